This design comes from an exercise in tuning for small area on the open sky130 flow, not from production work. Only simulation tests tie the RTL to the original design; equivalence was not proved. The runs stand in the order in which they began. Some may have run side by side, so a run need not build on the results above it, and the first need not be the original design. Some runs may be left out. An edit can pass the tests and still lose a function that they never use. Power figures rest on the tool's default switching activity, not on a simulated workload.

<file path="flow/run.sh">
#!/bin/bash
# synth_recipe.tcl (not shown) runs the flow's synth.tcl, then flattens the netlist and writes it again
# the make line also repeats each setting of config.mk as NAME=value (left out here)
make -C /OpenROAD-flow-scripts/flow DESIGN_CONFIG=/design/flow/config.mk WORK_HOME=/design/flow/orfs CLKGATE_MAP_FILE= SYNTH_SCRIPT=/design/flow/synth_recipe.tcl finish
</file>
<file path="flow/config.mk">
export PLATFORM = sky130hd
export DESIGN_NAME = arith_lite
export DESIGN_NICKNAME = arith_lite
export VERILOG_FILES = /design/flow/design.v
export SDC_FILE = /design/flow/constraint.sdc
export NUM_CORES = 4
export LEC_CHECK = 0
export CAP_MARGIN = 20
export CORE_MARGIN = 2
export CORE_UTILIZATION = 40
export SLEW_MARGIN = 20
</file>
<file path="flow/constraint.sdc">
create_clock -name core_clock -period 7.5 [get_ports {clk_i}]
set_input_delay 1.5000 -clock core_clock [delete_from_list [all_inputs] [get_ports {clk_i}]]
set_output_delay 1.5000 -clock core_clock [all_outputs]
set_load 0.01 [all_outputs]
</file>
<file path="flow/design.v">
module arith_lite(
   input logic clk_i,
   input logic rst_ni,
   input logic [31:0] inp_a,
   input logic [31:0] inp_b,
   input logic [1:0] op,
   output logic [31:0] sum_o,
   output logic [31:0] mult_o,
   output logic eq_o
);
   logic [1:0]  op_q;
   logic [2:0]  op_onehot;
   always_comb begin
      op_onehot = '0;
      for(int i=0; i<3; i++) begin
         if(op_q==i) begin
            op_onehot[i] = 1'b1;
         end
      end
   end
   logic [31:0] a_q, b_q;
   logic [31:0] sum_res, sum_q;
   logic [31:0] mul_res, mul_q;
   logic        eq_res, eq_q;
   assign sum_res = op_onehot[0] ? (a_q + b_q) : '0;
   assign mul_res = op_onehot[1] ? (a_q * b_q) : '0;
   assign eq_res  = op_onehot[2] ? (a_q == b_q) : 1'b0;   
   assign sum_o = sum_q;
   assign mult_o = mul_q;
   assign eq_o = eq_q;
   always_ff @(posedge clk_i, negedge rst_ni) begin
      if(~rst_ni) begin
         sum_q <= '0;
         mul_q <= '0;
         eq_q  <= '0;
         a_q   <= '0;
         b_q   <= '0;
         op_q  <= '0;
      end else begin
         sum_q <= sum_res;
         mul_q <= mul_res;
         eq_q  <= eq_res;
         op_q  <= op;
         a_q   <= inp_a;
         b_q   <= inp_b;
      end  
   end  
endmodule  
</file>
==> metrics.cfg, run 1 <==
[outcome]
outcome = finished clean

[worst_hold_path]
whs_endpoint = sum_q[31]$_DFF_PN0_
whs_path_depth = 3
hold_start = a_q[31]$_DFF_PN0_
hold_class = reg2reg

[clock_network]
ctsResizeCount = 0
cts_root_buf = clkbuf_16
ctsHtreeMaxLevel = 4
clk_pin_slew_ps = 80
post_cts_buffers = 0
hold_buffers = 0
clock_sinks = 131
cts_tree = yes
insertion_delay_ps = 500
clockBufferDepth = 2
numCtsBuffers = 17

[yosys]
synth-seq-cells = 131
synth-edff-count = 0
async_reset_ff_share_pct = 100.0
yosysSeqAreaShare_pct = 15.73
synth.distinct_cells = 60
synthCells = 2140
synth_top_flop_cell = dfrtp_1
syn_avg_cell_area_sq_um = 9.740
syn_area_sq_mm = 0.02084
synth-warning-count = 1

[worst_setup_path]
arrival_ps = 7640
slowest_delay_ps = 800
crit_slowest_cell = dfrtp_1
crit_chain = and2_1 > fa_1 > fa_1 > fa_1 > inv_1 > fa_1 > inv_1 > fa_1 > fa_1 > fa_1 > fa_1 > ha_1 > a21o_1 > a21o_1 > a21o_1 > a2111oi_0 > o211ai_1 > a31oi_1 > xor2_1 > nor2_1
crit-reg2reg-launch = b_q[7]$_DFF_PN0_
critPathLaunch = b_q[7]$_DFF_PN0_
end_kind = flop
worstPathRequired_ps = 7860
criticalPathCategory = reg2reg
path_max_fanout = 22
r2r_end = mul_q[28]$_DFF_PN0_
r2r_cells = 20
startpoint_type = flop
cpMostUsedCell = fa_1
regToRegSetupSlack_ps = 220

[final_layout]
layout.area.seq_sq_mm = 0.003281
multi_input_area_sq_mm = 0.01578
nFillCells = 4864
diodes = 0
final_cell_count_no_fill = 2961
nets = 2899
drive_gt1_share_pct = 5.085
area_growth_pct = 14.39

[detailed_routing]
drt-met1-wl_mm = 26.94
drt_pre_antenna_iters = 5
routed_wl_mm = 60.14
wl_met3_mm = 3.209
ant_nets = 0
wire_per_inst_microns = 20.31
viasPerCell = 5.074
drt-initial-drc-count = 922
drc = 0
route.vias.total = 15030
route.met2.wl_mm = 28.15
top_layer_used = met4

[floorplan]
io_pins = 133
placementRows = 83
start_util_pct = 40.55
core_sq_mm = 0.05141
die_h_microns = 232.3
die_width_microns = 232.3
die_area_sq_mm = 0.05395

[grt]
grt_max_degree = 76
grt_pass1_vias = 16700
overflow = 0
grt_usage_pct = 23.67
antenna_found_initial = 0
grt_pass1_wl_mm = 95.63

[sta]
timing.final.max_slew_violations = 0
finalSetupTns_ps = 0
fmax_mhz = 137.4
finalHoldViolations = 0
grt_setup_unrepaired = no
slew_headroom_pct = 34.75
finalSetupViolCount = 0
finClkSkew_ps = 21.17
period_share_pct = 97.04
whs_ps = 638.8
period_minus_slack_ps = 7278
worstMarginPinSlew_ps = 978.8

[placement]
placed_cells = 2929
dp_hpwl_mm = 48.81
io_buffers = 132
gp_congestion = 0.9267

[flow_run]
drv_cap = 0

synth_stat cells, types with 7 or more instances:
library cell  instances  area, sq um
xor2_1               31        271.5
xnor2_1              61        534.3
nor2b_1               7        43.79
a21oi_1              43        215.2
a211oi_1              8        60.06
clkbuf_1             86        322.8
nor3_1               30        150.1
o21a_1               14        105.1
fa_1                409         8188
and3_1                8        50.05
inv_1               386         1449
a21o_1               32        240.2
nand3_1               7        35.03
o21ai_1               7        35.03
dfrtp_1             131         3278
ha_1                154         1927
o21ai_0              26        130.1
and2_1              311         1946
nor2_1               55        206.5
nor4_1                9        56.30
nand2_1             238        893.4
per-stage QoR:
step | util [%] | area (sq um) | worst slack (ps)
floorplan | - | 20840 | 761.4
global placement | 45.16 | 23220 | 262.9
detailed placement | 45.16 | 23220 | 130.8
CTS | 46.37 | 23840 | 143.7
global route | 46.38 | 23840 | 17.37
finish | 46.38 | 23840 | 221.9
placed cells by master (no fill, tap or decap), types with 43 or more instances in the layout:
cell	n
fa_1	409
xnor2_1	61
buf_4	64
ha_1	154
inv_1	386
a21oi_1	43
nand2_1	238
and2_1	311
clkdlybuf4s50_1	131
dfrtp_1	129
nor2_1	55
critical path: cells and delay by family (launching register included):
kind / cells / cell delay, ps
adder cells (fa/ha/maj): 9 / 4220
AO/OA/AOI/OAI: 6 / 1540
flip-flops: 1 / 800
AND/OR/NAND/NOR: 2 / 300
XOR/XNOR: 1 / 160
buffers and inverters: 2 / 110
flip-flops by register name (all words and copies together) (netlist names):
signal and flops:
a_q 32, op_q 2, mul_q 32, b_q 32, sum_q 32, eq_q 1
routing by layer:
metal	global-route usage [%]	vias up
li1	-	6744
met1	31.88	7741
met2	38.39	454
met3	4.285	86
met4	8.133	0
met5	0	-
area by class of cell:
cell class	count	share of cell area, %
Sequential cell	131	13.76
Timing Repair Buffer	199	7.813
Inverter	386	6.077
Multi-Input combinational cell	1533	66.18
Clock buffer	17	1.784
Clock inverter	15	0.8186
Tap cell	680	3.568
worst max path at each step:
| stage | to |
|---|---|
| 3_5_place_dp | mul_q[28]$_DFF_PN0_ |
| 6_report | mul_q[28]$_DFF_PN0_ |
| 4_1_cts | mul_q[28]$_DFF_PN0_ |
| 3_3_place_gp | mul_q[31]$_DFF_PN0_ |
| 5_1_grt | mul_q[30]$_DFF_PN0_ |
| 2_1_floorplan | mul_q[28]$_DFF_PN0_ |
kinds of logic after synthesis:
kind of cell | share of synthesized area [%]
xor+xnor | 3.974
fa+ha+maj | 48.53
simple gates | 17.37
flops | 15.73
buf+inv | 8.590
mux | 0.09605
compound gates | 5.721
Power of run 1 is not shown: default switching activity piles up to over one toggle a cycle in this logic, so the estimate is an artifact.
==> run 2: too many edits to list; what changed since run 1 <==
flow/design.v: 48 -> 953 lines; modules unchanged: 0
  arith_lite: edited, 48 -> 938 lines, shown in part
  al_fa: new, 4 lines
  al_han: new, 4 lines
  al_sel3: new, 4 lines
  al_sel2: new, 3 lines
==> module arith_lite, changes in run 2, first 54 of 980 lines <==
@@ -1,48 +1,938 @@
 module arith_lite(
-   input logic clk_i,
-   input logic rst_ni,
-   input logic [31:0] inp_a,
-   input logic [31:0] inp_b,
-   input logic [1:0] op,
+   input  logic        clk_i,
+   input  logic        rst_ni,
+   input  logic [31:0] inp_a,
+   input  logic [31:0] inp_b,
+   input  logic [1:0]  op,
    output logic [31:0] sum_o,
    output logic [31:0] mult_o,
-   output logic eq_o
+   output logic        eq_o
 );
-   logic [1:0]  op_q;
-   logic [2:0]  op_onehot;
-   always_comb begin
-      op_onehot = '0;
-      for(int i=0; i<3; i++) begin
-         if(op_q==i) begin
-            op_onehot[i] = 1'b1;
-         end
-      end
+   wire [1:0] tag_d = {op[0] ^ op[1], ~op[0]};
+   wire       mul1  = op == 2'd1;
+   wire [31:0] m1 = mul1 ? {inp_a[30:0], 1'b0} : inp_b;
+   logic [31:0] ta_p, ta_g, ta_c, ta_s;
+   assign ta_p[0] = inp_a[0] ^ m1[0];
+   assign ta_g[0] = inp_a[0] & m1[0];
+   assign ta_p[1] = inp_a[1] ^ m1[1];
+   assign ta_g[1] = inp_a[1] & m1[1];
+   assign ta_p[2] = inp_a[2] ^ m1[2];
+   assign ta_g[2] = inp_a[2] & m1[2];
+   assign ta_p[3] = inp_a[3] ^ m1[3];
+   assign ta_g[3] = inp_a[3] & m1[3];
+   assign ta_p[4] = inp_a[4] ^ m1[4];
+   assign ta_g[4] = inp_a[4] & m1[4];
+   assign ta_p[5] = inp_a[5] ^ m1[5];
+   assign ta_g[5] = inp_a[5] & m1[5];
+   assign ta_p[6] = inp_a[6] ^ m1[6];
+   assign ta_g[6] = inp_a[6] & m1[6];
+   assign ta_p[7] = inp_a[7] ^ m1[7];
+   assign ta_g[7] = inp_a[7] & m1[7];
+   assign ta_p[8] = inp_a[8] ^ m1[8];
+   assign ta_g[8] = inp_a[8] & m1[8];
+   assign ta_p[9] = inp_a[9] ^ m1[9];
+   assign ta_g[9] = inp_a[9] & m1[9];
+   assign ta_p[10] = inp_a[10] ^ m1[10];
+   assign ta_g[10] = inp_a[10] & m1[10];
+   assign ta_p[11] = inp_a[11] ^ m1[11];
+   assign ta_g[11] = inp_a[11] & m1[11];
==> module al_fa as of run 2 <==
module al_fa(input logic a, input logic b, input logic c, output logic s, output logic co);
   assign s  = a ^ b ^ c;
   assign co = (a & b) | (a & c) | (b & c);
endmodule
==> module al_han as of run 2 <==
module al_han(input logic a, input logic b, output logic s, output logic co);
   assign s  = ~(a ^ b);
   assign co = a | b;
endmodule
==> module al_sel3 as of run 2 <==
module al_sel3(input logic s1, input logic a, input logic s2, input logic b,
               input logic s3, input logic t, output logic y);
   assign y = ~((s1 & a) | (s2 & b) | (s3 & t));
endmodule
==> module al_sel2 as of run 2 <==
module al_sel2(input logic s1, input logic a, input logic s3, input logic t, output logic y);
   assign y = ~((s1 & a) | (s3 & t));
endmodule
removed: flow/run.sh
==> flow/flow/run.sh (new file) <==
#!/bin/bash
set -euo pipefail
bash standard.sh 'BUFFER_PORTS_ARGS=-buffer_cell sky130_fd_sc_hd__buf_1' finish > flow_make.log 2>&1
==> flow/standard.sh (new file) <==
#!/bin/bash
# synth_recipe.tcl (not shown) runs the flow's synth.tcl, then flattens the netlist and writes it again
# the make line also repeats each setting of config.mk as NAME=value (left out here)
make -C /OpenROAD-flow-scripts/flow DESIGN_CONFIG=/design/flow/config.mk WORK_HOME=/design/flow/orfs CLKGATE_MAP_FILE= SYNTH_SCRIPT=/design/flow/synth_recipe.tcl "${@:-finish}"
--- a/flow/config.mk
+++ b/flow/config.mk
@@ -6,6 +6,11 @@
 export NUM_CORES = 4
 export LEC_CHECK = 0
+export ABC_AREA = 0
+export ABC_CLOCK_PERIOD_IN_PS = 100000
 export CAP_MARGIN = 20
 export CORE_MARGIN = 2
 export CORE_UTILIZATION = 40
+export PLACE_DENSITY = 0.5
 export SLEW_MARGIN = 20
+export SYNTH_HIERARCHICAL = 1
+export SYNTH_MINIMUM_KEEP_SIZE = 0
==> run 2 against run 1 <==
Clock-buffer cell count rose by 3. Register-to-register slack improved by 30 ps. First-iteration DRC count rose to 3.6 times the previous value. Routed wire length fell by 12%. Fmax rose by 0.41%.
==> metrics.cfg, run 2 <==
[clock_network]
ctsHtreeMaxLevel = 4  ; unchanged
post_cts_buffers = 0  ; unchanged
insertion_delay_ps = 460  ; -40 ps
ctsResizeCount = 0  ; unchanged
cts_root_buf = clkbuf_16
hold_buffers = 0  ; unchanged
numCtsBuffers = 17  ; unchanged
clock_sinks = 134  ; +2.3%
clockBufferDepth = 2  ; unchanged
clk_pin_slew_ps = 80  ; about the same
cts_tree = yes

[yosys]
synthCells = 1123  ; -48%
synth-seq-cells = 134  ; +2.3%
synthTopCellsByArea = fa_1 (33%), dfxtp_1 (20%), a222oi_1 (20%)
yosysTopAreaCellShare_pct = 32.65  ; -6.6 points
synth-warning-count = 7  ; +6
synth.distinct_cells = 45  ; -25%
synth-edff-count = 0  ; unchanged
synth_common_cells = a222oi_1 (256), fa_1 (213), dfxtp_1 (130)
yosysMostFrequentCell = a222oi_1
synth_top_flop_cell = dfxtp_1
syn_avg_cell_area_sq_um = 11.63  ; +19%
yosysSeqAreaShare_pct = 20.69  ; +5.0 points
async_reset_ff_share_pct = 2.985  ; -97 points
yosys.area.top_type = fa_1
syn_area_sq_mm = 0.01306  ; -37%

[grt]
antenna_found_initial = 0  ; unchanged
overflow = 0  ; unchanged
grt_usage_pct = 31.42  ; +7.8 points
grt_pass1_wl_mm = 77.65  ; -19%
grt_pass1_vias = 12010  ; -28%
grt_max_degree = 33  ; -57%

[floorplan]
start_util_pct = 40.35  ; -0.20 points
io_pins = 133  ; unchanged
core_sq_mm = 0.03237  ; -37%
placementRows = 66  ; -20%
die_area_sq_mm = 0.03411  ; -37%
die_width_microns = 184.7  ; -20%
die_h_microns = 184.7  ; -20%

[detailed_routing]
drt_pre_antenna_iters = 15  ; +10
ant_nets = 0  ; unchanged
drt-initial-drc-count = 3290  ; +260%
drc = 0  ; unchanged
routed_wl_mm = 52.94  ; -12%
wire_per_inst_microns = 29.20  ; +44%
viasPerCell = 6.779  ; +34%
route.vias.total = 12290  ; -18%

[worst_setup_path]
cp_top_family = adder cells
slowest_delay_ps = 630  ; -170 ps
regToRegSetupSlack_ps = 250  ; +30 ps
startpoint_type = flop
end_kind = flop
crit-reg2reg-launch = tag1_q[0]$_DFF_PN0_
critPathLaunch = tag1_q[0]$_DFF_PN0_
arrival_ps = 7590  ; -50 ps
crit_slowest_cell = a222oi_1
criticalPathCategory = reg2reg
worstPathRequired_ps = 7840  ; -20 ps
cpMostUsedCell = fa_1
path_max_fanout = 16  ; -27%
critPathBufInv = 3  ; +1

[sta]
whs_ps = 328.6  ; -310.2 ps
fmax_mhz = 138.0  ; +0.41%
period_minus_slack_ps = 7249  ; -29.37 ps
worstMarginPinSlew_ps = 1123  ; +144.0 ps
finalSetupViolCount = 0  ; unchanged
timing.final.max_slew_violations = 0  ; unchanged
finClkSkew_ps = 19.42  ; -1.746 ps
finalSetupTns_ps = 0  ; unchanged
setup_slack_ps = 251.2  ; +29.37 ps
period_share_pct = 96.65  ; -0.39 points
finalHoldViolations = 0  ; unchanged
slew_headroom_pct = 25.05  ; -9.7 points
grt_setup_unrepaired = no

[power_and_ir_drop]
max-vdd-ir-drop_mv = 0.2272
powerDensity_mw_per_mm2 = 323.3
p_leak_nw = 5.356

[worst_hold_path]
hold_start = e1_q$_DFF_P_
hold_class = reg2reg

[flow_run]
drv_cap = 0  ; unchanged

[final_layout]
drive_gt1_share_pct = 13.94  ; +8.9 points
final_util_pct = 47.84  ; +1.5 points
area_growth_pct = 18.57
nets = 1699  ; -41%
final_cell_mix = a222oi_1 (256), fa_1 (213), buf_1 (132)
final_common_cell = a222oi_1

[placement]
gp_congestion = 0.9626  ; +3.9%
place_ws_ps = 351.7  ; +220.9 ps
dp_hpwl_mm = 38.65  ; -21%
io_buffers = 132  ; unchanged

[outcome]
outcome = finished clean

[run 2: changes by cell type in the layout (fill, tap and decap cells not counted), sizes merged, moves of 30 or more]
cell,before,now
clkdlybuf4s50,131,0
mux2,0,30
nor2,55,90
buf,68,230
ha,154,60
nand2,238,25
dfxtp,0,130
and2,311,1
fa,409,213
a21oi,43,8
a222oi,0,256
dfrtp,131,4
inv,392,104
[run 2: where the power goes]
part | switching (W) | internal (W) | leakage, nW
sequential | 0.000255 | 0.000915 | 1.14
clock | 0.000388 | 0.000429 | 0.255
combinational | 0.00161 | 0.00141 | 3.96
total | 0.00225 | 0.00276 | 5.36
[run 2: cell type report]
| type | instances | area (sq um) |
|---|---|---|
| fillers | 3065 | 16880 |
| multi-input cells | 876 | 10010 |
| flip-flops and latches | 134 | 2703 |
| repair buffers | 230 | 1319 |
| well taps | 442 | 553.0 |
| clock buffers | 20 | 436.7 |
| inverters | 99 | 371.6 |
| clock inverters | 11 | 95.09 |
| diodes | 1 | 2.502 |
[run 2: per-layer routing]
metal	global-route usage (%)	share of wire, %	up-vias
li1	-	-	5048
met5	0	0	-
met1	42.15	39	5961
met4	15.37	5.3	0
met3	8.556	12	192
met2	46.86	43	1090
[run 2: per-module statistics from Yosys (local to each module, per instance)]
module / flops+latches / cells / area [sq um]
arith_lite: 134 / 655 / 6375
al_fa: 0 / 1 / 20.02
al_sel2: 0 / 1 / 12.51
al_sel3: 0 / 1 / 10.01
[run 2: metrics by stage]
stage          power [W]  instances  area (sq um)
2_1_floorplan   0.003277       1123         13090
3_3_place_gp    0.004199       1781         14950
3_5_place_dp    0.004200       1781         14950
4_1_cts         0.005039       1812         15480
5_1_grt         0.005525       1812         15480
6_report        0.005007       1813         15490
[run 2: worst paths after layout]
path                                             to  cells after the start
worst min register to register         e2_q$_DFF_P_                      0
worst max register to register     rn_q[31]$_DFF_P_                     25
max in group asynchronous       tag1_q[0]$_DFF_PN0_                      1
min in group asynchronous       tag2_q[0]$_DFF_PN0_                      1
worst min-delay path                   e2_q$_DFF_P_                      0
worst max-delay path               rn_q[31]$_DFF_P_                     25
[run 2: cells by family (layout without fill, tap and decap cells)]
| logic type | Yosys count | after routing | share of synthesized area [%] |
|---|---|---|---|
| AOI/OAI and AO/OA | 324 | 324 | 24.03 |
| DFF | 134 | 134 | 20.69 |
| buffers and inverters | 113 | 360 | 3.247 |
| muxes | 31 | 31 | 2.663 |
| adders and majority gates | 273 | 273 | 38.39 |
| xor gates and xnor gates | 59 | 59 | 3.956 |
| and+or+nand+nor | 189 | 189 | 7.012 |
| other | 0 | 1 | 0 |
==> inputs of run 3 (changes only) <==
--- a/flow/design.v
+++ b/flow/design.v
@@ -192,46 +192,45 @@
    assign ta_c[30] = ta_G29_0;
    assign ta_c[31] = ta_G30_0;
-   assign ta_s[0] = ta_p[0] ^ ta_c[0];
-   assign ta_s[1] = ta_p[1] ^ ta_c[1];
-   assign ta_s[2] = ta_p[2] ^ ta_c[2];
-   assign ta_s[3] = ta_p[3] ^ ta_c[3];
-   assign ta_s[4] = ta_p[4] ^ ta_c[4];
-   assign ta_s[5] = ta_p[5] ^ ta_c[5];
-   assign ta_s[6] = ta_p[6] ^ ta_c[6];
-   assign ta_s[7] = ta_p[7] ^ ta_c[7];
-   assign ta_s[8] = ta_p[8] ^ ta_c[8];
-   assign ta_s[9] = ta_p[9] ^ ta_c[9];
-   assign ta_s[10] = ta_p[10] ^ ta_c[10];
-   assign ta_s[11] = ta_p[11] ^ ta_c[11];
-   assign ta_s[12] = ta_p[12] ^ ta_c[12];
-   assign ta_s[13] = ta_p[13] ^ ta_c[13];
-   assign ta_s[14] = ta_p[14] ^ ta_c[14];
-   assign ta_s[15] = ta_p[15] ^ ta_c[15];
-   assign ta_s[16] = ta_p[16] ^ ta_c[16];
-   assign ta_s[17] = ta_p[17] ^ ta_c[17];
-   assign ta_s[18] = ta_p[18] ^ ta_c[18];
-   assign ta_s[19] = ta_p[19] ^ ta_c[19];
-   assign ta_s[20] = ta_p[20] ^ ta_c[20];
-   assign ta_s[21] = ta_p[21] ^ ta_c[21];
-   assign ta_s[22] = ta_p[22] ^ ta_c[22];
-   assign ta_s[23] = ta_p[23] ^ ta_c[23];
-   assign ta_s[24] = ta_p[24] ^ ta_c[24];
-   assign ta_s[25] = ta_p[25] ^ ta_c[25];
-   assign ta_s[26] = ta_p[26] ^ ta_c[26];
-   assign ta_s[27] = ta_p[27] ^ ta_c[27];
-   assign ta_s[28] = ta_p[28] ^ ta_c[28];
-   assign ta_s[29] = ta_p[29] ^ ta_c[29];
-   assign ta_s[30] = ta_p[30] ^ ta_c[30];
-   assign ta_s[31] = ta_p[31] ^ ta_c[31];
+   al_x2 u_ta_x0 (.a(ta_p[0]), .b(ta_c[0]), .y(ta_s[0]));
+   al_x2 u_ta_x1 (.a(ta_p[1]), .b(ta_c[1]), .y(ta_s[1]));
+   al_x2 u_ta_x2 (.a(ta_p[2]), .b(ta_c[2]), .y(ta_s[2]));
+   al_x2 u_ta_x3 (.a(ta_p[3]), .b(ta_c[3]), .y(ta_s[3]));
+   al_x2 u_ta_x4 (.a(ta_p[4]), .b(ta_c[4]), .y(ta_s[4]));
+   al_x2 u_ta_x5 (.a(ta_p[5]), .b(ta_c[5]), .y(ta_s[5]));
+   al_x2 u_ta_x6 (.a(ta_p[6]), .b(ta_c[6]), .y(ta_s[6]));
+   al_x2 u_ta_x7 (.a(ta_p[7]), .b(ta_c[7]), .y(ta_s[7]));
+   al_x2 u_ta_x8 (.a(ta_p[8]), .b(ta_c[8]), .y(ta_s[8]));
+   al_x2 u_ta_x9 (.a(ta_p[9]), .b(ta_c[9]), .y(ta_s[9]));
+   al_x2 u_ta_x10 (.a(ta_p[10]), .b(ta_c[10]), .y(ta_s[10]));
+   al_x2 u_ta_x11 (.a(ta_p[11]), .b(ta_c[11]), .y(ta_s[11]));
+   al_x2 u_ta_x12 (.a(ta_p[12]), .b(ta_c[12]), .y(ta_s[12]));
+   al_x2 u_ta_x13 (.a(ta_p[13]), .b(ta_c[13]), .y(ta_s[13]));
+   al_x2 u_ta_x14 (.a(ta_p[14]), .b(ta_c[14]), .y(ta_s[14]));
+   al_x2 u_ta_x15 (.a(ta_p[15]), .b(ta_c[15]), .y(ta_s[15]));
+   al_x2 u_ta_x16 (.a(ta_p[16]), .b(ta_c[16]), .y(ta_s[16]));
+   al_x2 u_ta_x17 (.a(ta_p[17]), .b(ta_c[17]), .y(ta_s[17]));
+   al_x2 u_ta_x18 (.a(ta_p[18]), .b(ta_c[18]), .y(ta_s[18]));
+   al_x2 u_ta_x19 (.a(ta_p[19]), .b(ta_c[19]), .y(ta_s[19]));
+   al_x2 u_ta_x20 (.a(ta_p[20]), .b(ta_c[20]), .y(ta_s[20]));
+   al_x2 u_ta_x21 (.a(ta_p[21]), .b(ta_c[21]), .y(ta_s[21]));
+   al_x2 u_ta_x22 (.a(ta_p[22]), .b(ta_c[22]), .y(ta_s[22]));
+   al_x2 u_ta_x23 (.a(ta_p[23]), .b(ta_c[23]), .y(ta_s[23]));
+   al_x2 u_ta_x24 (.a(ta_p[24]), .b(ta_c[24]), .y(ta_s[24]));
+   al_x2 u_ta_x25 (.a(ta_p[25]), .b(ta_c[25]), .y(ta_s[25]));
+   al_x2 u_ta_x26 (.a(ta_p[26]), .b(ta_c[26]), .y(ta_s[26]));
+   al_x2 u_ta_x27 (.a(ta_p[27]), .b(ta_c[27]), .y(ta_s[27]));
+   al_x2 u_ta_x28 (.a(ta_p[28]), .b(ta_c[28]), .y(ta_s[28]));
+   al_x2 u_ta_x29 (.a(ta_p[29]), .b(ta_c[29]), .y(ta_s[29]));
+   al_x2 u_ta_x30 (.a(ta_p[30]), .b(ta_c[30]), .y(ta_s[30]));
+   al_x2 u_ta_x31 (.a(ta_p[31]), .b(ta_c[31]), .y(ta_s[31]));
    wire ta_co = ta_G31_0;
    wire eq1 = ~|ta_p;
+   wire [31:0] t1 = {ta_s[31:1], (op == 2'd2) ? eq1 : ta_s[0]};
    logic [31:0] a_q, b_q, t_q;
-   logic        e1_q;
    logic [1:0]  tag1_q, tag2_q;
    always_ff @(posedge clk_i) begin
       a_q  <= inp_a;
       b_q  <= inp_b;
-      t_q  <= ta_s;
-      e1_q <= eq1;
+      t_q  <= t1;
    end
    always_ff @(posedge clk_i, negedge rst_ni) begin
@@ -255,5 +254,5 @@
       end
    end
-   wire pp0_0;  al_sel2 u_pp0_0 (.s1(s1[0]), .a(a_q[0]), .s3(s3[0]), .t(t_q[0]), .y(pp0_0));
+   wire pp0_0;  al_sel3 u_pp0_0 (.s1(s1[0]), .a(a_q[0]), .s2(1'b0), .b(1'b0), .s3(s3[0]), .t(t_q[0]), .y(pp0_0));
    wire pp0_1;  al_sel3 u_pp0_1 (.s1(s1[0]), .a(a_q[1]), .s2(s2[0]), .b(a_q[0]), .s3(s3[0]), .t(t_q[1]), .y(pp0_1));
    wire pp0_2;  al_sel3 u_pp0_2 (.s1(s1[0]), .a(a_q[2]), .s2(s2[0]), .b(a_q[1]), .s3(s3[0]), .t(t_q[2]), .y(pp0_2));
@@ -287,5 +286,5 @@
    wire pp0_30;  al_sel3 u_pp0_30 (.s1(s1[0]), .a(a_q[30]), .s2(s2[0]), .b(a_q[29]), .s3(s3[0]), .t(t_q[30]), .y(pp0_30));
    wire pp0_31;  al_sel3 u_pp0_31 (.s1(s1[0]), .a(a_q[31]), .s2(s2[0]), .b(a_q[30]), .s3(s3[0]), .t(t_q[31]), .y(pp0_31));
-   wire pp1_0;  al_sel2 u_pp1_0 (.s1(s1[1]), .a(a_q[0]), .s3(s3[1]), .t(t_q[0]), .y(pp1_0));
+   wire pp1_0;  al_sel3 u_pp1_0 (.s1(s1[1]), .a(a_q[0]), .s2(1'b0), .b(1'b0), .s3(s3[1]), .t(t_q[0]), .y(pp1_0));
    wire pp1_1;  al_sel3 u_pp1_1 (.s1(s1[1]), .a(a_q[1]), .s2(s2[1]), .b(a_q[0]), .s3(s3[1]), .t(t_q[1]), .y(pp1_1));
    wire pp1_2;  al_sel3 u_pp1_2 (.s1(s1[1]), .a(a_q[2]), .s2(s2[1]), .b(a_q[1]), .s3(s3[1]), .t(t_q[2]), .y(pp1_2));
@@ -317,5 +316,5 @@
    wire pp1_28;  al_sel3 u_pp1_28 (.s1(s1[1]), .a(a_q[28]), .s2(s2[1]), .b(a_q[27]), .s3(s3[1]), .t(t_q[28]), .y(pp1_28));
    wire pp1_29;  al_sel3 u_pp1_29 (.s1(s1[1]), .a(a_q[29]), .s2(s2[1]), .b(a_q[28]), .s3(s3[1]), .t(t_q[29]), .y(pp1_29));
-   wire pp2_0;  al_sel2 u_pp2_0 (.s1(s1[2]), .a(a_q[0]), .s3(s3[2]), .t(t_q[0]), .y(pp2_0));
+   wire pp2_0;  al_sel3 u_pp2_0 (.s1(s1[2]), .a(a_q[0]), .s2(1'b0), .b(1'b0), .s3(s3[2]), .t(t_q[0]), .y(pp2_0));
    wire pp2_1;  al_sel3 u_pp2_1 (.s1(s1[2]), .a(a_q[1]), .s2(s2[2]), .b(a_q[0]), .s3(s3[2]), .t(t_q[1]), .y(pp2_1));
    wire pp2_2;  al_sel3 u_pp2_2 (.s1(s1[2]), .a(a_q[2]), .s2(s2[2]), .b(a_q[1]), .s3(s3[2]), .t(t_q[2]), .y(pp2_2));
@@ -345,5 +344,5 @@
    wire pp2_26;  al_sel3 u_pp2_26 (.s1(s1[2]), .a(a_q[26]), .s2(s2[2]), .b(a_q[25]), .s3(s3[2]), .t(t_q[26]), .y(pp2_26));
    wire pp2_27;  al_sel3 u_pp2_27 (.s1(s1[2]), .a(a_q[27]), .s2(s2[2]), .b(a_q[26]), .s3(s3[2]), .t(t_q[27]), .y(pp2_27));
-   wire pp3_0;  al_sel2 u_pp3_0 (.s1(s1[3]), .a(a_q[0]), .s3(s3[3]), .t(t_q[0]), .y(pp3_0));
+   wire pp3_0;  al_sel3 u_pp3_0 (.s1(s1[3]), .a(a_q[0]), .s2(1'b0), .b(1'b0), .s3(s3[3]), .t(t_q[0]), .y(pp3_0));
    wire pp3_1;  al_sel3 u_pp3_1 (.s1(s1[3]), .a(a_q[1]), .s2(s2[3]), .b(a_q[0]), .s3(s3[3]), .t(t_q[1]), .y(pp3_1));
    wire pp3_2;  al_sel3 u_pp3_2 (.s1(s1[3]), .a(a_q[2]), .s2(s2[3]), .b(a_q[1]), .s3(s3[3]), .t(t_q[2]), .y(pp3_2));
@@ -371,5 +370,5 @@
    wire pp3_24;  al_sel3 u_pp3_24 (.s1(s1[3]), .a(a_q[24]), .s2(s2[3]), .b(a_q[23]), .s3(s3[3]), .t(t_q[24]), .y(pp3_24));
    wire pp3_25;  al_sel3 u_pp3_25 (.s1(s1[3]), .a(a_q[25]), .s2(s2[3]), .b(a_q[24]), .s3(s3[3]), .t(t_q[25]), .y(pp3_25));
-   wire pp4_0;  al_sel2 u_pp4_0 (.s1(s1[4]), .a(a_q[0]), .s3(s3[4]), .t(t_q[0]), .y(pp4_0));
+   wire pp4_0;  al_sel3 u_pp4_0 (.s1(s1[4]), .a(a_q[0]), .s2(1'b0), .b(1'b0), .s3(s3[4]), .t(t_q[0]), .y(pp4_0));
    wire pp4_1;  al_sel3 u_pp4_1 (.s1(s1[4]), .a(a_q[1]), .s2(s2[4]), .b(a_q[0]), .s3(s3[4]), .t(t_q[1]), .y(pp4_1));
    wire pp4_2;  al_sel3 u_pp4_2 (.s1(s1[4]), .a(a_q[2]), .s2(s2[4]), .b(a_q[1]), .s3(s3[4]), .t(t_q[2]), .y(pp4_2));
@@ -395,5 +394,5 @@
    wire pp4_22;  al_sel3 u_pp4_22 (.s1(s1[4]), .a(a_q[22]), .s2(s2[4]), .b(a_q[21]), .s3(s3[4]), .t(t_q[22]), .y(pp4_22));
    wire pp4_23;  al_sel3 u_pp4_23 (.s1(s1[4]), .a(a_q[23]), .s2(s2[4]), .b(a_q[22]), .s3(s3[4]), .t(t_q[23]), .y(pp4_23));
-   wire pp5_0;  al_sel2 u_pp5_0 (.s1(s1[5]), .a(a_q[0]), .s3(s3[5]), .t(t_q[0]), .y(pp5_0));
+   wire pp5_0;  al_sel3 u_pp5_0 (.s1(s1[5]), .a(a_q[0]), .s2(1'b0), .b(1'b0), .s3(s3[5]), .t(t_q[0]), .y(pp5_0));
    wire pp5_1;  al_sel3 u_pp5_1 (.s1(s1[5]), .a(a_q[1]), .s2(s2[5]), .b(a_q[0]), .s3(s3[5]), .t(t_q[1]), .y(pp5_1));
    wire pp5_2;  al_sel3 u_pp5_2 (.s1(s1[5]), .a(a_q[2]), .s2(s2[5]), .b(a_q[1]), .s3(s3[5]), .t(t_q[2]), .y(pp5_2));
@@ -417,5 +416,5 @@
    wire pp5_20;  al_sel3 u_pp5_20 (.s1(s1[5]), .a(a_q[20]), .s2(s2[5]), .b(a_q[19]), .s3(s3[5]), .t(t_q[20]), .y(pp5_20));
    wire pp5_21;  al_sel3 u_pp5_21 (.s1(s1[5]), .a(a_q[21]), .s2(s2[5]), .b(a_q[20]), .s3(s3[5]), .t(t_q[21]), .y(pp5_21));
-   wire pp6_0;  al_sel2 u_pp6_0 (.s1(s1[6]), .a(a_q[0]), .s3(s3[6]), .t(t_q[0]), .y(pp6_0));
+   wire pp6_0;  al_sel3 u_pp6_0 (.s1(s1[6]), .a(a_q[0]), .s2(1'b0), .b(1'b0), .s3(s3[6]), .t(t_q[0]), .y(pp6_0));
    wire pp6_1;  al_sel3 u_pp6_1 (.s1(s1[6]), .a(a_q[1]), .s2(s2[6]), .b(a_q[0]), .s3(s3[6]), .t(t_q[1]), .y(pp6_1));
    wire pp6_2;  al_sel3 u_pp6_2 (.s1(s1[6]), .a(a_q[2]), .s2(s2[6]), .b(a_q[1]), .s3(s3[6]), .t(t_q[2]), .y(pp6_2));
@@ -437,5 +436,5 @@
    wire pp6_18;  al_sel3 u_pp6_18 (.s1(s1[6]), .a(a_q[18]), .s2(s2[6]), .b(a_q[17]), .s3(s3[6]), .t(t_q[18]), .y(pp6_18));
    wire pp6_19;  al_sel3 u_pp6_19 (.s1(s1[6]), .a(a_q[19]), .s2(s2[6]), .b(a_q[18]), .s3(s3[6]), .t(t_q[19]), .y(pp6_19));
-   wire pp7_0;  al_sel2 u_pp7_0 (.s1(s1[7]), .a(a_q[0]), .s3(s3[7]), .t(t_q[0]), .y(pp7_0));
+   wire pp7_0;  al_sel3 u_pp7_0 (.s1(s1[7]), .a(a_q[0]), .s2(1'b0), .b(1'b0), .s3(s3[7]), .t(t_q[0]), .y(pp7_0));
    wire pp7_1;  al_sel3 u_pp7_1 (.s1(s1[7]), .a(a_q[1]), .s2(s2[7]), .b(a_q[0]), .s3(s3[7]), .t(t_q[1]), .y(pp7_1));
    wire pp7_2;  al_sel3 u_pp7_2 (.s1(s1[7]), .a(a_q[2]), .s2(s2[7]), .b(a_q[1]), .s3(s3[7]), .t(t_q[2]), .y(pp7_2));
@@ -455,5 +454,5 @@
    wire pp7_16;  al_sel3 u_pp7_16 (.s1(s1[7]), .a(a_q[16]), .s2(s2[7]), .b(a_q[15]), .s3(s3[7]), .t(t_q[16]), .y(pp7_16));
    wire pp7_17;  al_sel3 u_pp7_17 (.s1(s1[7]), .a(a_q[17]), .s2(s2[7]), .b(a_q[16]), .s3(s3[7]), .t(t_q[17]), .y(pp7_17));
-   wire pp8_0;  al_sel2 u_pp8_0 (.s1(s1[8]), .a(a_q[0]), .s3(s3[8]), .t(t_q[0]), .y(pp8_0));
+   wire pp8_0;  al_sel3 u_pp8_0 (.s1(s1[8]), .a(a_q[0]), .s2(1'b0), .b(1'b0), .s3(s3[8]), .t(t_q[0]), .y(pp8_0));
    wire pp8_1;  al_sel3 u_pp8_1 (.s1(s1[8]), .a(a_q[1]), .s2(s2[8]), .b(a_q[0]), .s3(s3[8]), .t(t_q[1]), .y(pp8_1));
    wire pp8_2;  al_sel3 u_pp8_2 (.s1(s1[8]), .a(a_q[2]), .s2(s2[8]), .b(a_q[1]), .s3(s3[8]), .t(t_q[2]), .y(pp8_2));
@@ -471,5 +470,5 @@
    wire pp8_14;  al_sel3 u_pp8_14 (.s1(s1[8]), .a(a_q[14]), .s2(s2[8]), .b(a_q[13]), .s3(s3[8]), .t(t_q[14]), .y(pp8_14));
    wire pp8_15;  al_sel3 u_pp8_15 (.s1(s1[8]), .a(a_q[15]), .s2(s2[8]), .b(a_q[14]), .s3(s3[8]), .t(t_q[15]), .y(pp8_15));
-   wire pp9_0;  al_sel2 u_pp9_0 (.s1(s1[9]), .a(a_q[0]), .s3(s3[9]), .t(t_q[0]), .y(pp9_0));
+   wire pp9_0;  al_sel3 u_pp9_0 (.s1(s1[9]), .a(a_q[0]), .s2(1'b0), .b(1'b0), .s3(s3[9]), .t(t_q[0]), .y(pp9_0));
    wire pp9_1;  al_sel3 u_pp9_1 (.s1(s1[9]), .a(a_q[1]), .s2(s2[9]), .b(a_q[0]), .s3(s3[9]), .t(t_q[1]), .y(pp9_1));
    wire pp9_2;  al_sel3 u_pp9_2 (.s1(s1[9]), .a(a_q[2]), .s2(s2[9]), .b(a_q[1]), .s3(s3[9]), .t(t_q[2]), .y(pp9_2));
@@ -485,5 +484,5 @@
    wire pp9_12;  al_sel3 u_pp9_12 (.s1(s1[9]), .a(a_q[12]), .s2(s2[9]), .b(a_q[11]), .s3(s3[9]), .t(t_q[12]), .y(pp9_12));
    wire pp9_13;  al_sel3 u_pp9_13 (.s1(s1[9]), .a(a_q[13]), .s2(s2[9]), .b(a_q[12]), .s3(s3[9]), .t(t_q[13]), .y(pp9_13));
-   wire pp10_0;  al_sel2 u_pp10_0 (.s1(s1[10]), .a(a_q[0]), .s3(s3[10]), .t(t_q[0]), .y(pp10_0));
+   wire pp10_0;  al_sel3 u_pp10_0 (.s1(s1[10]), .a(a_q[0]), .s2(1'b0), .b(1'b0), .s3(s3[10]), .t(t_q[0]), .y(pp10_0));
    wire pp10_1;  al_sel3 u_pp10_1 (.s1(s1[10]), .a(a_q[1]), .s2(s2[10]), .b(a_q[0]), .s3(s3[10]), .t(t_q[1]), .y(pp10_1));
    wire pp10_2;  al_sel3 u_pp10_2 (.s1(s1[10]), .a(a_q[2]), .s2(s2[10]), .b(a_q[1]), .s3(s3[10]), .t(t_q[2]), .y(pp10_2));
@@ -497,5 +496,5 @@
    wire pp10_10;  al_sel3 u_pp10_10 (.s1(s1[10]), .a(a_q[10]), .s2(s2[10]), .b(a_q[9]), .s3(s3[10]), .t(t_q[10]), .y(pp10_10));
    wire pp10_11;  al_sel3 u_pp10_11 (.s1(s1[10]), .a(a_q[11]), .s2(s2[10]), .b(a_q[10]), .s3(s3[10]), .t(t_q[11]), .y(pp10_11));
-   wire pp11_0;  al_sel2 u_pp11_0 (.s1(s1[11]), .a(a_q[0]), .s3(s3[11]), .t(t_q[0]), .y(pp11_0));
+   wire pp11_0;  al_sel3 u_pp11_0 (.s1(s1[11]), .a(a_q[0]), .s2(1'b0), .b(1'b0), .s3(s3[11]), .t(t_q[0]), .y(pp11_0));
    wire pp11_1;  al_sel3 u_pp11_1 (.s1(s1[11]), .a(a_q[1]), .s2(s2[11]), .b(a_q[0]), .s3(s3[11]), .t(t_q[1]), .y(pp11_1));
    wire pp11_2;  al_sel3 u_pp11_2 (.s1(s1[11]), .a(a_q[2]), .s2(s2[11]), .b(a_q[1]), .s3(s3[11]), .t(t_q[2]), .y(pp11_2));
@@ -507,5 +506,5 @@
    wire pp11_8;  al_sel3 u_pp11_8 (.s1(s1[11]), .a(a_q[8]), .s2(s2[11]), .b(a_q[7]), .s3(s3[11]), .t(t_q[8]), .y(pp11_8));
    wire pp11_9;  al_sel3 u_pp11_9 (.s1(s1[11]), .a(a_q[9]), .s2(s2[11]), .b(a_q[8]), .s3(s3[11]), .t(t_q[9]), .y(pp11_9));
-   wire pp12_0;  al_sel2 u_pp12_0 (.s1(s1[12]), .a(a_q[0]), .s3(s3[12]), .t(t_q[0]), .y(pp12_0));
+   wire pp12_0;  al_sel3 u_pp12_0 (.s1(s1[12]), .a(a_q[0]), .s2(1'b0), .b(1'b0), .s3(s3[12]), .t(t_q[0]), .y(pp12_0));
    wire pp12_1;  al_sel3 u_pp12_1 (.s1(s1[12]), .a(a_q[1]), .s2(s2[12]), .b(a_q[0]), .s3(s3[12]), .t(t_q[1]), .y(pp12_1));
    wire pp12_2;  al_sel3 u_pp12_2 (.s1(s1[12]), .a(a_q[2]), .s2(s2[12]), .b(a_q[1]), .s3(s3[12]), .t(t_q[2]), .y(pp12_2));
@@ -515,5 +514,5 @@
    wire pp12_6;  al_sel3 u_pp12_6 (.s1(s1[12]), .a(a_q[6]), .s2(s2[12]), .b(a_q[5]), .s3(s3[12]), .t(t_q[6]), .y(pp12_6));
    wire pp12_7;  al_sel3 u_pp12_7 (.s1(s1[12]), .a(a_q[7]), .s2(s2[12]), .b(a_q[6]), .s3(s3[12]), .t(t_q[7]), .y(pp12_7));
-   wire pp13_0;  al_sel2 u_pp13_0 (.s1(s1[13]), .a(a_q[0]), .s3(s3[13]), .t(t_q[0]), .y(pp13_0));
+   wire pp13_0;  al_sel3 u_pp13_0 (.s1(s1[13]), .a(a_q[0]), .s2(1'b0), .b(1'b0), .s3(s3[13]), .t(t_q[0]), .y(pp13_0));
    wire pp13_1;  al_sel3 u_pp13_1 (.s1(s1[13]), .a(a_q[1]), .s2(s2[13]), .b(a_q[0]), .s3(s3[13]), .t(t_q[1]), .y(pp13_1));
    wire pp13_2;  al_sel3 u_pp13_2 (.s1(s1[13]), .a(a_q[2]), .s2(s2[13]), .b(a_q[1]), .s3(s3[13]), .t(t_q[2]), .y(pp13_2));
@@ -521,9 +520,9 @@
    wire pp13_4;  al_sel3 u_pp13_4 (.s1(s1[13]), .a(a_q[4]), .s2(s2[13]), .b(a_q[3]), .s3(s3[13]), .t(t_q[4]), .y(pp13_4));
    wire pp13_5;  al_sel3 u_pp13_5 (.s1(s1[13]), .a(a_q[5]), .s2(s2[13]), .b(a_q[4]), .s3(s3[13]), .t(t_q[5]), .y(pp13_5));
-   wire pp14_0;  al_sel2 u_pp14_0 (.s1(s1[14]), .a(a_q[0]), .s3(s3[14]), .t(t_q[0]), .y(pp14_0));
+   wire pp14_0;  al_sel3 u_pp14_0 (.s1(s1[14]), .a(a_q[0]), .s2(1'b0), .b(1'b0), .s3(s3[14]), .t(t_q[0]), .y(pp14_0));
    wire pp14_1;  al_sel3 u_pp14_1 (.s1(s1[14]), .a(a_q[1]), .s2(s2[14]), .b(a_q[0]), .s3(s3[14]), .t(t_q[1]), .y(pp14_1));
    wire pp14_2;  al_sel3 u_pp14_2 (.s1(s1[14]), .a(a_q[2]), .s2(s2[14]), .b(a_q[1]), .s3(s3[14]), .t(t_q[2]), .y(pp14_2));
    wire pp14_3;  al_sel3 u_pp14_3 (.s1(s1[14]), .a(a_q[3]), .s2(s2[14]), .b(a_q[2]), .s3(s3[14]), .t(t_q[3]), .y(pp14_3));
-   wire pp15_0;  al_sel2 u_pp15_0 (.s1(s1[15]), .a(a_q[0]), .s3(s3[15]), .t(t_q[0]), .y(pp15_0));
+   wire pp15_0;  al_sel3 u_pp15_0 (.s1(s1[15]), .a(a_q[0]), .s2(1'b0), .b(1'b0), .s3(s3[15]), .t(t_q[0]), .y(pp15_0));
    wire pp15_1;  al_sel3 u_pp15_1 (.s1(s1[15]), .a(a_q[1]), .s2(s2[15]), .b(a_q[0]), .s3(s3[15]), .t(t_q[1]), .y(pp15_1));
    wire fs1, fc2;  al_fa u_fs1 (.a(pp0_4), .b(pp1_2), .c(pp2_0), .s(fs1), .co(fc2));
@@ -723,69 +722,99 @@
    wire fs389, fc390;  al_fa u_fs389 (.a(fc360), .b(fs385), .c(fs387), .s(fs389), .co(fc390));
    wire fs391, fc392;  al_fa u_fs391 (.a(fc362), .b(fs389), .c(fc364), .s(fs391), .co(fc392));
-   wire c31x = ^{pp0_31, pp10_11, pp11_9, pp12_7, pp13_5, pp14_3, pp15_1, pp1_29, pp2_27, pp3_25, pp4_23, pp5_21, pp6_19, pp7_17, pp8_15, pp9_13, fc366, fc368, fc370, fc372, fc374, fc376, fc378, fc380, fc382, fc384, fc386, fc388, fc390, fc392};
+   wire xs393;  al_x2 u_xs393 (.a(pp0_31), .b(pp10_11), .y(xs393));
+   wire xs394;  al_x2 u_xs394 (.a(pp11_9), .b(pp12_7), .y(xs394));
+   wire xs395;  al_x2 u_xs395 (.a(pp13_5), .b(pp14_3), .y(xs395));
+   wire xs396;  al_x2 u_xs396 (.a(pp15_1), .b(pp1_29), .y(xs396));
+   wire xs397;  al_x2 u_xs397 (.a(pp2_27), .b(pp3_25), .y(xs397));
+   wire xs398;  al_x2 u_xs398 (.a(pp4_23), .b(pp5_21), .y(xs398));
+   wire xs399;  al_x2 u_xs399 (.a(pp6_19), .b(pp7_17), .y(xs399));
+   wire xs400;  al_x2 u_xs400 (.a(pp8_15), .b(pp9_13), .y(xs400));
+   wire xs401;  al_x2 u_xs401 (.a(xs393), .b(xs394), .y(xs401));
+   wire xs402;  al_x2 u_xs402 (.a(xs395), .b(xs396), .y(xs402));
+   wire xs403;  al_x2 u_xs403 (.a(xs397), .b(xs398), .y(xs403));
+   wire xs404;  al_x2 u_xs404 (.a(xs399), .b(xs400), .y(xs404));
+   wire xs405;  al_x2 u_xs405 (.a(xs401), .b(xs402), .y(xs405));
+   wire xs406;  al_x2 u_xs406 (.a(xs403), .b(xs404), .y(xs406));
+   wire xs407;  al_x2 u_xs407 (.a(fc366), .b(fc368), .y(xs407));
+   wire xs408;  al_x2 u_xs408 (.a(fc370), .b(fc372), .y(xs408));
+   wire xs409;  al_x2 u_xs409 (.a(fc374), .b(xs405), .y(xs409));
+   wire xs410;  al_x2 u_xs410 (.a(xs406), .b(xs407), .y(xs410));
+   wire xs411;  al_x2 u_xs411 (.a(xs408), .b(xs409), .y(xs411));
+   wire xs412;  al_x2 u_xs412 (.a(xs410), .b(fc376), .y(xs412));
+   wire xs413;  al_x2 u_xs413 (.a(fc378), .b(xs411), .y(xs413));
+   wire xs414;  al_x2 u_xs414 (.a(fc380), .b(xs412), .y(xs414));
+   wire xs415;  al_x2 u_xs415 (.a(xs413), .b(xs414), .y(xs415));
+   wire xs416;  al_x2 u_xs416 (.a(fc382), .b(fc384), .y(xs416));
+   wire xs417;  al_x2 u_xs417 (.a(xs415), .b(xs416), .y(xs417));
+   wire xs418;  al_x2 u_xs418 (.a(xs417), .b(fc386), .y(xs418));
+   wire xs419;  al_x2 u_xs419 (.a(fc388), .b(xs418), .y(xs419));
+   wire xs420;  al_x2 u_xs420 (.a(xs419), .b(fc390), .y(xs420));
+   wire xs421;  al_x2 u_xs421 (.a(xs420), .b(fc392), .y(xs421));
+   wire c31x = xs421;
    logic [30:0] fa_p, fa_g, fa_c, fa_s;
    assign fa_p[0] = pp0_0 ^ 1'b1;
-   assign fa_g[0] = ~(pp0_0 | 1'b1);
+   assign fa_g[0] = pp0_0 & 1'b1;
    assign fa_p[1] = pp0_1 ^ 1'b1;
-   assign fa_g[1] = ~(pp0_1 | 1'b1);
+   assign fa_g[1] = pp0_1 & 1'b1;
    assign fa_p[2] = pp0_2 ^ pp1_0;
-   assign fa_g[2] = ~(pp0_2 | pp1_0);
+   assign fa_g[2] = pp0_2 & pp1_0;
    assign fa_p[3] = pp0_3 ^ pp1_1;
-   assign fa_g[3] = ~(pp0_3 | pp1_1);
+   assign fa_g[3] = pp0_3 & pp1_1;
    assign fa_p[4] = fs1 ^ 1'b1;
-   assign fa_g[4] = ~(fs1 | 1'b1);
+   assign fa_g[4] = fs1 & 1'b1;
    assign fa_p[5] = fc2 ^ fs3;
-   assign fa_g[5] = ~(fc2 | fs3);
+   assign fa_g[5] = fc2 & fs3;
    assign fa_p[6] = fs7 ^ 1'b1;
-   assign fa_g[6] = ~(fs7 | 1'b1);
+   assign fa_g[6] = fs7 & 1'b1;
    assign fa_p[7] = fc8 ^ fs11;
-   assign fa_g[7] = ~(fc8 | fs11);
+   assign fa_g[7] = fc8 & fs11;
    assign fa_p[8] = fs17 ^ 1'b1;
-   assign fa_g[8] = ~(fs17 | 1'b1);
+   assign fa_g[8] = fs17 & 1'b1;
    assign fa_p[9] = fc18 ^ fs23;
-   assign fa_g[9] = ~(fc18 | fs23);
+   assign fa_g[9] = fc18 & fs23;
    assign fa_p[10] = fs31 ^ 1'b1;
-   assign fa_g[10] = ~(fs31 | 1'b1);
+   assign fa_g[10] = fs31 & 1'b1;
    assign fa_p[11] = fs39 ^ fc32;
-   assign fa_g[11] = ~(fs39 | fc32);
+   assign fa_g[11] = fs39 & fc32;
    assign fa_p[12] = fs49 ^ 1'b1;
-   assign fa_g[12] = ~(fs49 | 1'b1);
+   assign fa_g[12] = fs49 & 1'b1;
    assign fa_p[13] = fc50 ^ fs59;
-   assign fa_g[13] = ~(fc50 | fs59);
+   assign fa_g[13] = fc50 & fs59;
    assign fa_p[14] = fs71 ^ 1'b1;
-   assign fa_g[14] = ~(fs71 | 1'b1);
+   assign fa_g[14] = fs71 & 1'b1;
    assign fa_p[15] = fs83 ^ fc72;
-   assign fa_g[15] = ~(fs83 | fc72);
+   assign fa_g[15] = fs83 & fc72;
    assign fa_p[16] = fs97 ^ 1'b1;
-   assign fa_g[16] = ~(fs97 | 1'b1);
+   assign fa_g[16] = fs97 & 1'b1;
    assign fa_p[17] = fc98 ^ fs111;
-   assign fa_g[17] = ~(fc98 | fs111);
+   assign fa_g[17] = fc98 & fs111;
    assign fa_p[18] = fs127 ^ 1'b1;
-   assign fa_g[18] = ~(fs127 | 1'b1);
+   assign fa_g[18] = fs127 & 1'b1;
    assign fa_p[19] = fs143 ^ fc128;
-   assign fa_g[19] = ~(fs143 | fc128);
+   assign fa_g[19] = fs143 & fc128;
    assign fa_p[20] = fs161 ^ 1'b1;
-   assign fa_g[20] = ~(fs161 | 1'b1);
+   assign fa_g[20] = fs161 & 1'b1;
    assign fa_p[21] = fs179 ^ fc162;
-   assign fa_g[21] = ~(fs179 | fc162);
+   assign fa_g[21] = fs179 & fc162;
    assign fa_p[22] = fs199 ^ 1'b1;
-   assign fa_g[22] = ~(fs199 | 1'b1);
+   assign fa_g[22] = fs199 & 1'b1;
    assign fa_p[23] = fs219 ^ fc200;
-   assign fa_g[23] = ~(fs219 | fc200);
+   assign fa_g[23] = fs219 & fc200;
    assign fa_p[24] = fs241 ^ 1'b1;
-   assign fa_g[24] = ~(fs241 | 1'b1);
+   assign fa_g[24] = fs241 & 1'b1;
    assign fa_p[25] = fs263 ^ fc242;
-   assign fa_g[25] = ~(fs263 | fc242);
+   assign fa_g[25] = fs263 & fc242;
    assign fa_p[26] = fs287 ^ 1'b1;
-   assign fa_g[26] = ~(fs287 | 1'b1);
+   assign fa_g[26] = fs287 & 1'b1;
    assign fa_p[27] = fs311 ^ fc288;
-   assign fa_g[27] = ~(fs311 | fc288);
+   assign fa_g[27] = fs311 & fc288;
    assign fa_p[28] = fs337 ^ 1'b1;
-   assign fa_g[28] = ~(fs337 | 1'b1);
+   assign fa_g[28] = fs337 & 1'b1;
    assign fa_p[29] = fs363 ^ fc338;
-   assign fa_g[29] = ~(fs363 | fc338);
+   assign fa_g[29] = fs363 & fc338;
    assign fa_p[30] = fs391 ^ 1'b1;
-   assign fa_g[30] = ~(fs391 | 1'b1);
-   wire fa_G1_0 = fa_g[1] | (fa_p[1] & fa_g[0]);
+   assign fa_g[30] = fs391 & 1'b1;
+   wire fa_g0c = fa_g[0] | (fa_p[0] & 1'b1);
+   wire fa_G1_0 = fa_g[1] | (fa_p[1] & fa_g0c);
    wire fa_G3_2 = fa_g[3] | (fa_p[3] & fa_g[2]);
    wire fa_P3_2 = fa_p[3] & fa_p[2];
@@ -861,6 +890,6 @@
    wire fa_G28_0 = fa_g[28] | (fa_p[28] & fa_G27_0);
    wire fa_G30_0 = fa_g[30] | (fa_p[30] & fa_G29_0);
-   assign fa_c[0] = 1'b0;
-   assign fa_c[1] = fa_g[0];
+   assign fa_c[0] = 1'b1;
+   assign fa_c[1] = fa_g0c;
    assign fa_c[2] = fa_G1_0;
    assign fa_c[3] = fa_G2_0;
@@ -892,42 +921,41 @@
    assign fa_c[29] = fa_G28_0;
    assign fa_c[30] = fa_G29_0;
-   assign fa_s[0] = fa_p[0] ^ fa_c[0];
-   assign fa_s[1] = fa_p[1] ^ fa_c[1];
-   assign fa_s[2] = fa_p[2] ^ fa_c[2];
-   assign fa_s[3] = fa_p[3] ^ fa_c[3];
-   assign fa_s[4] = fa_p[4] ^ fa_c[4];
-   assign fa_s[5] = fa_p[5] ^ fa_c[5];
-   assign fa_s[6] = fa_p[6] ^ fa_c[6];
-   assign fa_s[7] = fa_p[7] ^ fa_c[7];
-   assign fa_s[8] = fa_p[8] ^ fa_c[8];
-   assign fa_s[9] = fa_p[9] ^ fa_c[9];
-   assign fa_s[10] = fa_p[10] ^ fa_c[10];
-   assign fa_s[11] = fa_p[11] ^ fa_c[11];
-   assign fa_s[12] = fa_p[12] ^ fa_c[12];
-   assign fa_s[13] = fa_p[13] ^ fa_c[13];
-   assign fa_s[14] = fa_p[14] ^ fa_c[14];
-   assign fa_s[15] = fa_p[15] ^ fa_c[15];
-   assign fa_s[16] = fa_p[16] ^ fa_c[16];
-   assign fa_s[17] = fa_p[17] ^ fa_c[17];
-   assign fa_s[18] = fa_p[18] ^ fa_c[18];
-   assign fa_s[19] = fa_p[19] ^ fa_c[19];
-   assign fa_s[20] = fa_p[20] ^ fa_c[20];
-   assign fa_s[21] = fa_p[21] ^ fa_c[21];
-   assign fa_s[22] = fa_p[22] ^ fa_c[22];
-   assign fa_s[23] = fa_p[23] ^ fa_c[23];
-   assign fa_s[24] = fa_p[24] ^ fa_c[24];
-   assign fa_s[25] = fa_p[25] ^ fa_c[25];
-   assign fa_s[26] = fa_p[26] ^ fa_c[26];
-   assign fa_s[27] = fa_p[27] ^ fa_c[27];
-   assign fa_s[28] = fa_p[28] ^ fa_c[28];
-   assign fa_s[29] = fa_p[29] ^ fa_c[29];
-   assign fa_s[30] = fa_p[30] ^ fa_c[30];
+   al_x2 u_fa_x0 (.a(fa_p[0]), .b(fa_c[0]), .y(fa_s[0]));
+   al_x2 u_fa_x1 (.a(fa_p[1]), .b(fa_c[1]), .y(fa_s[1]));
+   al_x2 u_fa_x2 (.a(fa_p[2]), .b(fa_c[2]), .y(fa_s[2]));
+   al_x2 u_fa_x3 (.a(fa_p[3]), .b(fa_c[3]), .y(fa_s[3]));
+   al_x2 u_fa_x4 (.a(fa_p[4]), .b(fa_c[4]), .y(fa_s[4]));
+   al_x2 u_fa_x5 (.a(fa_p[5]), .b(fa_c[5]), .y(fa_s[5]));
+   al_x2 u_fa_x6 (.a(fa_p[6]), .b(fa_c[6]), .y(fa_s[6]));
+   al_x2 u_fa_x7 (.a(fa_p[7]), .b(fa_c[7]), .y(fa_s[7]));
+   al_x2 u_fa_x8 (.a(fa_p[8]), .b(fa_c[8]), .y(fa_s[8]));
+   al_x2 u_fa_x9 (.a(fa_p[9]), .b(fa_c[9]), .y(fa_s[9]));
+   al_x2 u_fa_x10 (.a(fa_p[10]), .b(fa_c[10]), .y(fa_s[10]));
+   al_x2 u_fa_x11 (.a(fa_p[11]), .b(fa_c[11]), .y(fa_s[11]));
+   al_x2 u_fa_x12 (.a(fa_p[12]), .b(fa_c[12]), .y(fa_s[12]));
+   al_x2 u_fa_x13 (.a(fa_p[13]), .b(fa_c[13]), .y(fa_s[13]));
+   al_x2 u_fa_x14 (.a(fa_p[14]), .b(fa_c[14]), .y(fa_s[14]));
+   al_x2 u_fa_x15 (.a(fa_p[15]), .b(fa_c[15]), .y(fa_s[15]));
+   al_x2 u_fa_x16 (.a(fa_p[16]), .b(fa_c[16]), .y(fa_s[16]));
+   al_x2 u_fa_x17 (.a(fa_p[17]), .b(fa_c[17]), .y(fa_s[17]));
+   al_x2 u_fa_x18 (.a(fa_p[18]), .b(fa_c[18]), .y(fa_s[18]));
+   al_x2 u_fa_x19 (.a(fa_p[19]), .b(fa_c[19]), .y(fa_s[19]));
+   al_x2 u_fa_x20 (.a(fa_p[20]), .b(fa_c[20]), .y(fa_s[20]));
+   al_x2 u_fa_x21 (.a(fa_p[21]), .b(fa_c[21]), .y(fa_s[21]));
+   al_x2 u_fa_x22 (.a(fa_p[22]), .b(fa_c[22]), .y(fa_s[22]));
+   al_x2 u_fa_x23 (.a(fa_p[23]), .b(fa_c[23]), .y(fa_s[23]));
+   al_x2 u_fa_x24 (.a(fa_p[24]), .b(fa_c[24]), .y(fa_s[24]));
+   al_x2 u_fa_x25 (.a(fa_p[25]), .b(fa_c[25]), .y(fa_s[25]));
+   al_x2 u_fa_x26 (.a(fa_p[26]), .b(fa_c[26]), .y(fa_s[26]));
+   al_x2 u_fa_x27 (.a(fa_p[27]), .b(fa_c[27]), .y(fa_s[27]));
+   al_x2 u_fa_x28 (.a(fa_p[28]), .b(fa_c[28]), .y(fa_s[28]));
+   al_x2 u_fa_x29 (.a(fa_p[29]), .b(fa_c[29]), .y(fa_s[29]));
+   al_x2 u_fa_x30 (.a(fa_p[30]), .b(fa_c[30]), .y(fa_s[30]));
    wire fa_co = fa_G30_0;
-   wire [31:0] r = {c31x ^ fa_co, fa_s[30], fa_s[29], fa_s[28], fa_s[27], fa_s[26], fa_s[25], fa_s[24], fa_s[23], fa_s[22], fa_s[21], fa_s[20], fa_s[19], fa_s[18], fa_s[17], fa_s[16], fa_s[15], fa_s[14], fa_s[13], fa_s[12], fa_s[11], fa_s[10], fa_s[9], fa_s[8], fa_s[7], fa_s[6], fa_s[5], fa_s[4], fa_s[3], fa_s[2], fa_s[1], fa_s[0]};
+   wire rn31;  al_x2 u_rn31 (.a(c31x), .b(fa_co), .y(rn31));
+   wire [31:0] rn = {rn31, fa_s[30], fa_s[29], fa_s[28], fa_s[27], fa_s[26], fa_s[25], fa_s[24], fa_s[23], fa_s[22], fa_s[21], fa_s[20], fa_s[19], fa_s[18], fa_s[17], fa_s[16], fa_s[15], fa_s[14], fa_s[13], fa_s[12], fa_s[11], fa_s[10], fa_s[9], fa_s[8], fa_s[7], fa_s[6], fa_s[5], fa_s[4], fa_s[3], fa_s[2], fa_s[1], fa_s[0]};
    logic [31:0] rn_q;
-   logic        e2_q;
    always_ff @(posedge clk_i) begin
-      rn_q <= ~r;
-      e2_q <= e1_q;
+      rn_q <= rn;
    end
    wire add_n = ~(tag2_q == 2'b01);
@@ -935,5 +963,6 @@
    assign sum_o  = ~(rn_q | {32{add_n}});
    assign mult_o = ~(rn_q | {32{mul_n}});
-   assign eq_o   = e2_q & (tag2_q == 2'b11);
+   wire eq_n  = ~(tag2_q == 2'b11);
+   assign eq_o   = ~(rn_q[0] | eq_n);
 endmodule
 module al_fa(input logic a, input logic b, input logic c, output logic s, output logic co);
@@ -941,7 +970,10 @@
    assign co = (a & b) | (a & c) | (b & c);
 endmodule
-module al_han(input logic a, input logic b, output logic s, output logic co);
-   assign s  = ~(a ^ b);
-   assign co = a | b;
+module al_ha(input logic a, input logic b, output logic s, output logic co);
+   assign s  = a ^ b;
+   assign co = a & b;
+endmodule
+module al_x2(input logic a, input logic b, output logic y);
+   assign y = a ^ b;
 endmodule
 module al_sel3(input logic s1, input logic a, input logic s2, input logic b,
@@ -949,5 +981,2 @@
    assign y = ~((s1 & a) | (s2 & b) | (s3 & t));
 endmodule
-module al_sel2(input logic s1, input logic a, input logic s3, input logic t, output logic y);
-   assign y = ~((s1 & a) | (s3 & t));
-endmodule
--- a/flow/config.mk
+++ b/flow/config.mk
@@ -11,4 +11,6 @@
 export CORE_MARGIN = 2
 export CORE_UTILIZATION = 40
+export CTS_BUF_LIST = sky130_fd_sc_hd__clkbuf_8
+export GPL_TIMING_DRIVEN = 0
 export PLACE_DENSITY = 0.5
 export SLEW_MARGIN = 20
==> run 3 against run 2 <==
Still clean on timing, DRC and antenna. Clock power is 17% lower. Worst setup slack improved by 140 ps. Utilization down 0.69 points. Clock-buffer cell count decreased by 3. Flip-flop and latch count down 2. Die area fell by 1.8%. Combinational power is 23% higher. Sequential share of layout area up 0.51 points. Cell area shrank 3.9%.
==> metrics.cfg, run 3 <==
[sta]
finalSetupViolCount = 0  ; unchanged
grt_setup_unrepaired = no
slew_headroom_pct = 15.88  ; -9.2 points
whs_ps = 398.1  ; +69.49 ps
timing.final.max_slew_violations = 0  ; unchanged
worstMarginPinSlew_ps = 1260  ; +137.4 ps
finalHoldViolations = 0  ; unchanged
setup_slack_ps = 387.8  ; +136.6 ps
period_minus_slack_ps = 7112  ; -136.6 ps
period_share_pct = 94.83  ; -1.8 points
fmax_mhz = 140.6  ; +1.9%
finClkSkew_ps = 23.52  ; +4.103 ps

[yosys]
synth_common_cells = a222oi_1 (272), fa_1 (196), dfxtp_1 (128)
async_reset_ff_share_pct = 3.030  ; +0.045 points
synthCells = 1109  ; -1.2%
syn_avg_cell_area_sq_um = 11.56  ; -0.64%
yosys.area.top_type = fa_1
synth-edff-count = 0  ; unchanged
synth_top_flop_cell = dfxtp_1
syn_area_sq_mm = 0.01282  ; -1.9%
yosysTopAreaCellShare_pct = 30.62  ; -2.0 points
synthTopCellsByArea = fa_1 (31%), a222oi_1 (21%), dfxtp_1 (20%)
yosysSeqAreaShare_pct = 20.78  ; +0.084 points
synth-warning-count = 7  ; unchanged
synth-seq-cells = 132  ; -1.5%
synth.distinct_cells = 47  ; +4.4%
yosysMostFrequentCell = a222oi_1

[clock_network]
cts_root_buf = clkbuf_8
cts_tree = yes
insertion_delay_ps = 510  ; +50 ps
numCtsBuffers = 17  ; unchanged
clock_sinks = 132  ; -1.5%
post_cts_buffers = 0  ; unchanged
clockBufferDepth = 2  ; unchanged
clk_pin_slew_ps = 90  ; about the same
ctsHtreeMaxLevel = 4  ; unchanged

[worst_setup_path]
critPathBufInv = 3  ; unchanged
startpoint_type = flop
cp_top_family = adder cells
path_max_fanout = 11  ; -5
slowest_delay_ps = 630  ; about the same
r2r_cells = 20  ; -20%
crit_chain = nand2b_1 > clkbuf_2 > nor3b_2 > buf_4 > buf_4 > a222oi_1 > fa_1 > fa_1 > fa_1 > fa_1 > fa_1 > ha_1 > a211o_1 > a2111oi_2 > o2111ai_1 > a21oi_2 > o21ai_0 > o21ai_0 > nand2b_1 > xor2_1
crit-reg2reg-launch = tag1_q[0]$_DFF_PN0_
crit_cells = 20  ; -20%
crit_slowest_cell = nor3b_2
r2r_end = rn_q[30]$_DFF_P_
end_kind = flop
worstPathRequired_ps = 7880  ; +40 ps
regToRegSetupSlack_ps = 390  ; +140 ps
criticalPathCategory = reg2reg
cpMostUsedCell = fa_1
arrival_ps = 7500  ; -90 ps

[grt]
grt_pass1_wl_mm = 76.72  ; -1.2%
grt_max_degree = 32  ; -3.0%
grt_usage_pct = 30.80  ; -0.62 points
overflow = 0  ; unchanged
antenna_found_initial = 0  ; unchanged
grt_pass1_vias = 12440  ; +3.6%

[placement]
io_buffers = 132  ; unchanged
gp_congestion = 0.8914  ; -7.4%
placed_cell_area_sq_mm = 0.01438  ; -3.8%
dp_hpwl_mm = 36.15  ; -6.5%
place_ws_ps = -577.8  ; -929.6 ps

[final_layout]
diodes = 0  ; -1
final_cell_mix = a222oi_1 (272), fa_1 (196), buf_1 (132)
nFillCells = 2997  ; -2.2%
nets = 1637  ; -3.6%
drive_gt1_share_pct = 10.47  ; -3.5 points
area_growth_pct = 16.10
final_common_cell = a222oi_1
design_area_sq_mm = 0.01488  ; -3.9%

[worst_hold_path]
hold_class = reg2reg
whs_path_depth = 0  ; unchanged
hold_start = tag1_q[1]$_DFF_PN0_
whs_endpoint = tag2_q[1]$_DFF_PN0_

[detailed_routing]
drt-initial-drc-count = 3769  ; +15%
routed_wl_mm = 51.95  ; -1.9%
route.vias.total = 12290  ; -0.016%
drt_pre_antenna_iters = 17  ; +2
ant_nets = 0  ; unchanged
viasPerCell = 7.067  ; +4.2%
drc = 0  ; unchanged
wire_per_inst_microns = 29.88  ; +2.3%

[power_and_ir_drop]
max-vdd-ir-drop_mv = 0.2675  ; +18%
powerDensity_mw_per_mm2 = 379.9  ; +17%
p_leak_nw = 4.838  ; -9.7%

[floorplan]
die_h_microns = 183.0  ; -0.92%
placementRows = 65  ; -1.5%
die_width_microns = 183.0  ; -0.92%
core_sq_mm = 0.03156  ; -2.5%
io_pins = 133  ; unchanged
start_util_pct = 40.61  ; +0.27 points
die_area_sq_mm = 0.03349  ; -1.8%

[flow_run]
drv_cap = 0  ; unchanged

[outcome]
outcome = finished clean

==> run 3: changes by cell type after synthesis, moves of 7 or more <==
cell,change
ha_1,-11
a222oi_1,+16
o21ai_0,+12
nand2b_1,+9
a21oi_1,+8
xnor2_1,-48
nand2_1,+14
a21o_1,+11
nor2b_1,-7
a22oi_2,-16
xor2_1,+83
fa_1,-17
inv_1,-71
==> run 3: power by group <==
part	internal, W	total, W	switching [W]
registers	0.000939	0.00126	0.000321
clock network	0.000317	0.000681	0.000365
logic	0.00163	0.00371	0.00208
==> run 3: kinds of logic (layout without fill, tap and decap cells) <==
kind of cell,count (synthesis),in the layout,synth area share (%)
AOI/OAI and AO/OA,349,349,25.38
xor gates and xnor gates,94,94,6.424
adders and majority gates,245,245,35.40
buffers and inverters,43,237,1.259
DFF,132,132,20.78
muxes,31,31,2.714
other,2,36,0.05860
and+or+nand+nor,213,213,7.986
==> run 3: area by class of cell <==
class | count | area [sq um] | share of cell area, %
Tap cell | 402 | 503.0 | 3.380
Inverter | 28 | 105.1 | 0.7064
Multi-Input combinational cell | 968 | 10280 | 69.06
Timing Repair Buffer | 162 | 828.3 | 5.567
Clock buffer | 17 | 234.0 | 1.572
Clock inverter | 15 | 197.7 | 1.329
Sequential cell | 132 | 2673 | 17.96
Buffer | 15 | 62.56 | 0.4204
==> run 3: worst max-delay path by stage <==
stage,from,end,slack (ps)
after global placement,tag1_q[0]$_DFF_PN0_,rn_q[30]$_DFF_P_,-3690
after floorplan,tag1_q[0]$_DFF_PN0_,rn_q[31]$_DFF_P_,60
after detailed placement,tag1_q[0]$_DFF_PN0_,rn_q[30]$_DFF_P_,-580
after CTS,tag1_q[0]$_DFF_PN0_,rn_q[30]$_DFF_P_,5
final,tag1_q[0]$_DFF_PN0_,rn_q[30]$_DFF_P_,390
after global routing,tag1_q[1]$_DFF_PN0_,rn_q[30]$_DFF_P_,10
==> run 3: routing by layer <==
layer,GRT usage [%],part of all wire [%],vias up
met3,7.824,13,182
li1,-,-,5071
met2,48.55,45,1038
met4,16.10,5.2,0
met5,0,0,-
met1,39.12,37,5998
==> run 3: what timing repair did <==
item,CTS,global route
hold buffers,0,0
gates resized for setup,15,8
endpoints found under the setup margin,8,5
pin swaps,0,1
==> run 3: metrics by stage <==
stage                     total power (W)  util, %  cells  setup TNS, ps
after global placement           0.004908    44.18   1677         -53400
after CTS                        0.005699    47.07   1739              0
after floorplan                  0.003900        -   1143              0
final                            0.005652    47.15   1739              0
after detailed placement         0.004983    45.58   1707          -2545
after global routing             0.006215    47.15   1739              0
==> run 3: modules after synthesis (local to each module, per instance) <==
module,area (sq um),flip-flops and latches
al_sel3,10.01,0
arith_lite,5355,132
al_x2,8.758,0
al_fa,20.02,0
==> inputs of run 4 (changes only) <==
--- a/flow/design.v
+++ b/flow/design.v
@@ -228,4 +228,5 @@
    wire [31:0] t1 = {ta_s[31:1], (op == 2'd2) ? eq1 : ta_s[0]};
    logic [31:0] a_q, b_q, t_q;
+   logic        m_q;
    logic [1:0]  tag1_q, tag2_q;
    always_ff @(posedge clk_i) begin
@@ -233,4 +234,5 @@
       b_q  <= inp_b;
       t_q  <= t1;
+      m_q  <= mul1;
    end
    always_ff @(posedge clk_i, negedge rst_ni) begin
@@ -243,5 +245,5 @@
       end
    end
-   wire mul = tag1_q == 2'b10;
+   wire mul = m_q;
    logic [15:0] s1, s2, s3;
    for (genvar j = 0; j < 16; j++) begin : g_dig
==> run 4 against run 3 <==
Still clean on timing, DRC and antenna. Sequential share of layout area is 0.32 points higher. Via count is 1.7% lower. Worst setup slack lost 55 ps. First-iteration DRC count fell by 3.1%. Synthesized area up 0.47%. Clock skew decreased by 1.6 ps. Fmax decreased by 0.77%.
==> metrics.cfg, run 4 <==
[worst_hold_path]
whs_endpoint = tag2_q[0]$_DFF_PN0_
whs_path_depth = 0  ; unchanged
hold_start = tag1_q[0]$_DFF_PN0_
hold_class = reg2reg

[sta]
worstMarginPinSlew_ps = 1228  ; -32.05 ps
finalHoldViolations = 0  ; unchanged
finClkSkew_ps = 21.90  ; -1.623 ps
period_share_pct = 95.57  ; +0.74 points
finalSetupViolCount = 0  ; unchanged
grt_setup_unrepaired = no
timing.final.max_slew_violations = 0  ; unchanged
slew_headroom_pct = 18.02  ; +2.1 points
period_minus_slack_ps = 7168  ; +55.48 ps
fmax_mhz = 139.5  ; -0.77%

[worst_setup_path]
r2r_cells = 18  ; -10%
worstPathRequired_ps = 7870  ; about the same
criticalPathCategory = reg2reg
cp_top_family = adder cells
path_max_fanout = 14  ; +3
r2r_end = rn_q[31]$_DFF_P_
crit_chain = clkbuf_1 > clkbuf_2 > nand2_1 > nor2_1 > a222oi_1 > fa_1 > fa_1 > fa_1 > fa_1 > fa_1 > fa_1 > ha_1 > and4_1 > o21ai_0 > a31o_2 > nand3_1 > a211o_1 > xor2_1
crit-reg2reg-launch = m_q$_DFF_P_
slowest_delay_ps = 920  ; +290 ps
end_kind = flop
cpMostUsedCell = fa_1
critPathBufInv = 2  ; -1
startpoint_type = flop
arrival_ps = 7540  ; +40 ps
crit_slowest_cell = nor2_1
regToRegSetupSlack_ps = 330  ; -60 ps

[yosys]
synth.distinct_cells = 46  ; -2.1%
syn_avg_cell_area_sq_um = 11.59  ; +0.29%
syn_area_sq_mm = 0.01288  ; +0.47%
synth-seq-cells = 133  ; +0.76%
yosys.area.top_type = fa_1
synth_top_flop_cell = dfxtp_1
yosysTopAreaCellShare_pct = 30.47  ; -0.14 points
async_reset_ff_share_pct = 3.008  ; -0.023 points
synth-edff-count = 0  ; unchanged
yosysMostFrequentCell = a222oi_1
synth-warning-count = 7  ; unchanged
synthTopCellsByArea = fa_1 (30%), a222oi_1 (21%), dfxtp_1 (20%)
synthCells = 1111  ; +0.18%
yosysSeqAreaShare_pct = 20.83  ; +0.059 points
synth_common_cells = a222oi_1 (272), fa_1 (196), dfxtp_1 (129)

[clock_network]
numCtsBuffers = 17  ; unchanged
clockBufferDepth = 2  ; unchanged
ctsHtreeMaxLevel = 4  ; unchanged
cts_root_buf = clkbuf_8
cts_tree = yes
clock_sinks = 133  ; +0.76%
insertion_delay_ps = 500  ; about the same
post_cts_buffers = 0  ; unchanged
clk_pin_slew_ps = 80  ; about the same

[floorplan]
die_width_microns = 183.4  ; +0.23%
core_sq_mm = 0.03164  ; +0.26%
start_util_pct = 40.70  ; +0.085 points
die_area_sq_mm = 0.03364  ; +0.46%
io_pins = 133  ; unchanged
placementRows = 65  ; unchanged
die_h_microns = 183.4  ; +0.23%

[detailed_routing]
drt_pre_antenna_iters = 17  ; unchanged
ant_nets = 0  ; unchanged
drt-initial-drc-count = 3653  ; -3.1%
routed_wl_mm = 51.78  ; -0.34%
drc = 0  ; unchanged
route.vias.total = 12080  ; -1.7%
wire_per_inst_microns = 30.07  ; +0.65%
viasPerCell = 7.015  ; -0.74%

[placement]
gp_congestion = 0.9053  ; +1.6%
placed_cell_area_sq_mm = 0.01430  ; -0.57%
placed_cells = 1688  ; -1.1%
dp_hpwl_mm = 35.13  ; -2.8%
io_buffers = 132  ; unchanged

[grt]
overflow = 0  ; unchanged
grt_max_degree = 33  ; +3.1%
antenna_found_initial = 0  ; unchanged
grt_pass1_wl_mm = 76.02  ; -0.91%
grt_usage_pct = 30.38  ; -0.42 points
grt_pass1_vias = 12120  ; -2.5%

[flow_run]
drv_cap = 0  ; unchanged

[final_layout]
final_cell_mix = a222oi_1 (272), fa_1 (196), buf_1 (132)
design_area_sq_mm = 0.01473  ; -1.0%
final_cell_count_no_fill = 1722  ; -0.98%
nFillCells = 2999  ; +0.067%
layout.area.seq_sq_mm = 0.002693  ; +0.75%
final_common_cell = a222oi_1
nets = 1619  ; -1.1%
area_growth_pct = 14.36
multi_input_area_sq_mm = 0.01025  ; -0.21%
drive_gt1_share_pct = 8.870  ; -1.6 points

[power_and_ir_drop]
p_leak_nw = 4.811  ; -0.56%
max-vdd-ir-drop_mv = 0.2190  ; -18%
powerDensity_mw_per_mm2 = 359.1  ; -5.5%

[outcome]
outcome = finished clean

run 4: cell types whose count changed in the layout (fill, tap and decap cells not counted), moves of 5 or more:
cell / previous run / this run
buf_4: 20 / 0
nand2_1: 38 / 52
o21ai_0: 15 / 7
inv_8: 7 / 0
nand2b_1: 18 / 11
nor3b_2: 7 / 0
a21o_2: 0 / 5
a31o_2: 1 / 6
and3_4: 5 / 0
and3b_1: 1 / 6
run 4: worst max path at each step:
stage	startpoint	endpoint	slack, ps	cells after the start
2_1_floorplan	m_q$_DFF_P_	rn_q[31]$_DFF_P_	1140	19
3_3_place_gp	m_q$_DFF_P_	rn_q[31]$_DFF_P_	-1170	18
3_5_place_dp	m_q$_DFF_P_	rn_q[27]$_DFF_P_	200	18
4_1_cts	m_q$_DFF_P_	rn_q[27]$_DFF_P_	160	18
5_1_grt	m_q$_DFF_P_	rn_q[31]$_DFF_P_	130	18
6_report	m_q$_DFF_P_	rn_q[31]$_DFF_P_	330	18
run 4: Yosys stat by module, one instance, submodules excluded:
module | cell area [sq um] | flops+latches | times used
al_sel3 | 10.01 | 0 | 272
arith_lite | 5415 | 133 | 1
al_fa | 20.02 | 0 | 196
al_x2 | 8.758 | 0 | 93
run 4: cells by family after synthesis:
kind of cell,after synthesis,share of synthesized area (%)
AOI/OAI and AO/OA,351,25.91
adders and majority gates,245,35.23
and+or+nand+nor,212,7.618
DFF,133,20.83
xor gates and xnor gates,94,6.394
buffers and inverters,43,1.253
muxes,31,2.701
other,2,0.05833
run 4: what timing repair did:
| action | CTS | global route |
|---|---|---|
| hold endpoints to repair | 0 | 0 |
| endpoints found under the setup margin | 0 | 5 |
| resized for setup | 0 | 6 |
| hold buffers | 0 | 0 |
run 4: power by group:
group	internal (W)	switching, W	total [W]	leakage (nW)
clock network	0.000303	0.000333	0.000635	0.208
logic	0.00147	0.00194	0.00340	3.47
registers	0.000934	0.000315	0.00125	1.14
run 4: area by class of cell:
cell class	instances	area share, %
Sequential cell	133	18.29
Clock buffer	17	1.589
Tap cell	402	3.416
Buffer	15	0.3909
Timing Repair Buffer	141	4.826
Antenna cell	1	0.01699
Clock inverter	15	1.122
Multi-Input combinational cell	970	69.64
Inverter	28	0.7137
run 4: per-layer routing:
| metal | wire (microns) | GRT usage [%] | vias to the layer above |
|---|---|---|---|
| met5 | 0 | 0 | - |
| met4 | 1936 | 13.60 | 0 |
| met3 | 6211 | 8.082 | 149 |
| met2 | 23290 | 46.90 | 997 |
| met1 | 20340 | 40.04 | 5900 |
| li1 | - | - | 5033 |
run 4: metrics by stage:
step                TNS (ps)  utilization, %  hold WS (ps)  setup slack [ps]  power [W]
floorplan                  0               -         331.2              1136   0.003658
global placement      -10360           44.26         333.7             -1169   0.004625
detailed placement         0           45.20         340.3             199.4   0.004657
CTS                        0           46.47         358.2             155.7   0.005305
global route               0           46.54         371.6             130.6   0.005782
finish                     0           46.55         355.2             332.3   0.005288
run 4: worst reg2reg max path, delay by kind of cell (launching register included):
family | cells | cell delay (ps)
compound gates | 4 | 940
flops | 1 | 480
xor+xnor | 1 | 160
buf+inv | 2 | 880
simple gates | 4 | 1410
fa+ha+maj | 7 | 3190
==> inputs of run 5 (changes only) <==
--- a/flow/design.v
+++ b/flow/design.v
@@ -11,5 +11,13 @@
    wire [1:0] tag_d = {op[0] ^ op[1], ~op[0]};
    wire       mul1  = op == 2'd1;
-   wire [31:0] m1 = mul1 ? {inp_a[30:0], 1'b0} : inp_b;
+   wire [31:0] m1;
+   wire        add1 = ~mul1;
+   for (genvar i = 0; i < 32; i++) begin : g_m1
+      if (i == 0) begin : g0
+         assign m1[i] = add1 & inp_b[i];
+      end else begin : gi
+         al_ao22 u_m (.a1(mul1), .a2(inp_a[i-1]), .b1(add1), .b2(inp_b[i]), .y(m1[i]));
+      end
+   end
    logic [31:0] ta_p, ta_g, ta_c, ta_s;
    assign ta_p[0] = inp_a[0] ^ m1[0];
@@ -976,4 +984,7 @@
    assign co = a & b;
 endmodule
+module al_ao22(input logic a1, input logic a2, input logic b1, input logic b2, output logic y);
+   assign y = (a1 & a2) | (b1 & b2);
+endmodule
 module al_x2(input logic a, input logic b, output logic y);
    assign y = a ^ b;
==> run 5 against run 4 <==
Final cell count rose by 0.52%. First-iteration DRC count decreased by 10%. Largest cell class unchanged. Global-route usage up 0.50 points. Sequential power about the same. Sequential share of layout area grew 0.087 points. Worst hold slack gained 8.8 ps.
==> metrics.cfg, run 5 <==
[outcome]
outcome = finished clean

[floorplan]
core_sq_mm = 0.03156  ; -0.26%
start_util_pct = 40.54  ; -0.16 points
io_pins = 133  ; unchanged
die_width_microns = 182.8  ; -0.31%
placementRows = 65  ; unchanged
die_area_sq_mm = 0.03343  ; -0.63%
die_h_microns = 182.8  ; -0.31%

[clock_network]
insertion_delay_ps = 510  ; about the same
ctsHtreeMaxLevel = 4  ; unchanged
clock_sinks = 133  ; unchanged
ctsResizeCount = 0  ; unchanged
numCtsBuffers = 17  ; unchanged
post_cts_buffers = 0  ; unchanged
cts_tree = yes
hold_buffers = 0  ; unchanged
clockBufferDepth = 2  ; unchanged
clk_pin_slew_ps = 90  ; about the same
cts_root_buf = clkbuf_8

[detailed_routing]
drc = 0  ; unchanged
wire_per_inst_microns = 29.93  ; -0.48%
viasPerCell = 7.091  ; +1.1%
drt-initial-drc-count = 3274  ; -10%
ant_nets = 0  ; unchanged
drt_pre_antenna_iters = 16  ; -1
route.vias.total = 12270  ; +1.6%
routed_wl_mm = 51.80  ; about the same

[grt]
grt_pass1_wl_mm = 76.44  ; +0.54%
overflow = 0  ; unchanged
grt_usage_pct = 30.89  ; +0.50 points
antenna_found_initial = 0  ; unchanged
grt_max_degree = 35  ; +6.1%
grt_pass1_vias = 12180  ; +0.45%

[power_and_ir_drop]
max-vdd-ir-drop_mv = 0.2989  ; +36%
p_leak_nw = 4.872  ; +1.3%
total_power_w = 0.005209  ; -1.5%
powerDensity_mw_per_mm2 = 355.4  ; -1.0%

[sta]
slew_headroom_pct = 20.02  ; +2.0 points
worstMarginPinSlew_ps = 1200  ; -28.40 ps
fmax_mhz = 143.9  ; +3.2%
timing.final.max_slew_violations = 0  ; unchanged
finClkSkew_ps = 21.68  ; -0.2189 ps
finalHoldViolations = 0  ; unchanged
whs_ps = 364.1  ; +8.836 ps
finalSetupViolCount = 0  ; unchanged
period_minus_slack_ps = 6948  ; -219.3 ps
grt_setup_unrepaired = no
period_share_pct = 92.64  ; -2.9 points

[worst_setup_path]
arrival_ps = 7340  ; -200 ps
criticalPathCategory = reg2reg
startpoint_type = flop
end_kind = flop
path_max_fanout = 21  ; +7
worstPathRequired_ps = 7890  ; +20 ps

[final_layout]
nets = 1629  ; +0.62%
design_area_sq_mm = 0.01466  ; -0.48%
area_growth_pct = 14.55
final_common_cell = a222oi_1
drive_gt1_share_pct = 7.073  ; -1.8 points
final_cell_mix = a222oi_1 (272), fa_1 (196), buf_1 (132)
diodes = 0  ; -1

[placement]
dp_hpwl_mm = 35.14  ; about the same
placed_cell_area_sq_mm = 0.01424  ; -0.42%
gp_congestion = 0.8964  ; -0.98%
io_buffers = 132  ; unchanged

[yosys]
yosysTopAreaCellShare_pct = 30.67  ; +0.20 points
synthTopCellsByArea = fa_1 (31%), a222oi_1 (21%), dfxtp_1 (20%)
async_reset_ff_share_pct = 3.008  ; unchanged
synth_common_cells = a222oi_1 (272), fa_1 (196), dfxtp_1 (129)
yosysMostFrequentCell = a222oi_1
yosysSeqAreaShare_pct = 20.97  ; +0.13 points
synth.distinct_cells = 50  ; +8.7%
synth-seq-cells = 133  ; unchanged
synth_top_flop_cell = dfxtp_1
synthCells = 1118  ; +0.63%
yosys.area.top_type = fa_1
synth-edff-count = 0  ; unchanged
syn_area_sq_mm = 0.01279  ; -0.64%
synth-warning-count = 7  ; unchanged
syn_avg_cell_area_sq_um = 11.44  ; -1.3%

[flow_run]
drv_cap = 0  ; unchanged

[worst_hold_path]
hold_class = reg2reg

-- run 5: power breakdown --
part | switching, W | leakage [nW] | total (W) | internal, W
Sequential | 0.000324 | 1.14 | 0.00126 | 0.000936
Combinational | 0.00184 | 3.54 | 0.00333 | 0.00150
Clock | 0.000362 | 0.196 | 0.000617 | 0.000254
-- run 5: cell families (layout without fill, tap and decap cells) --
logic type | Yosys count | count (layout) | synth area share (%)
xor gates and xnor gates | 94 | 94 | 6.435
other | 2 | 36 | 0.05870
and+or+nand+nor | 219 | 219 | 7.785
adders and majority gates | 245 | 245 | 35.46
DFF | 133 | 133 | 20.97
AOI/OAI and AO/OA | 383 | 383 | 28.06
buffers and inverters | 42 | 219 | 1.232
-- run 5: cell type report --
cell class,instances,area [sq um]
tap,402,503.0
clock inverter,14,135.1
buffer,11,43.79
timing repair buffer,145,740.7
fill,2980,16900
inverter,31,116.4
sequential,133,2693
clock buffer,18,247.7
multi-input combinational,977,10180
-- run 5: per-layer routing --
layer | vias to the layer above | part of all wire, % | track usage [%]
li1 | 5065 | - | -
met1 | 6004 | 38 | 39.68
met2 | 1004 | 44 | 48.70
met3 | 201 | 12 | 7.089
met4 | 0 | 6.0 | 16.35
met5 | - | 0 | 0
-- run 5: stage by stage --
stage          util [%]  instances  TNS (ps)  worst slack (ps)
3_5_place_dp      45.13       1698         0             97.85
3_3_place_gp      44.11       1686    -10580             -1141
5_1_grt           46.44       1731         0             185.6
6_report          46.44       1731         0             551.7
4_1_cts           46.34       1730         0             69.91
2_1_floorplan         -       1152         0              1072
-- run 5: worst max-delay path, cell delays in order (launching register included) --
cell,delay (ps)
dfxtp_1,350
clkbuf_1,470
clkbuf_2,450
nand2_1,150
nor2_4,380
buf_16,220
a222oi_1,120
fa_1,570
fa_1,430
fa_1,420
fa_1,390
fa_1,390
fa_1,530
a211o_1,350
a2111oi_2,450
o2111ai_1,210
a21oi_2,350
o21ai_2,140
o21ai_1,180
nand2_1,80
xor2_1,160
-- run 5: path summary, 6_finish.rpt --
kind                                     startpoint             endpoint  slack, ps  cells after the start
worst max-delay path                    m_q$_DFF_P_     rn_q[31]$_DFF_P_        550                     20
worst min-delay path            tag1_q[0]$_DFF_PN0_  tag2_q[0]$_DFF_PN0_        360                      0
worst max register to register          m_q$_DFF_P_     rn_q[31]$_DFF_P_        550                     20
worst min register to register  tag1_q[0]$_DFF_PN0_  tag2_q[0]$_DFF_PN0_        360                      0
max in group asynchronous                    rst_ni  tag1_q[1]$_DFF_PN0_       6510                      1
min in group asynchronous                    rst_ni  tag1_q[0]$_DFF_PN0_        810                      1
-- run 5: modules after synthesis, one instance, submodules excluded --
module	flip-flops and latches	area, sq um	cells	copies in the design
al_fa	0	20.02	1	196
arith_lite	133	5061	526	1
al_ao22	0	8.758	1	31
al_x2	0	8.758	1	93
al_sel3	0	10.01	1	272
==> inputs of run 6 (changes only) <==
==> flow/flow/run.sh (replaced) <==
#!/bin/bash
set -euo pipefail
bash standard.sh 'BUFFER_PORTS_ARGS=-buffer_cell sky130_fd_sc_hd__buf_1' \
  'CTS_ARGS=-sink_clustering_enable -repair_clock_nets -buf_list sky130_fd_sc_hd__clkbuf_8 -dont_use_dummy_load' \
  finish > flow_make.log 2>&1
==> run 6 against run 5 <==
Critical path type unchanged. Routed wire length shrank 0.64%. Fmax fell by 2.0%. Worst setup slack got worse by 140 ps. Clock power decreased by 25%. Flip-flop and latch count unchanged. Final cell count shrank 0.92%. Worst hold slack lost 4.9 ps. Synthesized area unchanged. Synthesized cell count unchanged. Via count is 1.7% lower. Cell area shrank 1.1%. Sequential power hardly changed.
==> metrics.cfg, run 6 <==
[clock_network]
ctsHtreeMaxLevel = 4  ; unchanged
insertion_delay_ps = 510  ; about the same
cts_root_buf = clkbuf_8
clock_sinks = 133  ; unchanged
cts_tree = yes
numCtsBuffers = 17  ; unchanged
clockBufferDepth = 2  ; unchanged
clk_pin_slew_ps = 90  ; about the same
hold_buffers = 0  ; unchanged
post_cts_buffers = 0  ; unchanged

[grt]
grt_pass1_wl_mm = 76.39  ; about the same
grtUsageMet1_pct = 39.82  ; +0.14 points
grt_util_met2_pct = 48.70  ; unchanged
grt_usage_pct = 30.86  ; about the same
grt_max_degree = 35  ; unchanged
grt.busiest_layer = met2
overflow = 0  ; unchanged
antenna_found_initial = 0  ; unchanged
grt_pass1_vias = 12110  ; -0.51%
grt_util_met3_pct = 7.327  ; +0.24 points

[worst_setup_path]
r2r_cells = 19  ; -5.0%
cpMostUsedCell = fa_1
path_max_fanout = 17  ; -19%
worstPathRequired_ps = 7870  ; -20 ps
critPathLaunch = m_q$_DFF_P_
slowest_delay_ps = 780  ; +210 ps
crit-reg2reg-launch = m_q$_DFF_P_
startpoint_type = flop
r2r_end = rn_q[31]$_DFF_P_
arrival_ps = 7460  ; +120 ps
crit_chain = clkbuf_1 > clkbuf_2 > nand2_1 > nor2_2 > a222oi_1 > fa_1 > fa_1 > fa_1 > fa_1 > fa_1 > fa_1 > ha_1 > a2111oi_2 > o2111ai_1 > a21oi_2 > o21ai_2 > o21ai_1 > nand2_1 > xor2_1
criticalPathCategory = reg2reg
regToRegSetupSlack_ps = 410  ; -140 ps
end_kind = flop
crit_slowest_cell = nor2_2

[floorplan]
placementRows = 65  ; unchanged
die_h_microns = 182.8  ; unchanged
io_pins = 133  ; unchanged
core_sq_mm = 0.03156  ; unchanged
die_width_microns = 182.8  ; unchanged
die_area_sq_mm = 0.03343  ; unchanged
start_util_pct = 40.54  ; unchanged

[detailed_routing]
routed_wl_mm = 51.47  ; -0.64%
viasPerCell = 7.034  ; -0.79%
drc = 0  ; unchanged
ant_nets = 0  ; unchanged
drt_pre_antenna_iters = 13  ; -3
drt-initial-drc-count = 3179  ; -2.9%
route.vias.total = 12060  ; -1.7%
wire_per_inst_microns = 30.01  ; +0.29%

[power_and_ir_drop]
total_power_w = 0.005060  ; -2.9%
max-vdd-ir-drop_mv = 0.3045  ; +1.9%
powerDensity_mw_per_mm2 = 349.1  ; -1.8%
p_leak_nw = 4.792  ; -1.6%

[yosys]
synthCells = 1118  ; unchanged
synth-seq-cells = 133  ; unchanged
synth-edff-count = 0  ; unchanged
syn_avg_cell_area_sq_um = 11.44  ; unchanged
async_reset_ff_share_pct = 3.008  ; unchanged
synth-warning-count = 7  ; unchanged
yosysTopAreaCellShare_pct = 30.67  ; unchanged
yosys.area.top_type = fa_1
synthTopCellsByArea = fa_1 (31%), a222oi_1 (21%), dfxtp_1 (20%)
yosysSeqAreaShare_pct = 20.97  ; unchanged
yosysMostFrequentCell = a222oi_1
synth_top_flop_cell = dfxtp_1
synth.distinct_cells = 50  ; unchanged
synth_common_cells = a222oi_1 (272), fa_1 (196), dfxtp_1 (129)
syn_area_sq_mm = 0.01279  ; unchanged

[worst_hold_path]
hold_class = reg2reg
whs_path_depth = 0  ; unchanged
hold_start = tag1_q[0]$_DFF_PN0_
whs_endpoint = tag2_q[0]$_DFF_PN0_

[sta]
worstMarginPinSlew_ps = 1235  ; +35.61 ps
timing.final.max_slew_violations = 0  ; unchanged
whs_ps = 359.2  ; -4.882 ps
period_minus_slack_ps = 7093  ; +144.2 ps
finalSetupViolCount = 0  ; unchanged
finClkSkew_ps = 41.15  ; +19.46 ps
finalHoldViolations = 0  ; unchanged
grt_setup_unrepaired = no
fmax_mhz = 141.0  ; -2.0%
slew_headroom_pct = 17.54  ; -2.5 points
period_share_pct = 94.57  ; +1.9 points
finalSetupTns_ps = 0  ; unchanged

[placement]
gp_congestion = 0.8964  ; unchanged
io_buffers = 132  ; unchanged
dp_hpwl_mm = 35.14  ; unchanged

[final_layout]
final_cell_mix = a222oi_1 (272), fa_1 (196), buf_1 (132)
nets = 1628  ; -0.061%
final_util_pct = 45.94  ; -0.50 points
diodes = 0  ; unchanged
area_growth_pct = 13.31
drive_gt1_share_pct = 6.017  ; -1.1 points
final_common_cell = a222oi_1

[outcome]
outcome = finished clean

[flow_run]
drv_cap = 0  ; unchanged

-- run 6: cell counts after synthesis --
No cell type changed its count.
-- run 6: stage by stage --
| stage | setup WS (ps) | std cells | area [sq um] |
|---|---|---|---|
| final | 407.4 | 1715 | 14500 |
| after CTS | 54.14 | 1715 | 14480 |
| after floorplan | 1072 | 1152 | 12920 |
| after global placement | -1141 | 1686 | 13920 |
| after detailed placement | 97.85 | 1698 | 14240 |
| after global routing | 158.3 | 1715 | 14500 |
-- run 6: Yosys stat by module, one instance, submodules excluded --
module / cells inside / times used / flops+latches / area (sq um)
al_fa: 1 / 196 / 0 / 20.02
arith_lite: 526 / 1 / 133 / 5061
al_x2: 1 / 93 / 0 / 8.758
al_sel3: 1 / 272 / 0 / 10.01
al_ao22: 1 / 31 / 0 / 8.758
-- run 6: cells by family after synthesis --
group / after synthesis / share of synthesized area (%)
compound gates: 383 / 28.06
fa+ha+maj: 245 / 35.46
simple gates: 219 / 7.785
flops: 133 / 20.97
xor+xnor: 94 / 6.435
buf+inv: 42 / 1.232
other cells: 2 / 0.05870
-- run 6: layer usage --
layer / routed length [microns] / share of wire, %
met3: 6098 / 12
met4: 3036 / 5.9
met2: 22910 / 45
met1: 19430 / 38
met5: 0 / 0
-- run 6: layout make-up --
type	instances	area (sq um)
fillers	2981	17060
multi-input cells	977	10170
flip-flops and latches	133	2693
repair buffers	144	733.2
well taps	402	503.0
clock buffers	17	234.0
inverters	31	116.4
plain buffers	11	43.79
-- run 6: power breakdown --
| group | leakage [nW] | internal (W) | switching, W |
|---|---|---|---|
| registers | 1.14 | 0.000937 | 0.000324 |
| logic | 3.53 | 0.00150 | 0.00184 |
| clock network | 0.122 | 0.000198 | 0.000266 |
-- run 6: how the worst max path moves through the flow --
| stage | to | slack, ps | cells past startpoint |
|---|---|---|---|
| finish | rn_q[31]$_DFF_P_ | 410 | 19 |
| global route | rn_q[31]$_DFF_P_ | 160 | 19 |
| CTS | rn_q[31]$_DFF_P_ | 50 | 18 |
| detailed placement | rn_q[31]$_DFF_P_ | 100 | 18 |
| global placement | rn_q[31]$_DFF_P_ | -1140 | 19 |
| floorplan | rn_q[31]$_DFF_P_ | 1070 | 19 |
-- run 6: worst max-delay path, delay by kind of cell (launching register included) --
kind,cells,cell delay (ps)
buffers and inverters,2,920
and+or+nand+nor,3,970
xor gates and xnor gates,1,160
adders and majority gates,7,3010
AOI/OAI and AO/OA,6,1520
DFF,1,350
-- run 6: what timing repair did --
item	in CTS	in global routing
resized for setup	0	6
endpoints found under the setup margin	0	8
endpoints found under the hold margin	0	0
==> inputs of run 7 (changes only) <==
--- a/flow/config.mk
+++ b/flow/config.mk
@@ -10,8 +10,8 @@
 export CAP_MARGIN = 20
 export CORE_MARGIN = 2
-export CORE_UTILIZATION = 40
+export CORE_UTILIZATION = 55
 export CTS_BUF_LIST = sky130_fd_sc_hd__clkbuf_8
 export GPL_TIMING_DRIVEN = 0
-export PLACE_DENSITY = 0.5
+export PLACE_DENSITY = 0.65
 export SLEW_MARGIN = 20
 export SYNTH_HIERARCHICAL = 1
==> run 7 against run 6 <==
Still clean. Worst setup slack worse by 130 ps. Synthesized area unchanged. Synthesized cell count unchanged. Cell area down 1.5%. Critical path depth unchanged. Via count up 3.8%. Fmax down 1.8%. Final cell count down 6.9%. Largest power group unchanged.
==> metrics.cfg, run 7 <==
[detailed_routing]
route.vias.total = 12520  ; +3.8%
drt-initial-drc-count = 3679  ; +16%
drc = 0  ; unchanged
wire_per_inst_microns = 30.40  ; +1.3%
drt_pre_antenna_iters = 19  ; +6
viasPerCell = 7.838  ; +11%
ant_nets = 0  ; unchanged
routed_wl_mm = 48.54  ; -5.7%

[yosys]
synth_top_flop_cell = dfxtp_1
yosysTopAreaCellShare_pct = 30.67  ; unchanged
syn_avg_cell_area_sq_um = 11.44  ; unchanged
synth-edff-count = 0  ; unchanged
yosysMostFrequentCell = a222oi_1
yosysSeqAreaShare_pct = 20.97  ; unchanged
synth-warning-count = 7  ; unchanged
synthCells = 1118  ; unchanged
synth_common_cells = a222oi_1 (272), fa_1 (196), dfxtp_1 (129)
syn_area_sq_mm = 0.01279  ; unchanged
synthTopCellsByArea = fa_1 (31%), a222oi_1 (21%), dfxtp_1 (20%)
yosys.area.top_type = fa_1
synth.distinct_cells = 50  ; unchanged
async_reset_ff_share_pct = 3.008  ; unchanged
synth-seq-cells = 133  ; unchanged

[clock_network]
ctsHtreeMaxLevel = 4  ; unchanged
cts_tree = yes
post_cts_buffers = 0  ; unchanged
insertion_delay_ps = 480  ; -30 ps
cts_root_buf = clkbuf_8
clock_sinks = 133  ; unchanged
ctsResizeCount = 0  ; unchanged
hold_buffers = 0  ; unchanged
clockBufferDepth = 2  ; unchanged
clk_pin_slew_ps = 90  ; about the same
numCtsBuffers = 17  ; unchanged

[worst_setup_path]
cpMostUsedCell = fa_1
critPathBufInv = 2  ; unchanged
criticalPathCategory = reg2reg
startpoint_type = flop
crit-reg2reg-launch = m_q$_DFF_P_
path_max_fanout = 13  ; -4
end_kind = flop
worstPathRequired_ps = 7830  ; -40 ps
crit_chain = clkbuf_1 > clkbuf_2 > nand2_1 > nor2_4 > a222oi_1 > fa_1 > fa_1 > fa_1 > fa_1 > fa_1 > fa_1 > a211o_1 > a2111oi_2 > o2111ai_1 > a21oi_2 > o21ai_2 > o21ai_1 > nand2_1 > xor2_1
critPathLaunch = m_q$_DFF_P_
arrival_ps = 7560  ; +100 ps
crit_slowest_cell = fa_1
slowest_delay_ps = 550  ; -230 ps
cp_top_family = adder cells

[final_layout]
drive_gt1_share_pct = 5.945  ; -0.072 points
final_cell_count_no_fill = 1597  ; -6.9%
multi_input_area_sq_mm = 0.01019  ; +0.12%
layout.area.seq_sq_mm = 0.002694  ; about the same
nFillCells = 1890  ; -37%
area_growth_pct = 11.66
diodes = 0  ; unchanged
nets = 1627  ; -0.061%
final_util_pct = 62.90  ; +17 points
design_area_sq_mm = 0.01429  ; -1.5%
final_cell_mix = a222oi_1 (272), fa_1 (196), buf_1 (132)
final_common_cell = a222oi_1

[grt]
antenna_found_initial = 0  ; unchanged
overflow = 0  ; unchanged
grt_max_degree = 35  ; unchanged
grt_pass1_wl_mm = 71.80  ; -6.0%
grt_pass1_vias = 12300  ; +1.6%
grt_usage_pct = 39.20  ; +8.3 points

[sta]
timing.final.max_slew_violations = 0  ; unchanged
grt_setup_unrepaired = no
worstMarginPinSlew_ps = 1250  ; +15.04 ps
finClkSkew_ps = 49.82  ; +8.676 ps
finalHoldViolations = 0  ; unchanged
fmax_mhz = 138.4  ; -1.8%
finalSetupViolCount = 0  ; unchanged
period_share_pct = 96.34  ; +1.8 points
period_minus_slack_ps = 7225  ; +132.8 ps
slew_headroom_pct = 16.65  ; -0.89 points
whs_ps = 347.6  ; -11.58 ps

[floorplan]
io_pins = 133  ; unchanged
start_util_pct = 56.34  ; +16 points
die_width_microns = 156.5  ; -14%
placementRows = 55  ; -15%
die_h_microns = 156.5  ; -14%
die_area_sq_mm = 0.02450  ; -27%
core_sq_mm = 0.02271  ; -28%

[outcome]
outcome = finished clean

[placement]
io_buffers = 132  ; unchanged
gp_congestion = 0.9422  ; +5.1%
dp_hpwl_mm = 31.53  ; -10%
placed_cells = 1577  ; -7.1%
placed_cell_area_sq_mm = 0.01401  ; -1.6%

[power_and_ir_drop]
switchingPower_w = 0.002417  ; -0.46%
p_seq_share_pct = 25.0  ; about the same
max-vdd-ir-drop_mv = 0.3640  ; +20%
p_comb_share_pct = 65.8  ; about the same
powerDensity_mw_per_mm2 = 353.1  ; +1.2%
clkPwrFrac_pct = 9.2  ; about the same
p_leak_nw = 4.762  ; -0.64%
total_power_w = 0.005044  ; -0.32%
swShare_pct = 47.92  ; -0.068 points
p_int_w = 0.002627  ; -0.19%

[worst_hold_path]
hold_class = reg2reg
hold_start = tag1_q[1]$_DFF_PN0_

[flow_run]
drv_cap = 0  ; unchanged

[run 7: kinds of logic after synthesis]
| family | count (synthesis) | share of synthesized area (%) |
|---|---|---|
| adder cells (fa/ha/maj) | 245 | 35.46 |
| buffers and inverters | 42 | 1.232 |
| flip-flops | 133 | 20.97 |
| AO/OA/AOI/OAI | 383 | 28.06 |
| XOR/XNOR | 94 | 6.435 |
| other | 2 | 0.05870 |
| AND/OR/NAND/NOR | 219 | 7.785 |
[run 7: modules after synthesis, one instance, submodules excluded]
module      cell area, sq um  copies in the design
al_ao22                8.758                    31
al_fa                  20.02                   196
al_sel3                10.01                   272
al_x2                  8.758                    93
arith_lite              5061                     1
[run 7: power groups by stage]
| stage | logic [W] | registers, W | clock network, W |
|---|---|---|---|
| CTS | 0.00334 | 0.00122 | 0.000470 |
| global placement | 0.00324 | 0.00123 | 0 |
| detailed placement | 0.00333 | 0.00123 | 0 |
| finish | 0.00332 | 0.00126 | 0.000464 |
| global route | 0.00379 | 0.00125 | 0.000495 |
| floorplan | 0.00262 | 0.00109 | 0 |
[run 7: per-layer routing]
layer	wire length, microns	GRT usage (%)	vias to the layer above
met1	16840	49.82	5913
met2	21240	60.71	1255
met4	3289	22.24	0
met3	7170	10.50	286
met5	0	0.6211	-
li1	-	-	5063
[run 7: area by class of cell]
type | count | share of cell area (%)
plain buffers | 11 | 0.3066
clock buffers | 17 | 1.638
inverters | 31 | 0.8146
multi-input cells | 979 | 71.31
flip-flops and latches | 133 | 18.86
well taps | 285 | 2.496
repair buffers | 141 | 4.581
[run 7: worst paths after layout]
check                                 endpoint  slack, ps  cells past startpoint
min                        tag2_q[1]$_DFF_PN0_        350                      0
max in group asynchronous  tag1_q[1]$_DFF_PN0_       6440                      1
max                           rn_q[31]$_DFF_P_        270                     19
min reg2reg                tag2_q[1]$_DFF_PN0_        350                      0
max reg2reg                   rn_q[31]$_DFF_P_        270                     19
min in group asynchronous  tag2_q[0]$_DFF_PN0_        880                      1
[run 7: through the flow]
stage               setup WS, ps  TNS (ps)
floorplan                   1072         0
global placement           -1168    -10150
detailed placement         137.8         0
CTS                        82.66         0
global route               4.533         0
finish                     274.6         0
==> inputs of run 8 (changes only) <==
--- a/flow/config.mk
+++ b/flow/config.mk
@@ -10,8 +10,8 @@
 export CAP_MARGIN = 20
 export CORE_MARGIN = 2
-export CORE_UTILIZATION = 55
+export CORE_UTILIZATION = 62
 export CTS_BUF_LIST = sky130_fd_sc_hd__clkbuf_8
 export GPL_TIMING_DRIVEN = 0
-export PLACE_DENSITY = 0.65
+export PLACE_DENSITY = 0.72
 export SLEW_MARGIN = 20
 export SYNTH_HIERARCHICAL = 1
==> run 8 against run 7 <==
Critical path depth is the same. Combinational power is 1% higher. Global-route usage rose by 2.9 points. Routed wire length shrank 2.9%. Clock-buffer cell count is the same. Die area decreased by 11%. Cell area is 0.33% lower. Synthesized area unchanged. Utilization up 7.5 points. Sequential power hardly changed. Total power up 0.68%. Largest power group unchanged. Final cell count shrank 1.0%.
==> metrics.cfg, run 8 <==
[worst_hold_path]
hold_class = reg2reg
hold_start = tag1_q[1]$_DFF_PN0_

[sta]
period_minus_slack_ps = 7118  ; -106.9 ps
setup_slack_ps = 381.5  ; +106.9 ps
finalHoldViolations = 0  ; unchanged
period_share_pct = 94.91  ; -1.4 points
worstMarginPinSlew_ps = 1239  ; -11.28 ps
slew_headroom_pct = 17.29  ; +0.64 points
fmax_mhz = 140.5  ; +1.5%
finalSetupViolCount = 0  ; unchanged
grt_setup_unrepaired = no
finClkSkew_ps = 50.77  ; +0.9443 ps
timing.final.max_slew_violations = 0  ; unchanged

[power_and_ir_drop]
max-vdd-ir-drop_mv = 0.3350  ; -8.0%
switchingPower_w = 0.002442  ; +1.1%
p_comb_share_pct = 66.2  ; +0.4 points
p_int_w = 0.002636  ; +0.33%
p_leak_nw = 4.748  ; -0.29%
powerDensity_mw_per_mm2 = 356.7  ; +1.0%
clkPwrFrac_pct = 9.1  ; about the same
p_seq_share_pct = 24.7  ; -0.3 points
swShare_pct = 48.10  ; +0.18 points

[detailed_routing]
drc = 0  ; unchanged
route.vias.total = 12740  ; +1.8%
drt-initial-drc-count = 4172  ; +13%
ant_nets = 0  ; unchanged
wire_per_inst_microns = 29.82  ; -1.9%
viasPerCell = 8.058  ; +2.8%
routed_wl_mm = 47.15  ; -2.9%
drt_pre_antenna_iters = 21  ; +2

[final_layout]
drive_gt1_share_pct = 5.721  ; -0.22 points
design_area_sq_mm = 0.01424  ; -0.33%
nFillCells = 1555  ; -18%
area_growth_pct = 11.29
final_util_pct = 70.36  ; +7.5 points
final_cell_count_no_fill = 1581  ; -1.0%
final_cell_mix = a222oi_1 (272), fa_1 (196), buf_1 (132)
nets = 1626  ; -0.061%
diodes = 0  ; unchanged
final_common_cell = a222oi_1

[outcome]
outcome = finished clean

[worst_setup_path]
startpoint_type = flop
crit_chain = clkbuf_1 > clkbuf_2 > nand2_1 > nor2_4 > a222oi_1 > fa_1 > fa_1 > fa_1 > fa_1 > fa_1 > ha_1 > a211o_1 > a2111oi_2 > o2111ai_1 > a21oi_2 > o21bai_2 > o21ai_1 > nand2_1 > xor2_1
cp_top_family = adder cells
critPathLaunch = m_q$_DFF_P_
criticalPathCategory = reg2reg
path_max_fanout = 14  ; +1
critPathBufInv = 2  ; unchanged
slowest_delay_ps = 620  ; +70 ps
crit-reg2reg-launch = m_q$_DFF_P_
crit_slowest_cell = fa_1
cpMostUsedCell = fa_1
worstPathRequired_ps = 7800  ; -30 ps
end_kind = flop
arrival_ps = 7420  ; -140 ps

[placement]
place_ws_ps = 196.0  ; +58.21 ps
placed_cells = 1561  ; -1.0%
io_buffers = 132  ; unchanged
dp_hpwl_mm = 30.85  ; -2.1%
gp_congestion = 0.9865  ; +4.7%
placed_cell_area_sq_mm = 0.01396  ; -0.31%

[floorplan]
placementRows = 52  ; -5.5%
die_width_microns = 147.6  ; -5.7%
start_util_pct = 63.23  ; +6.9 points
io_pins = 133  ; unchanged
die_h_microns = 147.6  ; -5.7%
die_area_sq_mm = 0.02180  ; -11%
core_sq_mm = 0.02023  ; -11%

[yosys]
yosysTopAreaCellShare_pct = 30.67  ; unchanged
synthTopCellsByArea = fa_1 (31%), a222oi_1 (21%), dfxtp_1 (20%)
synth-warning-count = 7  ; unchanged
synth-edff-count = 0  ; unchanged
synth.distinct_cells = 50  ; unchanged
yosysMostFrequentCell = a222oi_1
syn_avg_cell_area_sq_um = 11.44  ; unchanged
yosys.area.top_type = fa_1
yosysSeqAreaShare_pct = 20.97  ; unchanged
synth_common_cells = a222oi_1 (272), fa_1 (196), dfxtp_1 (129)
synth-seq-cells = 133  ; unchanged
synthCells = 1118  ; unchanged
async_reset_ff_share_pct = 3.008  ; unchanged
synth_top_flop_cell = dfxtp_1
syn_area_sq_mm = 0.01279  ; unchanged

[flow_run]
drv_cap = 0  ; unchanged

[grt]
grt_pass1_vias = 12290  ; -0.12%
antenna_found_initial = 0  ; unchanged
grt_max_degree = 35  ; unchanged
overflow = 0  ; unchanged
grt_pass1_wl_mm = 69.33  ; -3.4%
grt_usage_pct = 42.13  ; +2.9 points

[clock_network]
post_cts_buffers = 0  ; unchanged
clockBufferDepth = 2  ; unchanged
clk_pin_slew_ps = 80  ; about the same
cts_root_buf = clkbuf_8
clock_sinks = 133  ; unchanged
cts_tree = yes
insertion_delay_ps = 470  ; about the same
numCtsBuffers = 17  ; unchanged
hold_buffers = 0  ; unchanged
ctsHtreeMaxLevel = 4  ; unchanged

==> run 8: metal layers <==
| layer | share of wire [%] | vias to the layer above | wire length (microns) | track usage [%] |
|---|---|---|---|---|
| li1 | - | 5047 | - | - |
| met1 | 33 | 5913 | 15490 | 52.34 |
| met2 | 42 | 1375 | 19770 | 63.84 |
| met3 | 16 | 404 | 7613 | 14.44 |
| met4 | 9.1 | 0 | 4276 | 25.38 |
| met5 | 0 | - | 0 | 0 |
==> run 8: area by class of cell <==
class / count / area, sq um / area share (%)
tap: 270 / 337.8 / 2.373
buffer: 11 / 43.79 / 0.3076
sequential: 133 / 2693 / 18.91
timing repair buffer: 139 / 623.1 / 4.376
clock buffer: 17 / 234.0 / 1.643
multi-input combinational: 980 / 10190 / 71.57
inverter: 31 / 116.4 / 0.8173
==> run 8: path summary, 6_finish.rpt <==
check                      depth (start not counted)                   to  slack [ps]
min in group asynchronous                          1  tag2_q[1]$_DFF_PN0_         870
min reg2reg                                        0  tag2_q[1]$_DFF_PN0_         340
max                                               19     rn_q[27]$_DFF_P_         380
max reg2reg                                       19     rn_q[27]$_DFF_P_         380
max in group asynchronous                          1  tag1_q[1]$_DFF_PN0_        6430
min                                                0  tag2_q[1]$_DFF_PN0_         340
==> run 8: logic make-up after synthesis <==
family          Yosys count  share of synthesized area [%]
other cells               2                        0.05870
flops                   133                          20.97
simple gates            219                          7.785
buf+inv                  42                          1.232
fa+ha+maj               245                          35.46
xor+xnor                 94                          6.435
compound gates          383                          28.06
==> run 8: metrics by stage <==
step	total power (W)	hold slack, ps	setup TNS [ps]
6_report	0.005078	343.8	0
5_1_grt	0.005500	360.1	0
4_1_cts	0.005025	338.5	0
3_5_place_dp	0.004567	334.7	0
3_3_place_gp	0.004427	334.7	-7705
2_1_floorplan	0.003711	331.2	0
==> run 8: timing repair <==
action / in CTS / in global routing
endpoints found under the setup margin: 0 / 6
endpoints found under the hold margin: 0 / 0
gates resized for setup: 0 / 6
==> run 8: power groups by stage <==
stage / sequential [W] / clock [W] / combinational, W
2_1_floorplan: 0.00109 / 0 / 0.00262
3_3_place_gp: 0.00122 / 0 / 0.00321
3_5_place_dp: 0.00122 / 0 / 0.00334
4_1_cts: 0.00121 / 0.000462 / 0.00335
5_1_grt: 0.00125 / 0.000487 / 0.00376
6_report: 0.00126 / 0.000460 / 0.00336
==> run 8: modules after synthesis, one instance, submodules excluded <==
| module | times used | cells | area [sq um] |
|---|---|---|---|
| al_sel3 | 272 | 1 | 10.01 |
| arith_lite | 1 | 526 | 5061 |
| al_fa | 196 | 1 | 20.02 |
| al_x2 | 93 | 1 | 8.758 |
| al_ao22 | 31 | 1 | 8.758 |

-- separate check: timing with driven ports --
In the flow no input, the clock included, has a driving cell. The finished layouts below were timed again as built, in two steps.
Step 1 assumes that a clkbuf_16 drives the clock port and a buf_2 every other input.
Step 2 adds t to the input delays and takes it off the output delays; t is the mean of the earliest and latest rising clock arrival at the registers after step 1. Input paths then give back, and output paths get back, about the clock's delay inside the block.
Slacks: ideal ports / drivers / drivers and shift; pairs: ideal ports / drivers.
run | t, ns | setup slack, ns | pins driven straight from the clock port
run 1 | 0.540 | 0.222 / 0.222 / 0.222 | 1
run 2 | 0.502 | 0.251 / 0.251 / 0.251 | 1
run 3 | 0.546 | 0.388 / 0.388 / 0.388 | 1
run 4 | 0.542 | 0.332 / 0.332 / 0.332 | 1
run 5 | 0.552 | 0.552 / 0.552 / 0.552 | 1
run 6 | 0.538 | 0.407 / 0.407 / 0.407 | 1
run 7 | 0.497 | 0.275 / 0.275 / 0.275 | 1
run 8 | 0.486 | 0.382 / 0.382 / 0.382 | 1
After both steps setup and hold are still met in every run listed.
